Source: an optimization exercise on an open RTL-to-GDS flow (aim: small area). Production flows keep margins and buffers that such runs may drop.
Only simulation tests tie the RTL to the original design; equivalence was not proved.
Order is by start time. A run may have started before the one above it ended, and the first run may already hold edits.
The series may have gaps, and a smaller design here may also do less where the tests do not look.
In runs 5 to 7 the design's own scripts or RTL, not TritonCTS, make the clock network.
The clock port is modelled as an ideal driver, which makes a skipped or thinned clock tree look cheaper than it is; a real chip needs a root buffer or a tree.

<file path="flow/config.mk">
export PLATFORM = sky130hd
export DESIGN_NAME = main
export DESIGN_NICKNAME = main
export VERILOG_FILES = /design/flow/design.v
export SDC_FILE = /design/flow/constraint.sdc
export NUM_CORES = 4
export LEC_CHECK = 0
export CAP_MARGIN = 20
export CORE_MARGIN = 2
export CORE_UTILIZATION = 40
export SLEW_MARGIN = 20
</file>
<file path="flow/constraint.sdc">
create_clock -name core_clock -period 37.0 [get_ports {clk}]
set_input_delay 7.4000 -clock core_clock [delete_from_list [all_inputs] [get_ports {clk}]]
set_output_delay 7.4000 -clock core_clock [all_outputs]
set_load 0.01 [all_outputs]
</file>
<file path="flow/design.v">
module receiver (
    input  wire       clk,
    input  wire       rst_n,
    input  wire       rx,
    output reg  [7:0] data_out,
    output reg        data_ready
);
    parameter integer CLK_FREQ = 27_000_000;
    parameter integer BAUD_RATE = 115200;
    localparam integer CYC_PER_BIT = CLK_FREQ / BAUD_RATE;
    localparam integer HALF_CYC_PER_BIT = CYC_PER_BIT / 2;
    reg [1:0] rx_sync;
    always @(posedge clk or negedge rst_n) begin
        if (!rst_n) begin
            rx_sync <= 2'b11;
        end else begin
            rx_sync <= {rx_sync[0], rx};
        end
    end
    localparam [1:0] STATE_IDLE = 2'd0;
    localparam [1:0] STATE_START = 2'd1;
    localparam [1:0] STATE_DATA = 2'd2;
    localparam [1:0] STATE_STOP = 2'd3;
    reg [ 1:0] state;
    reg [ 2:0] bit_index;
    reg [15:0] clk_count;
    reg [ 7:0] rx_shift_reg;
    always @(posedge clk or negedge rst_n) begin
        if (!rst_n) begin
            state        <= STATE_IDLE;
            data_out     <= 8'd0;
            data_ready   <= 1'b0;
            bit_index    <= 3'd0;
            clk_count    <= 16'd0;
            rx_shift_reg <= 8'd0;
        end else begin
            data_ready <= 1'b0;
            case (state)
                STATE_IDLE: begin
                    clk_count <= 16'd0;
                    bit_index <= 3'd0;
                    if (rx_sync[1] == 1'b0) begin
                        state <= STATE_START;
                    end
                end
                STATE_START: begin
                    if (clk_count < HALF_CYC_PER_BIT - 1) begin
                        clk_count <= clk_count + 1'b1;
                    end else begin
                        if (rx_sync[1] == 1'b0) begin
                            clk_count <= 16'd0;
                            state     <= STATE_DATA;
                        end else begin
                            state <= STATE_IDLE;
                        end
                    end
                end
                STATE_DATA: begin
                    if (clk_count < CYC_PER_BIT - 1) begin
                        clk_count <= clk_count + 1'b1;
                    end else begin
                        clk_count               <= 16'd0;
                        rx_shift_reg[bit_index] <= rx_sync[1];
                        if (bit_index < 3'd7) begin
                            bit_index <= bit_index + 1'b1;
                        end else begin
                            bit_index <= 3'd0;
                            state     <= STATE_STOP;
                        end
                    end
                end
                STATE_STOP: begin
                    if (clk_count < CYC_PER_BIT - 1) begin
                        clk_count <= clk_count + 1'b1;
                    end else begin
                        clk_count <= 16'd0;
                        if (rx_sync[1] == 1'b1) begin
                            data_out   <= rx_shift_reg;
                            data_ready <= 1'b1;
                        end
                        state <= STATE_IDLE;
                    end
                end
                default: begin
                    state <= STATE_IDLE;
                end
            endcase
        end
    end
endmodule
module transmitter (
    input  wire       clk,
    input  wire       rst_n,
    input  wire [7:0] data_in,
    input  wire       tx_start,
    output reg        tx,
    output reg        busy
);
    parameter integer CLK_FREQ = 27_000_000;
    parameter integer BAUD_RATE = 115200;
    localparam integer CYC_PER_BIT = CLK_FREQ / BAUD_RATE;
    localparam [1:0] STATE_IDLE = 2'd0;
    localparam [1:0] STATE_START = 2'd1;
    localparam [1:0] STATE_DATA = 2'd2;
    localparam [1:0] STATE_STOP = 2'd3;
    reg [ 1:0] state;
    reg [ 2:0] bit_index;
    reg [15:0] clk_count;
    reg [ 7:0] tx_shift_reg;
    always @(posedge clk or negedge rst_n) begin
        if (!rst_n) begin
            state        <= STATE_IDLE;
            tx           <= 1'b1;   
            busy         <= 1'b0;
            bit_index    <= 3'd0;
            clk_count    <= 16'd0;
            tx_shift_reg <= 8'd0;
        end else begin
            case (state)
                STATE_IDLE: begin
                    tx        <= 1'b1;   
                    busy      <= 1'b0;
                    bit_index <= 3'd0;
                    clk_count <= 16'd0;
                    if (tx_start) begin
                        tx_shift_reg <= data_in;
                        state        <= STATE_START;
                        busy         <= 1'b1;
                    end
                end
                STATE_START: begin
                    tx <= 1'b0;   
                    if (clk_count < CYC_PER_BIT - 1) begin
                        clk_count <= clk_count + 1'b1;
                    end else begin
                        clk_count <= 16'd0;
                        state     <= STATE_DATA;
                    end
                end
                STATE_DATA: begin
                    tx <= tx_shift_reg[bit_index];   
                    if (clk_count < CYC_PER_BIT - 1) begin
                        clk_count <= clk_count + 1'b1;
                    end else begin
                        clk_count <= 16'd0;
                        if (bit_index < 3'd7) begin
                            bit_index <= bit_index + 1'b1;
                        end else begin
                            bit_index <= 3'd0;
                            state     <= STATE_STOP;
                        end
                    end
                end
                STATE_STOP: begin
                    tx <= 1'b1;   
                    if (clk_count < CYC_PER_BIT - 1) begin
                        clk_count <= clk_count + 1'b1;
                    end else begin
                        clk_count <= 16'd0;
                        state     <= STATE_IDLE;
                        busy      <= 1'b0;
                    end
                end
                default: state <= STATE_IDLE;
            endcase
        end
    end
endmodule
module fifo (
    input  wire       clk,
    input  wire       rst_n,
    input  wire       write_en,
    input  wire [7:0] write_data,
    output wire       write_full,   
    input  wire       read_en,
    output wire [7:0] read_data,    
    output wire       read_empty,   
    output wire [4:0] count         
);
    parameter integer DEPTH = 16;
    parameter integer ADDR_WIDTH = 4;
    reg [         7:0] fifo_mem  [DEPTH-1:0];
    reg [ADDR_WIDTH:0] write_ptr;
    reg [ADDR_WIDTH:0] read_ptr;
    always @(posedge clk or negedge rst_n) begin
        if (!rst_n) begin
            write_ptr <= 5'd0;
            read_ptr  <= 5'd0;
        end else begin
            if (write_en && !write_full) begin
                fifo_mem[write_ptr[ADDR_WIDTH-1:0]] <= write_data;
                write_ptr                           <= write_ptr + 1'b1;
            end
            if (read_en && !read_empty) begin
                read_ptr <= read_ptr + 1'b1;
            end
        end
    end
    wire [ADDR_WIDTH:0] fill_level = write_ptr - read_ptr;
    assign write_full = fill_level == DEPTH;
    assign read_empty = (write_ptr == read_ptr);
    assign read_data = fifo_mem[read_ptr[ADDR_WIDTH-1:0]];
    assign count = (write_ptr >= read_ptr) ? 
                   (write_ptr[ADDR_WIDTH-1:0] - read_ptr[ADDR_WIDTH-1:0]) :
                   (DEPTH - read_ptr[ADDR_WIDTH-1:0] + write_ptr[ADDR_WIDTH-1:0]);
endmodule
module main (
    input  wire clk,
    input  wire rst_n,
    input  wire rx,
    output wire tx
);
    wire [7:0] rx_data;
    wire       rx_data_ready;
    wire [7:0] fifo_read_data;
    wire       fifo_empty;
    wire       fifo_full;
    wire [4:0] fifo_count;
    reg        fifo_read_en;
    wire       tx_busy;
    reg        tx_start;
    reg  [7:0] tx_data;
    receiver uart_receiver (
        .clk       (clk),
        .rst_n     (rst_n),
        .rx        (rx),
        .data_out  (rx_data),
        .data_ready(rx_data_ready)
    );
    fifo buffer (
        .clk       (clk),
        .rst_n     (rst_n),
        .write_en  (rx_data_ready),
        .write_data(rx_data),
        .write_full(fifo_full),
        .read_en   (fifo_read_en),
        .read_data (fifo_read_data),
        .read_empty(fifo_empty),
        .count     (fifo_count)
    );
    transmitter uart_transmitter (
        .clk     (clk),
        .rst_n   (rst_n),
        .tx_start(tx_start),
        .data_in (tx_data),
        .tx      (tx),
        .busy    (tx_busy)
    );
    always @(posedge clk or negedge rst_n) begin
        if (!rst_n) begin
            fifo_read_en <= 1'b0;
            tx_start     <= 1'b0;
            tx_data      <= 8'd0;
        end else begin
            fifo_read_en <= 1'b0;
            tx_start     <= 1'b0;
            if (!fifo_empty && !tx_busy && !tx_start) begin
                fifo_read_en <= 1'b1;   
                tx_data      <= fifo_read_data;   
                tx_start     <= 1'b1;   
            end
        end
    end
    wire [7:0] tx_captured;
    wire       tx_captured_ready;
    receiver tx_monitor (
        .clk       (clk),
        .rst_n     (rst_n),
        .rx        (tx),
        .data_out  (tx_captured),
        .data_ready(tx_captured_ready)
    );
    reg [7:0] last_tx_captured;
    always @(posedge clk or negedge rst_n) begin
        if (!rst_n) last_tx_captured <= 8'd0;
        else if (tx_captured_ready) last_tx_captured <= tx_captured;
    end
endmodule
</file>
<file path="flow/run.sh">
#!/bin/bash
# synth_recipe.tcl (not shown) runs the flow's synth.tcl, then flattens the netlist and writes it again
# the make line also repeats each setting of config.mk as NAME=value (left out here)
make -C /OpenROAD-flow-scripts/flow DESIGN_CONFIG=/design/flow/config.mk WORK_HOME=/design/flow/orfs CLKGATE_MAP_FILE= SYNTH_SCRIPT=/design/flow/synth_recipe.tcl finish
</file>
==> results of run 1 <==
final timing paths:
path | start | endpoint | slack [ns] | cells past startpoint
worst max-delay path | uart_transmitter.tx | tx | 28.06 | 1
worst min-delay path | uart_receiver.rx_sync[0] | uart_receiver.rx_sync[1] | 0.36 | 0
worst max register to register | buffer.read_ptr[3] | buffer.fifo_mem[3][7] | 33.11 | 8
worst min register to register | uart_receiver.rx_sync[0] | uart_receiver.rx_sync[1] | 0.36 | 0
max in group asynchronous | rst_n | uart_transmitter.clk_count[2] | 29.00 | 2
min in group asynchronous | rst_n | uart_transmitter.busy | 6.87 | 1
stage by stage:
| step | hold slack, ns | instance area, um2 |
|---|---|---|
| floorplan | 0.345 | 9560 |
| global placement | 0.349 | 9890 |
| detailed placement | 0.349 | 9890 |
| CTS | 0.357 | 10700 |
| global route | 0.359 | 10700 |
| finish | 0.355 | 10700 |
metal layers:
layer / up-vias / part of all wire, %
li1: 2760 / -
met1: 2976 / 43
met2: 222 / 47
met3: 46 / 7.0
met4: 0 / 2.5
met5: - / 0
logic make-up after synthesis:
family | count (synthesis) | synth area share (%)
other cells | 1 | 0.0393
flops | 218 | 64.0
fa+ha+maj | 26 | 3.41
compound gates | 155 | 12.2
xor+xnor | 20 | 1.84
simple gates | 212 | 10.9
mux | 43 | 5.11
buf+inv | 60 | 2.52
layout by cell type (no fill, tap or decap), types with 8 or more instances in the layout:
cell type | netlist | layout
edfxtp_1 | 128 | 128
dfrtp_1 | 87 | 87
nor2_1 | 57 | 57
nand2_1 | 57 | 57
nand3_1 | 27 | 27
o21ai_0 | 26 | 26
ha_1 | 26 | 26
clkbuf_16 | 0 | 25
inv_1 | 24 | 24
mux2_2 | 24 | 24
a21oi_1 | 20 | 20
mux2i_1 | 16 | 16
a22oi_1 | 15 | 15
xnor2_1 | 12 | 12
a22o_1 | 10 | 10
o31ai_1 | 10 | 10
and3_1 | 9 | 9
nor2b_1 | 9 | 9
nor3_1 | 10 | 9
o22ai_1 | 9 | 9
xor2_1 | 8 | 8
a31oi_1 | 8 | 8
buf_4 | 0 | 8
conb_1 | 1 | 8
cell type report:
cell class	instances	area, um2	area share (%)
Inverter	24	90.1	0.843
Clock buffer	29	651	6.09
Timing Repair Buffer	10	80.1	0.749
Clock inverter	14	144	1.35
Tap cell	319	399	3.73
Sequential cell	218	6100	57.1
Multi-Input combinational cell	464	3220	30.2
==> out/results.ini, run 1 <==
[global_routing]
antenna_found_initial=0
grt_busiest_layer=met2
grt_overflow_total=0
grt_pass1_wl_mm=33.9
grtUsageMet1_pct=24.5
grt_use_met2_pct=28.1
grt_max_degree=59
grt_pass1_vias=5934
track_usage_pct=17.6
grt_use_met3_pct=3.27

[placement]
post-place-ws_ns=27.74
dp_cells=1035
gp_congestion=0.905
port_buffers=3
hpwl_mm=14.1

[sta]
tightest_slew_ns=1.07
finalHoldViolations=0
final_max_slew_viol_count=0
fin_ws_ns=28.06
setup_violations=0
setup_tns_ns=0
finalCritPeriodShare_pct=24.2
rsz0062_at_grt=no
slew_headroom_pct=28.0
skew_ns=0.0164
post-route-min-period_ns=8.94
fmax_ghz=0.112

[routing]
drt_iter0_drc=671
vias_per_cell=5.57
drc=0
drtAntennaViolNets=0
vias=6004
post_drt_wl_per_cell_um=19.9
routed_wl_mm=21.4
drtPass1Iterations=6

[worst_setup_path]
endpoint_kind=primary output
slowest_stage=clkdlybuf4s50_1
startpoint_type=register
path_cells=clkdlybuf4s50_1
cp.required_ns=29.60
cpLargestDelayFamily=buffers and inverters
crit_arrival_ns=1.54
slowest_delay_ns=0.52
crit_type=reg -> out
cp_max_fo=1
crit_buf_inv=1

[synth]
ys_top_cells_by_area=edfxtp_1 (40%), dfrtp_1 (23%), ha_1 (3.4%)
synthDistinctLibCells=69
synth_seq_cells=218
ys.flop_type=edfxtp_1
synth_edf_count=128
synthesis.area_um2=9530
yosysTopAreaCellShare_pct=40.3
seq_area_frac_synth_pct=64.0
synth_cells=735
yosysWarnings=5
yosysMostFrequentCell=edfxtp_1
syn_area_per_cell_um2=13.0
synth_top_area_cell=edfxtp_1
postSynth.asyncResetShare_pct=41.3
synth_common_cells=edfxtp_1 (128), dfrtp_1 (87), nand2_1 (57), nor2_1 (57), nand3_1 (27)

[floorplanning]
dieHeight_um=158
die-width_um=158
initial_core_util_pct=40.7
die_area_um2=25100
row_count=56
io_pins=4
core_um2=23400

[layout]
final_util_pct=45.7
fillerInstances=2087
largest_reg_flops=128
diodes=0
area_growth_pct=12.1
stdcell_count=1078
final_net_count=772
drive_gt1_share_pct=12.6

[clock_network]
post_cts_buffers=0
clkLatencyLatePin_ns=0.52
cts.reportedPaths.clkPinSlew_ns=0.06
holdBufCountCts=0
numCtsBuffers=25
cts_tree=built
clockBufferDepth=3
cts_max_level=1
cts_root_buf=clkbuf_16
clock_sinks=218
ctsResizeCount=0

[hold_path]
min_path_type=reg -> reg

[flow_run]
maxCapViolCount=0

[outcome]
status=no timing/DRC/antenna violations

Power of run 1 is not shown: the default activity estimate is doubtful for this run.
==> run 2: changes to the inputs <==
==> flow/design.v (replaced) <==
module receiver (
    input  wire       clk,
    input  wire       rst_n,
    input  wire       rx,
    output reg  [2:0] bit_index,
    output reg        sample,
    output reg        data_ready
);
    localparam [1:0] STATE_IDLE = 2'd0;
    localparam [1:0] STATE_START = 2'd1;
    localparam [1:0] STATE_DATA = 2'd2;
    localparam [1:0] STATE_STOP = 2'd3;
    reg [1:0] rx_sync;
    reg [1:0] state;
    reg [7:0] clk_count;
    wire rxs = rx_sync[1];
    always @(posedge clk or negedge rst_n) begin
        if (!rst_n) rx_sync <= 2'b11;
        else rx_sync <= {rx_sync[0], rx};
    end
    always @(posedge clk or negedge rst_n) begin
        if (!rst_n) begin
            state      <= STATE_IDLE;
            data_ready <= 1'b0;
            bit_index  <= 3'd0;
        end else begin
            data_ready <= 1'b0;
            case (state)
                STATE_IDLE: begin
                    if (!rxs) state <= STATE_START;
                end
                STATE_START: begin
                    if (clk_count == 8'd116) state <= rxs ? STATE_IDLE : STATE_DATA;
                end
                STATE_DATA: begin
                    if (clk_count == 8'd233) begin
                        bit_index <= bit_index + 1'b1;
                        if (bit_index == 3'd7) state <= STATE_STOP;
                    end
                end
                default: begin
                    if (clk_count == 8'd233) begin
                        data_ready <= rxs;
                        state      <= STATE_IDLE;
                    end
                end
            endcase
        end
    end
    always @(posedge clk) begin
        if (state == STATE_IDLE || (state == STATE_START && clk_count == 8'd116) || clk_count == 8'd233)
            clk_count <= 8'd0;
        else clk_count <= clk_count + 1'b1;
        if (state == STATE_DATA && clk_count == 8'd233) sample <= rxs;
    end
endmodule
module transmitter (
    input  wire       clk,
    input  wire       rst_n,
    input  wire       start,
    input  wire       fetch_hit,
    input  wire       tap,
    output reg  [2:0] place,
    output wire       idle,
    output wire       taking,
    output reg        tx
);
    localparam [2:0] STATE_IDLE = 3'd0;
    localparam [2:0] STATE_PEND = 3'd1;
    localparam [2:0] STATE_START = 3'd2;
    localparam [2:0] STATE_DATA = 3'd3;
    localparam [2:0] STATE_STOP = 3'd4;
    reg [2:0] state;
    reg [7:0] clk_count;
    reg       next_bit;
    assign idle = state == STATE_IDLE;
    assign taking = state == STATE_PEND;
    wire last = clk_count == 8'd233;
    always @(posedge clk or negedge rst_n) begin
        if (!rst_n) begin
            state <= STATE_IDLE;
            place <= 3'd1;
            tx    <= 1'b1;
        end else begin
            case (state)
                STATE_IDLE: begin
                    tx    <= 1'b1;
                    place <= 3'd1;
                    if (start) state <= STATE_PEND;
                end
                STATE_PEND: begin
                    tx    <= 1'b1;
                    state <= STATE_START;
                end
                STATE_START: begin
                    tx <= 1'b0;
                    if (last) begin
                        state <= STATE_DATA;
                        place <= place + 1'b1;
                    end
                end
                STATE_DATA: begin
                    if (clk_count == 8'd0) tx <= next_bit;
                    if (last) begin
                        place <= place + 1'b1;
                        if (place == 3'd1) state <= STATE_STOP;
                    end
                end
                default: begin
                    tx <= 1'b1;
                    if (last) state <= STATE_IDLE;
                end
            endcase
        end
    end
    always @(posedge clk) begin
        if (state == STATE_IDLE || state == STATE_PEND || last) clk_count <= 8'd0;
        else clk_count <= clk_count + 1'b1;
        if (fetch_hit) next_bit <= tap;
    end
endmodule
module fifo (
    input  wire       clk,
    input  wire       rst_n,
    input  wire       write_en,
    input  wire       write_bit,
    output wire       tap,
    output reg  [4:0] phase_slot,
    output reg  [2:0] phase_bit
);
    reg [143:0] line;
    assign tap = line[143];
    always @(posedge clk) begin
        line <= {line[142:0], write_en ? write_bit : line[143]};
    end
    always @(posedge clk or negedge rst_n) begin
        if (!rst_n) begin
            phase_slot <= 5'd0;
            phase_bit  <= 3'd0;
        end else begin
            phase_bit <= phase_bit + 1'b1;
            if (phase_bit == 3'd7) phase_slot <= (phase_slot == 5'd17) ? 5'd0 : phase_slot + 1'b1;
        end
    end
endmodule
module main (
    input  wire clk,
    input  wire rst_n,
    input  wire rx,
    output wire tx
);
    wire [4:0] phase_slot;
    wire [2:0] phase_bit;
    wire       tap;
    wire [2:0] rx_place;
    wire       rx_bit;
    wire       rx_ready;
    wire [2:0] tx_place;
    wire       tx_idle;
    reg  [4:0] wr_slot;
    reg  [4:0] tx_slot;
    wire       tx_taking;
    wire [4:0] wr_next = (wr_slot == 5'd17) ? 5'd0 : wr_slot + 1'b1;
    wire [4:0] tx_next = (tx_slot == 5'd17) ? 5'd0 : tx_slot + 1'b1;
    wire       empty   = wr_slot == tx_next;
    wire       full    = wr_next == tx_slot;
    fifo line (
        .clk       (clk),
        .rst_n     (rst_n),
        .write_en  ({phase_slot, phase_bit} == {wr_slot, rx_place}),
        .write_bit (rx_bit),
        .tap       (tap),
        .phase_slot(phase_slot),
        .phase_bit (phase_bit)
    );
    receiver uart_receiver (
        .clk       (clk),
        .rst_n     (rst_n),
        .rx        (rx),
        .bit_index (rx_place),
        .sample    (rx_bit),
        .data_ready(rx_ready)
    );
    transmitter uart_transmitter (
        .clk      (clk),
        .rst_n    (rst_n),
        .start    (!empty),
        .fetch_hit({phase_slot, phase_bit} == {tx_slot, tx_place}),
        .tap      (tap),
        .place    (tx_place),
        .idle     (tx_idle),
        .taking   (tx_taking),
        .tx       (tx)
    );
    always @(posedge clk or negedge rst_n) begin
        if (!rst_n) begin
            wr_slot <= 5'd1;
            tx_slot <= 5'd0;
        end else begin
            if (rx_ready && !full) wr_slot <= wr_next;
            if (tx_taking) tx_slot <= tx_next;
        end
    end
endmodule
==> run 2 against run 1 <==
Still clean on timing, DRC and antenna. Core utilization up 1.2 points. Design area down 39%. Hold slack worse by 0.031 ns. Sequential cell count down 23. Register-to-register slack better by 1.5 ns. Clock-buffer cell count down 11. Critical path type unchanged. Critical endpoint unchanged.
==> out/results.ini, run 2 <==
[outcome]
status=no timing/DRC/antenna violations  ; unchanged

[global_routing]
antenna_found_initial=0  ; unchanged
grt_pass1_wl_mm=13.3  ; was 33.9 mm
grt_max_degree=34  ; was 59
grt_overflow_total=0  ; unchanged
track_usage_pct=11.6  ; was 17.6%
grt_pass1_vias=2774  ; was 5934

[sta]
skew_ns=0.0116  ; was 0.0164 ns
finalHoldViolations=0  ; unchanged
final_max_slew_viol_count=0  ; unchanged
fin_ws_ns=28.14  ; was 28.06 ns
fmax_ghz=0.113  ; was 0.112 GHz
setup_violations=0  ; unchanged
slew_headroom_pct=59.1  ; was 28.0%
setup_tns_ns=0  ; unchanged
fin_hold_ws_ns=0.324  ; was 0.355 ns
finalCritPeriodShare_pct=23.9  ; was 24.2%
rsz0062_at_grt=no  ; unchanged
post-route-min-period_ns=8.86  ; was 8.94 ns
tightest_slew_ns=0.609  ; was 1.07 ns

[flow_run]
maxCapViolCount=0  ; unchanged

[placement]
post-place-ws_ns=28.57  ; was 27.74 ns
gp_congestion=0.775  ; was 0.905
port_buffers=3  ; unchanged
hpwl_mm=4.69  ; was 14.1 mm

[worst_setup_path]
cp.required_ns=29.60  ; about the same
cpLargestDelayFamily=flip-flops  ; was buffers and inverters
crit_type=reg -> out  ; unchanged
cp.depth=1  ; unchanged
cp_max_fo=2  ; was 1
slowest_delay_ns=0.53  ; was 0.52 ns
endpoint_kind=primary output  ; unchanged
crit_buf_inv=1  ; unchanged
crit_arrival_ns=1.46  ; was 1.54 ns
r2r_cells=7  ; was 8
slowest_stage=dfstp_2  ; was clkdlybuf4s50_1
startpoint_type=register  ; unchanged
path_cells=clkdlybuf4s50_1  ; unchanged

[synth]
postSynth.asyncResetShare_pct=16.9  ; was 41.3%
yosysTopAreaCellShare_pct=56.1  ; was 40.3%
synth_top_family_by_area=simple AND/OR/NAND/NOR gates  ; was compound AO/OA/AOI/OAI gates
ys.flop_type=dfxtp_1  ; was edfxtp_1
synth_top_area_cell=dfxtp_1  ; was edfxtp_1
yosysWarnings=4  ; was 5
ys_top_cells_by_area=dfxtp_1 (56%), dfrtp_1 (12%), xnor2_1 (4.4%)  ; was edfxtp_1 (40%), dfrtp_1 (23%), ha_1 (3.4%)
synth_seq_cells=195  ; was 218
synth_edf_count=2  ; was 128
synth-simple-area-share_pct=10.1  ; was 10.9%
syn_area_per_cell_um2=13.0  ; about the same
synthDistinctLibCells=47  ; was 69
synth_common_cells=dfxtp_1 (160), nor2_1 (36), xnor2_1 (29)  ; was edfxtp_1 (128), dfrtp_1 (87), nand2_1 (57), nor2_1 (57), nand3_1 (27)
synth_fa_ha_area_share_pct=3.94  ; was 3.41%
yosysMostFrequentCell=dfxtp_1  ; was edfxtp_1
synth_compound_area_share_pct=3.81  ; was 12.2%
seq_area_frac_synth_pct=71.7  ; was 64.0%
synthMuxAreaShare_pct=1.93  ; was 5.11%
synthesis.area_um2=5710  ; was 9530 um2
synthXorXnorAreaFrac_pct=6.59  ; was 1.84%
synth_cells=438  ; was 735

[routing]
vias=2848  ; was 6004
routed_wl_mm=7.61  ; was 21.4 mm
wl_met1_mm=4.14  ; was 9.31 mm
vias_per_cell=4.44  ; was 5.57
wl_met3_um=264  ; was 1.50 mm
drtPass1Iterations=4  ; was 6
drtAntennaViolNets=0  ; unchanged
post_drt_wl_per_cell_um=11.9  ; was 19.9 um
top_layer_used=met4  ; unchanged
drc=0  ; unchanged
drt_iter0_drc=146  ; was 671
route.met2.wl_mm=3.15  ; was 10.1 mm

[clock_network]
cts.reportedPaths.clkPinSlew_ns=0.07  ; was 0.06 ns
ctsResizeCount=0  ; unchanged
clockBufferDepth=2  ; was 3
clkLatencyLatePin_ns=0.42  ; was 0.52 ns
numCtsBuffers=17  ; was 25
post_cts_buffers=0  ; unchanged
cts_root_buf=clkbuf_16  ; unchanged
clock_sinks=195  ; was 218
cts_tree=built  ; unchanged
cts_max_level=4  ; was 1
holdBufCountCts=0  ; unchanged

[layout]
final_common_cell=dfxtp_1  ; was edfxtp_1
area_growth_pct=14.2  ; was 12.1%
drive_gt1_share_pct=9.74  ; was 12.6%
final_net_count=470  ; was 772
diodes=0  ; unchanged
final_cell_mix=dfxtp_1 (160), nor2_1 (36), xnor2_1 (29), dfrtp_1 (28), ha_1 (18)  ; was edfxtp_1 (128), dfrtp_1 (87), nor2_1 (57), nand2_1 (57), nand3_1 (27)
largest_reg_flops=144  ; was 128

[floorplanning]
core_um2=13900  ; was 23400 um2
initial_core_util_pct=41.0  ; was 40.7%
die-width_um=123  ; was 158 um
die_area_um2=15300  ; was 25100 um2
dieHeight_um=123  ; was 158 um
io_pins=4  ; unchanged
row_count=43  ; was 56

[hold_path]
min_path_type=reg -> reg  ; unchanged
min_path_cells=0  ; unchanged

-- run 2: cell count changes in the layout (fill, tap and decap cells not counted), moves of 12 or more --
cell and change:
mux2_2 -20, nor2_1 -21, edfxtp_1 -126, nand3_1 -12, dfxtp_1 +160, nand2_1 -41
o21ai_0 -17, a22oi_1 -14, mux2i_1 -14, inv_1 -12, xnor2_1 +17, dfrtp_1 -59
-- run 2: kinds of logic after synthesis --
kind of cell    count (synthesis)
compound gates                 36
xor+xnor                       43
fa+ha+maj                      18
buf+inv                        24
flops                         195
mux                            10
simple gates                  112
-- run 2: area by class of cell --
type	count	area (um2)
clock buffer	18	439
clock inverter	14	174
fill	1204	7410
inverter	12	45.0
multi-input combinational	219	1510
sequential	195	4100
tap	180	225
timing repair buffer	4	37.5
-- run 2: final timing paths --
kind                                             end  slack (ns)                 from
max                                               tx       28.14  uart_transmitter.tx
min                                   line.line[127]        0.32       line.line[126]
max reg2reg                uart_transmitter.state[0]       34.65           tx_slot[0]
min reg2reg                           line.line[127]        0.32       line.line[126]
max in group asynchronous  uart_transmitter.place[0]       29.27                rst_n
min in group asynchronous                 tx_slot[2]        7.38                rst_n
-- run 2: stage by stage --
| step | cells | util [%] | instance area, um2 |
|---|---|---|---|
| after CTS | 642 | 46.8 | 6520 |
| final | 642 | 46.8 | 6520 |
| after global routing | 642 | 46.8 | 6520 |
| after global placement | 610 | 42.4 | 5910 |
| after floorplan | 438 | - | 5710 |
| after detailed placement | 610 | 42.4 | 5910 |
-- run 2: routing by layer --
metal  GRT usage (%)  up-vias
li1                -     1484
met1            16.7     1330
met2            15.3       28
met3            4.84        6
met4            4.26        0
met5               0        -
Power of run 2 is not shown: the default activity estimate is doubtful for this run.
==> run 3: changes to the inputs <==
==> flow/design.v (replaced) <==
module receiver (
    input  wire       clk,
    input  wire       rst_n,
    input  wire       rx,
    output wire [2:0] place,
    output reg        sample,
    output reg        data_ready
);
    reg [1:0] rx_sync;
    reg       active;
    reg [3:0] step;
    reg [7:0] count;
    wire rxs = rx_sync[1];
    wire at_sample = count[7] & count[6] & count[5] & count[3] & count[0];
    assign place = step[2:0];
    always @(posedge clk or negedge rst_n) begin
        if (!rst_n) rx_sync <= 2'b11;
        else rx_sync <= {rx_sync[0], rx};
    end
    always @(posedge clk or negedge rst_n) begin
        if (!rst_n) begin
            active     <= 1'b0;
            step       <= 4'd0;
            data_ready <= 1'b0;
        end else begin
            data_ready <= 1'b0;
            if (!active) begin
                if (!rxs) begin
                    active <= 1'b1;
                    step   <= 4'd0;
                end
            end else if (at_sample) begin
                if (step == 4'd0) begin
                    if (rxs) active <= 1'b0;
                    else step <= 4'd1;
                end else if (step == 4'd9) begin
                    data_ready <= rxs;
                    active     <= 1'b0;
                end else begin
                    step <= step + 1'b1;
                end
            end
        end
    end
    always @(posedge clk) begin
        if (!active) count <= 8'd117;
        else if (at_sample) count <= 8'd0;
        else count <= count + 1'b1;
        if (active && at_sample && step != 4'd0 && step != 4'd9) sample <= rxs;
    end
endmodule
module transmitter (
    input  wire       clk,
    input  wire       rst_n,
    input  wire       start,
    input  wire       fetch_hit,
    input  wire       tap,
    output wire [2:0] place,
    output wire       taking,
    output reg        tx
);
    reg [3:0] step;
    reg [7:0] count;
    reg       next_bit;
    wire last = count[7] & count[6] & count[5] & count[3] & count[0];
    wire first = count == 8'd0;
    wire idle = step == 4'd0;
    assign taking = step == 4'd1;
    assign place = step[2:0];
    always @(posedge clk or negedge rst_n) begin
        if (!rst_n) begin
            step <= 4'd0;
            tx   <= 1'b1;
        end else begin
            if (idle) begin
                if (start) step <= 4'd1;
            end else if (taking) begin
                step <= 4'd2;
            end else if (last) begin
                step <= (step == 4'd11) ? 4'd0 : step + 1'b1;
            end
            if (step == 4'd2) tx <= 1'b0;
            else if (step >= 4'd3 && step <= 4'd10) begin
                if (first) tx <= next_bit;
            end else tx <= 1'b1;
        end
    end
    always @(posedge clk) begin
        if (idle || taking || last) count <= 8'd0;
        else count <= count + 1'b1;
        if (fetch_hit) next_bit <= tap;
    end
endmodule
module fifo (
    input  wire       clk,
    input  wire       rst_n,
    input  wire       write_en,
    input  wire       write_bit,
    output wire       tap,
    output reg  [4:0] phase_slot,
    output reg  [2:0] phase_place
);
    reg [143:0] line;
    assign tap = line[143];
    always @(posedge clk) begin
        line <= {line[142:0], write_en ? write_bit : line[143]};
    end
    always @(posedge clk or negedge rst_n) begin
        if (!rst_n) begin
            phase_slot  <= 5'd8;
            phase_place <= 3'd0;
        end else begin
            phase_place <= phase_place + 1'b1;
            if (phase_place == 3'd7) phase_slot <= slot_succ(phase_slot);
        end
    end
    function [4:0] slot_succ(input [4:0] s);
        slot_succ = {s[3:0], ~(s[4] ^ (s[0] & ~s[3]))};
    endfunction
endmodule
module main (
    input  wire clk,
    input  wire rst_n,
    input  wire rx,
    output wire tx
);
    wire [4:0] phase_slot;
    wire [2:0] phase_place;
    wire       tap;
    wire [2:0] rx_place;
    wire       rx_bit;
    wire       rx_ready;
    wire [2:0] tx_place;
    wire       tx_taking;
    reg  [4:0] wr_slot;
    reg  [4:0] tx_slot;
    wire [4:0] wr_next = slot_succ(wr_slot);
    wire [4:0] tx_next = slot_succ(tx_slot);
    wire       empty   = wr_slot == tx_next;
    wire       full    = wr_next == tx_slot;
    function [4:0] slot_succ(input [4:0] s);
        slot_succ = {s[3:0], ~(s[4] ^ (s[0] & ~s[3]))};
    endfunction
    fifo line (
        .clk        (clk),
        .rst_n      (rst_n),
        .write_en   ({phase_slot, phase_place} == {wr_slot, rx_place}),
        .write_bit  (rx_bit),
        .tap        (tap),
        .phase_slot (phase_slot),
        .phase_place(phase_place)
    );
    receiver uart_receiver (
        .clk       (clk),
        .rst_n     (rst_n),
        .rx        (rx),
        .place     (rx_place),
        .sample    (rx_bit),
        .data_ready(rx_ready)
    );
    transmitter uart_transmitter (
        .clk      (clk),
        .rst_n    (rst_n),
        .start    (!empty),
        .fetch_hit({phase_slot, phase_place} == {tx_slot, tx_place}),
        .tap      (tap),
        .place    (tx_place),
        .taking   (tx_taking),
        .tx       (tx)
    );
    always @(posedge clk or negedge rst_n) begin
        if (!rst_n) begin
            wr_slot <= 5'd17;
            tx_slot <= 5'd8;
        end else begin
            if (rx_ready && !full) wr_slot <= wr_next;
            if (tx_taking) tx_slot <= tx_next;
        end
    end
endmodule
--- a/flow/config.mk
+++ b/flow/config.mk
@@ -7,5 +7,5 @@
 export LEC_CHECK = 0
 export CAP_MARGIN = 20
 export CORE_MARGIN = 2
-export CORE_UTILIZATION = 40
+export CORE_UTILIZATION = 70
 export SLEW_MARGIN = 20
==> run 3 against run 2 <==
Clock-buffer cell count is 1 lower. Maximum frequency down 1.4%. Register-to-register slack better by 0.33 ns. Clock skew down 0.0020 ns. Synthesized cell count decreased by 7.5%. Design area shrank 3.9%. Non-clock buffer count stayed put. Sequential cell count decreased by 2. Routed wire length rose by 29%. Critical endpoint unchanged. Highest routed layer unchanged.
==> out/results.ini, run 3 <==
[routing]
vias=2916  ; was 2848
drc=0  ; unchanged
wl_met1_mm=4.26  ; was 4.14 mm
routed_wl_mm=9.84  ; was 7.61 mm
post_drt_wl_per_cell_um=18.5  ; was 11.9 um
vias_per_cell=5.47  ; was 4.44
drt_iter0_drc=115  ; was 146
route.met2.wl_mm=5.08  ; was 3.15 mm
drtPass1Iterations=4  ; unchanged
wl_met3_um=267  ; was 264 um
drtAntennaViolNets=0  ; unchanged
top_layer_used=met4  ; unchanged

[synth]
yosysWarnings=4  ; unchanged
ys_top_cells_by_area=dfxtp_1 (58%), dfrtp_1 (11%), xnor2_1 (4.7%)  ; was dfxtp_1 (56%), dfrtp_1 (12%), xnor2_1 (4.4%)
synthesis.area_um2=5550  ; was 5710 um2
postSynth.asyncResetShare_pct=16.1  ; was 16.9%
yosysMostFrequentCell=dfxtp_1  ; unchanged
seq_area_frac_synth_pct=72.9  ; was 71.7%
synth_seq_cells=193  ; was 195
syn_area_per_cell_um2=13.7  ; was 13.0 um2
synth_cells=405  ; was 438
yosysTopAreaCellShare_pct=57.7  ; was 56.1%
synthDistinctLibCells=51  ; was 47
synth_common_cells=dfxtp_1 (160), xnor2_1 (30), dfrtp_1 (24)  ; was dfxtp_1 (160), nor2_1 (36), xnor2_1 (29)
ys.flop_type=dfxtp_1  ; unchanged
synth_edf_count=2  ; unchanged
synth_top_area_cell=dfxtp_1  ; unchanged

[clock_network]
ctsResizeCount=0  ; unchanged
cts_max_level=4  ; unchanged
cts_tree=built  ; unchanged
cts.reportedPaths.clkPinSlew_ns=0.08  ; was 0.07 ns
clkLatencyLatePin_ns=0.54  ; was 0.42 ns
clockBufferDepth=2  ; unchanged
numCtsBuffers=17  ; unchanged
cts_root_buf=clkbuf_8  ; was clkbuf_16
clock_sinks=193  ; was 195
holdBufCountCts=0  ; unchanged
post_cts_buffers=0  ; unchanged

[worst_setup_path]
cp.required_ns=29.60  ; about the same
worstReg2RegStart=uart_transmitter.step[0]  ; was tx_slot[0]
crit_type=reg -> out  ; unchanged
crit_arrival_ns=1.58  ; was 1.46 ns
path_cells=clkdlybuf4s50_1  ; unchanged
rrSetupSlack_ns=34.98  ; was 34.65 ns
cp_max_fo=2  ; unchanged
crit_buf_inv=1  ; unchanged
endpoint_kind=primary output  ; unchanged
slowest_delay_ns=0.53  ; about the same
slowest_stage=dfstp_2  ; unchanged
critPathLaunch=uart_transmitter.tx  ; unchanged
cpLargestDelayFamily=flip-flops  ; unchanged
startpoint_type=register  ; unchanged

[sta]
finalCritPeriodShare_pct=24.3  ; was 23.9%
setup_tns_ns=0  ; unchanged
finalHoldViolations=0  ; unchanged
tightest_slew_ns=0.561  ; was 0.609 ns
setup_violations=0  ; unchanged
post-route-min-period_ns=8.98  ; was 8.86 ns
skew_ns=0.00958  ; was 0.0116 ns
final_max_slew_viol_count=0  ; unchanged
slew_headroom_pct=62.4  ; was 59.1%
fmax_ghz=0.111  ; was 0.113 GHz
rsz0062_at_grt=no  ; unchanged

[placement]
port_buffers=3  ; unchanged
gp_congestion=0.865  ; was 0.775
hpwl_mm=4.67  ; was 4.69 mm

[global_routing]
grt_max_degree=32  ; was 34
grt_pass1_wl_mm=16.4  ; was 13.3 mm
grt_pass1_vias=3074  ; was 2774
track_usage_pct=26.0  ; was 11.6%
grt_overflow_total=0  ; unchanged
antenna_found_initial=0  ; unchanged

[layout]
diodes=0  ; unchanged
drive_gt1_share_pct=14.6  ; was 9.74%
final_cell_mix=dfxtp_1 (160), xnor2_1 (30), dfrtp_1 (24), nor2_1 (22)  ; was dfxtp_1 (160), nor2_1 (36), xnor2_1 (29), dfrtp_1 (28), ha_1 (18)
area_growth_pct=13.0  ; was 14.2%
largest_reg_flops=144  ; unchanged
final_common_cell=dfxtp_1  ; unchanged
final_net_count=433  ; was 470

[floorplanning]
row_count=32  ; was 43
die-width_um=93.0  ; was 123 um
initial_core_util_pct=72.2  ; was 41.0%
io_pins=4  ; unchanged
die_area_um2=8660  ; was 15300 um2
dieHeight_um=93.0  ; was 123 um
core_um2=7690  ; was 13900 um2

[flow_run]
maxCapViolCount=0  ; unchanged

[hold_path]
min_path_type=reg -> reg  ; unchanged
min_from=line.line[126]  ; unchanged

[outcome]
status=no timing/DRC/antenna violations  ; unchanged

[run 3: cell types whose count changed in the layout (fill, tap and decap cells not counted), sizes merged, moves of 4 or more]
cell   before  now
ha         18   12
nor3        6    2
nor2       36   22
mux2        8   13
xor2       14    7
a21oi      12    5
dfrtp      28   24
[run 3: stage by stage]
stage	hold WS, ns	setup WS [ns]	instances	area, um2	utilization (%)
floorplan	0.310	29.07	405	5550	-
global placement	0.312	28.57	501	5650	73.5
detailed placement	0.312	28.57	501	5650	73.5
CTS	0.330	28.00	533	6270	81.6
global route	0.331	27.97	533	6270	81.6
finish	0.326	28.02	533	6270	81.6
[run 3: final timing paths]
path                                             to  cells after the start
setup / recovery                                 tx                      1
hold / removal                       line.line[127]                      0
setup reg to reg           uart_transmitter.step[1]                      6
hold reg to reg                      line.line[127]                      0
max in group asynchronous                wr_slot[4]                      2
min in group asynchronous  uart_transmitter.step[0]                      2
[run 3: cell type report]
type	count	area [um2]
sequential	193	4050
fill	396	1420
multi-input combinational	186	1370
clock buffer	17	414
clock inverter	15	210
tap	102	128
inverter	16	60.1
timing repair buffer	4	37.5
[run 3: cell families (layout without fill, tap and decap cells)]
family | count (synthesis) | after routing | share of synthesized area (%)
fa+ha+maj | 12 | 12 | 2.71
buf+inv | 26 | 52 | 2.30
compound gates | 36 | 36 | 4.69
mux | 17 | 17 | 3.36
flops | 193 | 193 | 72.9
xor+xnor | 38 | 38 | 6.13
simple gates | 83 | 83 | 7.87
[run 3: worst register-to-register path, cell delays in order (launching register included)]
cell and delay [ns]:
dfrtp_1 0.53, inv_1 0.12, ha_1 0.26, nor2_1 0.33, o22ai_4 0.19, o31a_1 0.17, mux2_1 0.32
[run 3: routing by layer]
layer / vias to the layer above / GRT usage [%]
met3: 21 / 6.61
li1: 1371 / -
met4: 0 / 11.9
met1: 1466 / 32.8
met5: - / 0
met2: 58 / 42.6
Power of run 3 is not shown: the default activity estimate is doubtful for this run.
==> run 4: changes to the inputs <==
==> flow/flow/run.sh (new file) <==
#!/bin/bash
# Layout flow: the standard ORFS flow (standard.sh) with
#  - an area-oriented ABC mapping script and no separate adder mapping in
#    synthesis (registers are untouched: they are mapped before ABC runs),
#  - a denser floorplan,
#  - clock tree synthesis without dummy loads, with the buffers below.
# Each step's full output is in orfs/logs; make's own output in make.log.
set -euo pipefail
here=$(pwd)
source flow/params.sh
rm -rf scripts_local
cp -r "$FLOW_HOME/scripts" scripts_local
cp flow/abc.script scripts_local/abc_speed.script
bash standard.sh SCRIPTS_DIR="$here/scripts_local" ADDER_MAP_FILE= \
  CORE_UTILIZATION="$UTIL" PLACE_DENSITY="$DENSITY" CTS_ARGS="$CTS" finish > make.log 2>&1
==> flow/flow/abc.script (new file) <==
strash
dc2
dch -f
amap
==> flow/flow/params.sh (new file) <==
UTIL=70
DENSITY=0.75
CTS="-sink_clustering_enable -repair_clock_nets -dont_use_dummy_load -buf_list sky130_fd_sc_hd__clkbuf_8 -sink_clustering_size 20 -sink_clustering_max_diameter 60"
==> flow/standard.sh (new file) <==
#!/bin/bash
# synth_recipe.tcl (not shown) runs the flow's synth.tcl, then flattens the netlist and writes it again
# the make line also repeats each setting of config.mk as NAME=value (left out here)
make -C /OpenROAD-flow-scripts/flow DESIGN_CONFIG=/design/flow/config.mk WORK_HOME=/design/flow/orfs CLKGATE_MAP_FILE= SYNTH_SCRIPT=/design/flow/synth_recipe.tcl "${@:-finish}"
--- a/flow/config.mk
+++ b/flow/config.mk
@@ -7,5 +7,5 @@
 export LEC_CHECK = 0
 export CAP_MARGIN = 20
 export CORE_MARGIN = 2
-export CORE_UTILIZATION = 70
+export CORE_UTILIZATION = 40
 export SLEW_MARGIN = 20
removed: flow/run.sh
==> run 4 against run 3 <==
Non-clock buffer count unchanged. Core utilization is 3.0 points lower. Register-to-register slack worse by 0.39 ns. Design area fell by 14%. Highest routed layer unchanged. Synthesized area down 9.8%. Largest cell class unchanged. Via count shrank 7.1%. Critical path depth is the same.
==> out/results.ini, run 4 <==
[synth]
yosysMostFrequentCell=dfxtp_1  ; unchanged
synth-simple-area-share_pct=6.77  ; was 7.87%
synth_top_family_by_area=compound AO/OA/AOI/OAI gates  ; was simple AND/OR/NAND/NOR gates
yosysTopAreaCellShare_pct=64.0  ; was 57.7%
synth_edf_count=2  ; unchanged
postSynth.asyncResetShare_pct=16.1  ; unchanged
synth_compound_area_share_pct=9.30  ; was 4.69%
synth_seq_cells=193  ; unchanged
synthDistinctLibCells=28  ; was 51
syn_area_per_cell_um2=13.0  ; was 13.7 um2
synth_common_cells=dfxtp_1 (160), clkinv_1 (41), nor2_1 (37)  ; was dfxtp_1 (160), xnor2_1 (30), dfrtp_1 (24)
synth_cells=386  ; was 405
synthMuxAreaShare_pct=0  ; was 3.36%
synth_top_area_cell=dfxtp_1  ; unchanged
synth_fa_ha_area_share_pct=0  ; was 2.71%
seq_area_frac_synth_pct=80.9  ; was 72.9%
ys.flop_type=dfxtp_1  ; unchanged
yosysWarnings=4  ; unchanged
ys_top_cells_by_area=dfxtp_1 (64%), dfrtp_1 (12%), o22ai_1 (4.5%)  ; was dfxtp_1 (58%), dfrtp_1 (11%), xnor2_1 (4.7%)
synthXorXnorAreaFrac_pct=0  ; was 6.13%
synthesis.area_um2=5010  ; was 5550 um2

[layout]
fillerInstances=398  ; was 396
area_growth_pct=7.82  ; was 13.0%
multi_input_area_um2=805  ; was 1370 um2
final_area_um2=5400  ; was 6270 um2
final_net_count=412  ; was 433
drive_gt1_share_pct=6.14  ; was 14.6%
diodes=0  ; unchanged
final_common_cell=dfxtp_1  ; unchanged
final_cell_mix=dfxtp_1 (160), clkinv_1 (41), nor2_1 (37), o22ai_1 (36), dfrtp_1 (24)  ; was dfxtp_1 (160), xnor2_1 (30), dfrtp_1 (24), nor2_1 (22)
regArea_um2=4050  ; unchanged
largest_reg_flops=144  ; unchanged

[hold_path]
min_path_type=reg -> reg  ; unchanged
holdPathEnd=line.line[92]  ; was line.line[127]
min_path_cells=0  ; unchanged
min_from=line.line[91]  ; was line.line[126]

[worst_setup_path]
crit_buf_inv=1  ; unchanged
cp_max_fo=2  ; unchanged
slowest_delay_ns=0.53  ; about the same
worstReg2RegStart=uart_receiver.count[5]  ; was uart_transmitter.step[0]
slowest_stage=dfstp_2  ; unchanged
cpLargestDelayFamily=flip-flops  ; unchanged
r2r_cells=9  ; was 6
reg2reg_to=uart_receiver.step[3]  ; was uart_transmitter.step[1]
rrSetupSlack_ns=34.59  ; was 34.98 ns
path_cells=clkdlybuf4s50_1  ; unchanged
endpoint_kind=primary output  ; unchanged
crit_arrival_ns=1.46  ; was 1.58 ns
cp.required_ns=29.60  ; about the same
startpoint_type=register  ; unchanged
crit_type=reg -> out  ; unchanged

[clock_network]
clkLatencyLatePin_ns=0.44  ; was 0.54 ns
ctsResizeCount=0  ; unchanged
numCtsBuffers=17  ; unchanged
cts.reportedPaths.clkPinSlew_ns=0.10  ; was 0.08 ns
clock_sinks=193  ; unchanged
cts_max_level=4  ; unchanged
post_cts_buffers=0  ; unchanged
cts_tree=built  ; unchanged
clockBufferDepth=2  ; unchanged
holdBufCountCts=0  ; unchanged
cts_root_buf=clkbuf_8  ; unchanged

[floorplanning]
die-width_um=88.6  ; was 93.0 um
core_um2=6870  ; was 7690 um2
row_count=30  ; was 32
die_area_um2=7840  ; was 8660 um2
dieHeight_um=88.6  ; was 93.0 um
io_pins=4  ; unchanged
initial_core_util_pct=72.9  ; was 72.2%

[placement]
gp_congestion=0.966  ; was 0.865
hpwl_mm=4.29  ; was 4.67 mm
place_area_um2=5160  ; was 5650 um2
port_buffers=3  ; unchanged

[sta]
post-route-min-period_ns=8.86  ; was 8.98 ns
rsz0062_at_grt=no  ; unchanged
setup_tns_ns=0  ; unchanged
setup_violations=0  ; unchanged
slew_headroom_pct=56.1  ; was 62.4%
finalHoldViolations=0  ; unchanged
finalCritPeriodShare_pct=23.9  ; was 24.3%
fmax_ghz=0.113  ; was 0.111 GHz
skew_ns=0.0288  ; was 0.00958 ns
tightest_slew_ns=0.654  ; was 0.561 ns
final_max_slew_viol_count=0  ; unchanged

[global_routing]
grt_overflow_total=0  ; unchanged
grt_pass1_wl_mm=11.4  ; was 16.4 mm
grt_max_degree=32  ; unchanged
track_usage_pct=20.0  ; was 26.0%
antenna_found_initial=0  ; unchanged
grt_pass1_vias=2466  ; was 3074

[routing]
drtAntennaViolNets=0  ; unchanged
vias=2708  ; was 2916
drt_iter0_drc=189  ; was 115
drtPass1Iterations=4  ; unchanged
post_drt_wl_per_cell_um=13.8  ; was 18.5 um
drc=0  ; unchanged
vias_per_cell=5.38  ; was 5.47
routed_wl_mm=6.93  ; was 9.84 mm

[flow_run]
maxCapViolCount=0  ; unchanged

[outcome]
status=no timing/DRC/antenna violations  ; unchanged

==> run 4: cell types whose count changed after synthesis, moves of 7 or more <==
| cell | change |
|---|---|
| clkinv_1 | +41 |
| ha_1 | -12 |
| inv_1 | -16 |
| mux2_2 | -12 |
| nand3_1 | -11 |
| nor2_1 | +15 |
| o22ai_1 | +36 |
| xnor2_1 | -30 |
| xor2_1 | -7 |
==> run 4: final cells by class <==
| class | instances | share of cell area [%] |
|---|---|---|
| inverters | 41 | 2.85 |
| well taps | 96 | 2.23 |
| repair buffers | 4 | 0.695 |
| multi-input cells | 152 | 14.9 |
| clock buffers | 17 | 4.33 |
| flip-flops and latches | 193 | 75.0 |
==> run 4: cell families after synthesis <==
group	count (synthesis)
DFF	193
and+or+nand+nor	79
AOI/OAI and AO/OA	73
buffers and inverters	41
==> run 4: routing by layer <==
layer | vias up | track usage (%) | share of wire [%]
met5 | - | 0 | 0
met2 | 58 | 29.3 | 46
met3 | 22 | 8.02 | 4.5
li1 | 1349 | - | -
met1 | 1279 | 26.9 | 48
met4 | 0 | 8.26 | 2.0
==> run 4: worst max path at each step <==
stage | endpoint | slack, ns | depth (start not counted) | from
global route | tx | 28.09 | 1 | uart_transmitter.tx
detailed placement | tx | 28.57 | 1 | uart_transmitter.tx
global placement | tx | 28.57 | 1 | uart_transmitter.tx
floorplan | tx | 29.07 | 0 | uart_transmitter.tx
finish | tx | 28.14 | 1 | uart_transmitter.tx
CTS | tx | 28.12 | 1 | uart_transmitter.tx
==> run 4: through the flow <==
step / hold slack, ns / utilization, % / setup slack (ns) / std cells
final: 0.296 / 78.6 / 28.14 / 503
after global routing: 0.310 / 78.6 / 28.09 / 503
after CTS: 0.302 / 78.6 / 28.12 / 503
after detailed placement: 0.312 / 75.2 / 28.57 / 486
after global placement: 0.313 / 75.2 / 28.57 / 486
after floorplan: 0.310 / - / 29.07 / 386
Power of run 4 is not shown: the default activity estimate is doubtful for this run.
==> run 5: changes to the inputs <==
==> flow/flow/run.sh (replaced) <==
#!/bin/bash
# Layout flow: the standard ORFS flow (standard.sh) with
#  - an area-oriented ABC mapping script and no separate adder mapping in
#    synthesis (registers are untouched: they are mapped before ABC runs),
#  - a denser floorplan,
#  - a clock tree built by flow/manual_cts.tcl in place of TritonCTS: the
#    clock port drives one root buffer, which drives a few leaf buffers, each
#    feeding the registers of one placement cluster.
# Each step's full output is in orfs/logs; make's own output in make.log.
set -euo pipefail
here=$(pwd)
source flow/params.sh
rm -rf scripts_local
cp -r "$FLOW_HOME/scripts" scripts_local
cp flow/abc.script scripts_local/abc_speed.script
sed -i 's|^log_cmd clock_tree_synthesis .*|source $::env(MANUAL_CTS_TCL)|' scripts_local/cts.tcl
grep -q MANUAL_CTS_TCL scripts_local/cts.tcl
export MANUAL_CTS_TCL="$here/flow/manual_cts.tcl" MCTS_CLOCK_NET=clk MCTS_K MCTS_LEAF MCTS_ROOT
bash standard.sh SCRIPTS_DIR="$here/scripts_local" ADDER_MAP_FILE= \
  CORE_UTILIZATION="$UTIL" PLACE_DENSITY="$DENSITY" finish > make.log 2>&1
==> flow/flow/manual_cts.tcl (new file) <==
# Clock tree built by hand: the clock port drives an optional root buffer,
# which drives MCTS_K leaf buffers; the registers are split among the leaf
# buffers by k-means on their placed positions.
set mcts_k $::env(MCTS_K)
set mcts_leaf $::env(MCTS_LEAF)
set mcts_root [expr {[info exists ::env(MCTS_ROOT)] ? $::env(MCTS_ROOT) : ""}]
set db [ord::get_db]
set block [ord::get_db_block]
set clknet [$block findNet $::env(MCTS_CLOCK_NET)]
set sinks [list]
set xs [list]
set ys [list]
foreach it [$clknet getITerms] {
  set b [[$it getInst] getBBox]
  lappend sinks $it
  lappend xs [expr {([$b xMin] + [$b xMax]) / 2.0}]
  lappend ys [expr {([$b yMin] + [$b yMax]) / 2.0}]
}
set n [llength $sinks]
puts "manual cts: $n sinks, $mcts_k leaf buffers $mcts_leaf, root '$mcts_root'"
# initial centres: sinks spread along a space-filling order (sorted by x)
set order [lsort -real -indices $xs]
set cx [list]
set cy [list]
for {set k 0} {$k < $mcts_k} {incr k} {
  set i [lindex $order [expr {int(($k + 0.5) * $n / $mcts_k)}]]
  lappend cx [lindex $xs $i]
  lappend cy [lindex $ys $i]
}
set cap [expr {int(ceil(double($n) / $mcts_k * 1.15))}]
for {set iter 0} {$iter < 50} {incr iter} {
  # balanced assignment: nearest centre with room, sinks taken in order of distance
  set pairs [list]
  for {set i 0} {$i < $n} {incr i} {
    for {set k 0} {$k < $mcts_k} {incr k} {
      set dx [expr {[lindex $xs $i] - [lindex $cx $k]}]
      set dy [expr {[lindex $ys $i] - [lindex $cy $k]}]
      lappend pairs [list [expr {abs($dx) + abs($dy)}] $i $k]
    }
  }
  set pairs [lsort -real -index 0 $pairs]
  set assign [lrepeat $n -1]
  set count [lrepeat $mcts_k 0]
  foreach p $pairs {
    lassign $p d i k
    if {[lindex $assign $i] >= 0} continue
    if {[lindex $count $k] >= $cap} continue
    lset assign $i $k
    lset count $k [expr {[lindex $count $k] + 1}]
  }
  set sx [lrepeat $mcts_k 0.0]
  set sy [lrepeat $mcts_k 0.0]
  for {set i 0} {$i < $n} {incr i} {
    set k [lindex $assign $i]
    lset sx $k [expr {[lindex $sx $k] + [lindex $xs $i]}]
    lset sy $k [expr {[lindex $sy $k] + [lindex $ys $i]}]
  }
  for {set k 0} {$k < $mcts_k} {incr k} {
    set c [lindex $count $k]
    if {$c > 0} {
      lset cx $k [expr {[lindex $sx $k] / $c}]
      lset cy $k [expr {[lindex $sy $k] / $c}]
    }
  }
}
puts "manual cts: cluster sizes $count"
set leaf_master [$db findMaster $mcts_leaf]
set driver_net $clknet
if {$mcts_root ne ""} {
  set root_master [$db findMaster $mcts_root]
  set root [odb::dbInst_create $block $root_master "clkroot_buf"]
  set rx 0.0
  set ry 0.0
  for {set k 0} {$k < $mcts_k} {incr k} {
    set rx [expr {$rx + [lindex $cx $k]}]
    set ry [expr {$ry + [lindex $cy $k]}]
  }
  $root setLocation [expr {int($rx / $mcts_k)}] [expr {int($ry / $mcts_k)}]
  $root setPlacementStatus PLACED
  set root_net [odb::dbNet_create $block "clknet_root"]
  $root_net setSigType CLOCK
  [$root findITerm A] connect $clknet
  [$root findITerm X] connect $root_net
  set driver_net $root_net
}
for {set k 0} {$k < $mcts_k} {incr k} {
  set buf [odb::dbInst_create $block $leaf_master "clkleaf_buf_$k"]
  $buf setLocation [expr {int([lindex $cx $k])}] [expr {int([lindex $cy $k])}]
  $buf setPlacementStatus PLACED
  set net [odb::dbNet_create $block "clknet_leaf_$k"]
  $net setSigType CLOCK
  [$buf findITerm A] connect $driver_net
  [$buf findITerm X] connect $net
  set leafnet($k) $net
}
for {set i 0} {$i < $n} {incr i} {
  set it [lindex $sinks $i]
  $it disconnect
  $it connect $leafnet([lindex $assign $i])
}
$clknet setSigType CLOCK
set_propagated_clock [all_clocks]
==> flow/flow/params.sh (replaced) <==
UTIL=75
DENSITY=0.80
MCTS_K=10
MCTS_LEAF=sky130_fd_sc_hd__clkbuf_8
MCTS_ROOT=sky130_fd_sc_hd__clkbuf_16
==> run 5 against run 4 <==
Synthesized cell count unchanged. Highest routed layer unchanged. Sequential share of layout area increased by 1.3 points. Sequential cell count unchanged. Critical path type unchanged. Hold slack improved by 0.016 ns. Largest cell class unchanged. Synthesized area unchanged. First-iteration DRC count increased by 15%. Via count increased by 2.3%. Critical path depth unchanged. Maximum frequency increased by 0.45%. Design area decreased by 1.8%. Routed wire length increased by 22%.
==> out/results.ini, run 5 <==
[synth]
synth_common_cells=dfxtp_1 (160), clkinv_1 (41), nor2_1 (37)  ; unchanged
synth_top_area_cell=dfxtp_1  ; unchanged
synthDistinctLibCells=28  ; unchanged
syn_area_per_cell_um2=13.0  ; unchanged
synth_cells=386  ; unchanged
yosysMostFrequentCell=dfxtp_1  ; unchanged
postSynth.asyncResetShare_pct=16.1  ; unchanged
yosysTopAreaCellShare_pct=64.0  ; unchanged
synthesis.area_um2=5010  ; unchanged
synth_seq_cells=193  ; unchanged
ys.flop_type=dfxtp_1  ; unchanged
seq_area_frac_synth_pct=80.9  ; unchanged
yosysWarnings=4  ; unchanged
ys_top_cells_by_area=dfxtp_1 (64%), dfrtp_1 (12%), o22ai_1 (4.5%)  ; unchanged
synth_edf_count=2  ; unchanged

[placement]
dp_cells=467  ; was 486
port_buffers=3  ; unchanged
gp_congestion=0.935  ; was 0.966
hpwl_mm=5.86  ; was 4.29 mm

[sta]
tightest_slew_ns=0.640  ; was 0.654 ns
final_max_slew_viol_count=0  ; unchanged
fmax_ghz=0.113  ; about the same
slew_headroom_pct=57.0  ; was 56.1%
rsz0062_at_grt=no  ; unchanged
post-route-min-period_ns=8.82  ; was 8.86 ns
skew_ns=0.0399  ; was 0.0288 ns
setup_tns_ns=0  ; unchanged
finalCritPeriodShare_pct=23.8  ; was 23.9%
finalHoldViolations=0  ; unchanged
setup_violations=0  ; unchanged

[hold_path]
min_path_type=reg -> reg  ; unchanged
min_from=line.line[87]  ; was line.line[91]
min_path_cells=0  ; unchanged

[worst_setup_path]
critPathLaunch=uart_transmitter.tx  ; unchanged
cp.depth=1  ; unchanged
r2r_cells=9  ; unchanged
crit_buf_inv=1  ; unchanged
slowest_stage=dfstp_2  ; unchanged
path_cells=clkdlybuf4s50_1  ; unchanged
endpoint_kind=primary output  ; unchanged
cp_max_fo=2  ; unchanged
startpoint_type=register  ; unchanged
slowest_delay_ns=0.55  ; was 0.53 ns
cp.required_ns=29.60  ; about the same
crit_type=reg -> out  ; unchanged
worstReg2RegStart=uart_receiver.count[5]  ; unchanged
cpLargestDelayFamily=flip-flops  ; unchanged
crit_arrival_ns=1.42  ; was 1.46 ns

[floorplanning]
row_count=29  ; was 30
initial_core_util_pct=78.4  ; was 72.9%
dieHeight_um=85.7  ; was 88.6 um
die-width_um=85.7  ; was 88.6 um
io_pins=4  ; unchanged
die_area_um2=7340  ; was 7840 um2
core_um2=6390  ; was 6870 um2

[flow_run]
maxCapViolCount=0  ; unchanged

[global_routing]
antenna_found_initial=0  ; unchanged
track_usage_pct=23.5  ; was 20.0%
grt_overflow_total=0  ; unchanged
grt_pass1_wl_mm=13.6  ; was 11.4 mm
grt_pass1_vias=2795  ; was 2466
grt_max_degree=32  ; unchanged

[routing]
drtPass1Iterations=4  ; unchanged
drtAntennaViolNets=0  ; unchanged
vias_per_cell=5.80  ; was 5.38
post_drt_wl_per_cell_um=17.7  ; was 13.8 um
drc=0  ; unchanged
drt_iter0_drc=217  ; was 189
vias=2771  ; was 2708
routed_wl_mm=8.44  ; was 6.93 mm

[layout]
final_cell_mix=dfxtp_1 (160), clkinv_1 (41), nor2_1 (37), o22ai_1 (36), dfrtp_1 (24)  ; unchanged
diodes=0  ; unchanged
stdcell_count=478  ; was 503
final_common_cell=dfxtp_1  ; unchanged
regArea_um2=4050  ; unchanged
drive_gt1_share_pct=4.74  ; was 6.14%
largest_reg_flops=144  ; unchanged
multi_input_area_um2=805  ; unchanged
area_growth_pct=5.92  ; was 7.82%
fillerInstances=328  ; was 398
final_net_count=406  ; was 412

[clock_network]
ctsResizeCount=0  ; unchanged
clkLatencyLatePin_ns=0.36  ; was 0.44 ns
holdBufCountCts=0  ; unchanged
cts.reportedPaths.clkPinSlew_ns=0.12  ; was 0.10 ns
post_cts_buffers=0  ; unchanged

[outcome]
status=no timing/DRC/antenna violations  ; unchanged

[run 5: final cells by class]
class / count / share of cell area (%)
repair buffers: 4 / 0.708
plain buffers: 11 / 3.07
inverters: 41 / 2.90
multi-input cells: 152 / 15.2
well taps: 77 / 1.82
flip-flops and latches: 193 / 76.3
[run 5: stage by stage]
stage | setup slack [ns] | cell area (um2) | hold slack (ns) | utilization [%]
2_1_floorplan | 29.07 | 5010 | 0.310 | -
3_3_place_gp | 28.57 | 5140 | 0.312 | 80.5
3_5_place_dp | 28.56 | 5140 | 0.312 | 80.5
4_1_cts | 28.18 | 5300 | 0.316 | 83.0
5_1_grt | 28.15 | 5300 | 0.316 | 83.0
6_report | 28.18 | 5300 | 0.313 | 83.0
[run 5: worst paths after layout]
kind | endpoint | slack (ns)
max | tx | 28.18
min reg2reg | line.line[88] | 0.31
max in group asynchronous | line.phase_slot[3] | 29.17
min in group asynchronous | line.phase_slot[0] | 7.46
min | line.line[88] | 0.31
max reg2reg | uart_receiver.step[3] | 34.51
[run 5: cells by family after synthesis]
| logic type | Yosys count | share of synthesized area (%) |
|---|---|---|
| buffers and inverters | 41 | 3.07 |
| AOI/OAI and AO/OA | 73 | 9.30 |
| DFF | 193 | 80.9 |
| and+or+nand+nor | 79 | 6.77 |
[run 5: metal layers]
metal | wire length, um | global-route usage, % | up-vias
met5 | 0 | 0 | -
met4 | 385 | 8.66 | 0
met3 | 382 | 3.37 | 37
met2 | 4220 | 41.3 | 87
met1 | 3460 | 30.0 | 1316
li1 | - | - | 1331
Power of run 5 is not shown: the default activity estimate is doubtful for this run.
==> run 6: changes to the inputs <==
--- a/flow/design.v
+++ b/flow/design.v
@@ -97,8 +97,7 @@
     input  wire       write_en,
     input  wire       write_bit,
     output wire       tap,
-    output reg  [4:0] phase_slot,
-    output reg  [2:0] phase_place
+    output reg  [2:0] phase
 );
     reg [143:0] line;
     assign tap = line[143];
@@ -106,17 +105,9 @@
         line <= {line[142:0], write_en ? write_bit : line[143]};
     end
     always @(posedge clk or negedge rst_n) begin
-        if (!rst_n) begin
-            phase_slot  <= 5'd8;
-            phase_place <= 3'd0;
-        end else begin
-            phase_place <= phase_place + 1'b1;
-            if (phase_place == 3'd7) phase_slot <= slot_succ(phase_slot);
-        end
+        if (!rst_n) phase <= 3'd0;
+        else phase <= phase + 1'b1;
     end
-    function [4:0] slot_succ(input [4:0] s);
-        slot_succ = {s[3:0], ~(s[4] ^ (s[0] & ~s[3]))};
-    endfunction
 endmodule
 module main (
     input  wire clk,
@@ -124,31 +115,35 @@
     input  wire rx,
     output wire tx
 );
-    wire [4:0] phase_slot;
-    wire [2:0] phase_place;
+    wire [2:0] phase;
     wire       tap;
     wire [2:0] rx_place;
     wire       rx_bit;
     wire       rx_ready;
     wire [2:0] tx_place;
     wire       tx_taking;
+    localparam [4:0] AT_TAP = 5'd8;
     reg  [4:0] wr_slot;
     reg  [4:0] tx_slot;
-    wire [4:0] wr_next = slot_succ(wr_slot);
-    wire [4:0] tx_next = slot_succ(tx_slot);
-    wire       empty   = wr_slot == tx_next;
-    wire       full    = wr_next == tx_slot;
+    wire       turn    = phase == 3'd7;
+    wire       empty   = wr_slot == slot_succ(tx_slot);
+    wire       full    = slot_succ(wr_slot) == tx_slot;
+    wire       commit  = rx_ready && !full;
+    wire       wr_at_tap = wr_slot[2:0] == AT_TAP[2:0];
+    wire       tx_at_tap = tx_slot[2:0] == AT_TAP[2:0];
     function [4:0] slot_succ(input [4:0] s);
         slot_succ = {s[3:0], ~(s[4] ^ (s[0] & ~s[3]))};
     endfunction
+    function [4:0] slot_pred(input [4:0] s);
+        slot_pred = {~s[0] ^ (s[1] & ~s[4]), s[4:1]};
+    endfunction
     fifo line (
-        .clk        (clk),
-        .rst_n      (rst_n),
-        .write_en   ({phase_slot, phase_place} == {wr_slot, rx_place}),
-        .write_bit  (rx_bit),
-        .tap        (tap),
-        .phase_slot (phase_slot),
-        .phase_place(phase_place)
+        .clk      (clk),
+        .rst_n    (rst_n),
+        .write_en (wr_at_tap && phase == rx_place),
+        .write_bit(rx_bit),
+        .tap      (tap),
+        .phase    (phase)
     );
     receiver uart_receiver (
         .clk       (clk),
@@ -162,7 +157,7 @@
         .clk      (clk),
         .rst_n    (rst_n),
         .start    (!empty),
-        .fetch_hit({phase_slot, phase_place} == {tx_slot, tx_place}),
+        .fetch_hit(tx_at_tap && phase == tx_place),
         .tap      (tap),
         .place    (tx_place),
         .taking   (tx_taking),
@@ -173,8 +168,10 @@
             wr_slot <= 5'd17;
             tx_slot <= 5'd8;
         end else begin
-            if (rx_ready && !full) wr_slot <= wr_next;
-            if (tx_taking) tx_slot <= tx_next;
+            if (commit && !turn) wr_slot <= slot_succ(wr_slot);
+            else if (!commit && turn) wr_slot <= slot_pred(wr_slot);
+            if (tx_taking && !turn) tx_slot <= slot_succ(tx_slot);
+            else if (!tx_taking && turn) tx_slot <= slot_pred(tx_slot);
         end
     end
 endmodule
--- a/flow/flow/manual_cts.tcl
+++ b/flow/flow/manual_cts.tcl
@@ -27,7 +27,7 @@
   lappend cx [lindex $xs $i]
   lappend cy [lindex $ys $i]
 }
-set cap [expr {int(ceil(double($n) / $mcts_k * 1.15))}]
+set cap [expr {int(ceil(double($n) / $mcts_k)) + 1}]
 for {set iter 0} {$iter < 50} {incr iter} {
   # balanced assignment: nearest centre with room, sinks taken in order of distance
   set pairs [list]
==> run 6 against run 5 <==
Still clean on timing, DRC and antenna. Global-route usage is 0.67 points lower. Clock skew is 0.022 ns lower. Design area is 2.4% lower. Core utilization is 1.1 points lower. Critical path depth stayed put. Synthesized cell count is 0.78% lower. Die area is 2.5% lower. Cell count is 0.63% lower. Routed wire length is 7.8% lower. First-iteration DRC count is 23% lower. Worst setup slack better by 0.015 ns. Hold slack better by 0.014 ns. Critical endpoint unchanged.
==> out/results.ini, run 6 <==
[outcome]
status=no timing/DRC/antenna violations  ; unchanged

[sta]
final_max_slew_viol_count=0  ; unchanged
setup_tns_ns=0  ; unchanged
skew_ns=0.0177  ; was 0.0399 ns
finalCritPeriodShare_pct=23.8  ; about the same
fin_hold_ws_ns=0.327  ; was 0.313 ns
fmax_ghz=0.114  ; was 0.113 GHz
tightest_slew_ns=0.632  ; was 0.640 ns
finalHoldViolations=0  ; unchanged
slew_headroom_pct=57.5  ; was 57.0%
fin_ws_ns=28.20  ; was 28.18 ns
setup_violations=0  ; unchanged
post-route-min-period_ns=8.80  ; was 8.82 ns
rsz0062_at_grt=no  ; unchanged

[synth]
synth_seq_cells=188  ; was 193
syn_area_per_cell_um2=12.7  ; was 13.0 um2
synth_common_cells=dfxtp_1 (160), nor2_1 (41), clkinv_1 (38)  ; was dfxtp_1 (160), clkinv_1 (41), nor2_1 (37)
synth_top_area_cell=dfxtp_1  ; unchanged
synth_edf_count=2  ; unchanged
postSynth.asyncResetShare_pct=13.8  ; was 16.1%
synthDistinctLibCells=25  ; was 28
seq_area_frac_synth_pct=80.4  ; was 80.9%
synth_cells=383  ; was 386
ys.flop_type=dfxtp_1  ; unchanged
yosysTopAreaCellShare_pct=65.7  ; was 64.0%
yosysWarnings=4  ; unchanged
synthesis.area_um2=4880  ; was 5010 um2
yosysMostFrequentCell=dfxtp_1  ; unchanged
ys_top_cells_by_area=dfxtp_1 (66%), dfrtp_1 (10%), dfstp_2 (3.2%)  ; was dfxtp_1 (64%), dfrtp_1 (12%), o22ai_1 (4.5%)

[layout]
final_common_cell=dfxtp_1  ; unchanged
drive_gt1_share_pct=4.52  ; was 4.74%
final_cell_mix=dfxtp_1 (160), nor2_1 (41), clkinv_1 (38), nand2_1 (32), dfrtp_1 (20)  ; was dfxtp_1 (160), clkinv_1 (41), nor2_1 (37), o22ai_1 (36), dfrtp_1 (24)
diodes=0  ; unchanged
fillerInstances=336  ; was 328
largest_reg_flops=144  ; unchanged
area_growth_pct=6.08  ; was 5.92%
stdcell_count=475  ; was 478
final_net_count=403  ; was 406

[worst_setup_path]
r2r_cells=9  ; unchanged
crit_buf_inv=1  ; unchanged
cpLargestDelayFamily=flip-flops  ; unchanged
crit_type=reg -> out  ; unchanged
startpoint_type=register  ; unchanged
rrSetupSlack_ns=34.34  ; was 34.51 ns
reg2reg_to=uart_receiver.step[3]  ; unchanged
cp.required_ns=29.60  ; about the same
slowest_delay_ns=0.54  ; was 0.55 ns
slowest_stage=dfstp_2  ; unchanged
crit_arrival_ns=1.40  ; was 1.42 ns
path_cells=clkdlybuf4s50_1  ; unchanged
worstReg2RegStart=uart_receiver.active  ; was uart_receiver.count[5]
cp_max_fo=2  ; unchanged
endpoint_kind=primary output  ; unchanged

[hold_path]
min_from=line.line[87]  ; unchanged
min_path_type=reg -> reg  ; unchanged
min_path_cells=0  ; unchanged
holdPathEnd=line.line[88]  ; unchanged

[routing]
vias_per_cell=5.55  ; was 5.80
vias=2638  ; was 2771
drc=0  ; unchanged
drtAntennaViolNets=0  ; unchanged
drtPass1Iterations=4  ; unchanged
routed_wl_mm=7.78  ; was 8.44 mm
drt_iter0_drc=167  ; was 217
post_drt_wl_per_cell_um=16.4  ; was 17.7 um

[floorplanning]
die-width_um=84.6  ; was 85.7 um
io_pins=4  ; unchanged
initial_core_util_pct=77.2  ; was 78.4%
dieHeight_um=84.6  ; was 85.7 um
core_um2=6310  ; was 6390 um2
die_area_um2=7160  ; was 7340 um2
row_count=29  ; unchanged

[placement]
post-place-ws_ns=28.56  ; about the same
port_buffers=3  ; unchanged
dp_cells=464  ; was 467
gp_congestion=0.875  ; was 0.935
hpwl_mm=5.07  ; was 5.86 mm

[global_routing]
grt_use_met3_pct=2.75  ; was 3.37%
grt_busiest_layer=met2  ; unchanged
grt_max_degree=27  ; was 32
grt_use_met2_pct=38.2  ; was 41.3%
grt_pass1_wl_mm=13.3  ; was 13.6 mm
grt_overflow_total=0  ; unchanged
track_usage_pct=22.9  ; was 23.5%
grtUsageMet1_pct=31.0  ; was 30.0%
antenna_found_initial=0  ; unchanged
grt_pass1_vias=2778  ; was 2795

[clock_network]
holdBufCountCts=0  ; unchanged
post_cts_buffers=0  ; unchanged
cts.reportedPaths.clkPinSlew_ns=0.11  ; was 0.12 ns
ctsResizeCount=0  ; unchanged
clkLatencyLatePin_ns=0.35  ; was 0.36 ns

[flow_run]
maxCapViolCount=0  ; unchanged

## run 6: cell count changes after synthesis, moves of 2 or more
cell,change
nor3_1,+3
nand3_1,+3
o221ai_1,+11
o211ai_1,+2
dfrtp_1,-4
nand2_1,+11
nor2_1,+4
clkinv_1,-3
nor4_1,-2
o22ai_1,-25
## run 6: worst reg2reg max path, delay by kind of cell, from the launching register on
| family | cells | cell delay, ns |
|---|---|---|
| flops | 1 | 0.53 |
| compound gates | 3 | 0.86 |
| buf+inv | 2 | 0.36 |
| simple gates | 4 | 0.80 |
## run 6: layer usage
| layer | up-vias | part of all wire, % |
|---|---|---|
| li1 | 1307 | - |
| met1 | 1231 | 45 |
| met2 | 77 | 48 |
| met3 | 23 | 4.1 |
| met4 | 0 | 3.4 |
| met5 | - | 0 |
## run 6: how the worst max path moves through the flow
stage / startpoint / slack, ns / depth (start not counted) / end
2_1_floorplan: uart_transmitter.tx / 29.07 / 0 / tx
3_3_place_gp: uart_transmitter.tx / 28.58 / 1 / tx
3_5_place_dp: uart_transmitter.tx / 28.56 / 1 / tx
4_1_cts: uart_transmitter.tx / 28.18 / 1 / tx
5_1_grt: uart_transmitter.tx / 28.15 / 1 / tx
6_report: uart_transmitter.tx / 28.20 / 1 / tx
## run 6: layout make-up
class                   count  area, um2  area share [%]
flip-flops and latches    188       3920            75.8
multi-input cells         157        813            15.7
plain buffers              11        163            3.14
inverters                  38        143            2.76
well taps                  77       96.3            1.86
repair buffers              4       37.5           0.726
## run 6: through the flow
| stage | utilization [%] | instance area (um2) |
|---|---|---|
| after detailed placement | 79.4 | 5010 |
| after floorplan | - | 4880 |
| after global routing | 81.9 | 5170 |
| final | 81.9 | 5170 |
| after CTS | 81.9 | 5170 |
| after global placement | 79.4 | 5010 |
## run 6: kinds of logic after synthesis
group,after synthesis,share of synthesized area [%]
and+or+nand+nor,97,8.31
DFF,188,80.4
buffers and inverters,38,2.92
AOI/OAI and AO/OA,60,8.36
Power of run 6 is not shown: the default activity estimate is doubtful for this run.
==> run 7: changes to the inputs <==
--- a/flow/flow/run.sh
+++ b/flow/flow/run.sh
@@ -15,6 +15,7 @@
 cp flow/abc.script scripts_local/abc_speed.script
 sed -i 's|^log_cmd clock_tree_synthesis .*|source $::env(MANUAL_CTS_TCL)|' scripts_local/cts.tcl
 grep -q MANUAL_CTS_TCL scripts_local/cts.tcl
+export BUFFER_PORTS_ARGS="-inputs -outputs -buffer_cell sky130_fd_sc_hd__buf_1"
 export MANUAL_CTS_TCL="$here/flow/manual_cts.tcl" MCTS_CLOCK_NET=clk MCTS_K MCTS_LEAF MCTS_ROOT
 bash standard.sh SCRIPTS_DIR="$here/scripts_local" ADDER_MAP_FILE= \
   CORE_UTILIZATION="$UTIL" PLACE_DENSITY="$DENSITY" finish > make.log 2>&1
==> flow/flow/params.sh (replaced) <==
UTIL=85
DENSITY=0.90
MCTS_K=10
MCTS_LEAF=sky130_fd_sc_hd__clkbuf_8
MCTS_ROOT=sky130_fd_sc_hd__clkbuf_16
==> run 7 against run 6 <==
Largest cell class unchanged. Critical endpoint unchanged. Critical path type unchanged. Synthesized area stayed put. Routed wire length up 67%. Still clean on timing, DRC and antenna. Global-route usage increased by 20 points.
==> out/results.ini, run 7 <==
[outcome]
status=no timing/DRC/antenna violations  ; unchanged

[synth]
synthDistinctLibCells=25  ; unchanged
synthesis.area_um2=4880  ; unchanged
yosysTopAreaCellShare_pct=65.7  ; unchanged
yosysWarnings=4  ; unchanged
synth_edf_count=2  ; unchanged
postSynth.asyncResetShare_pct=13.8  ; unchanged
ys.flop_type=dfxtp_1  ; unchanged
synth_common_cells=dfxtp_1 (160), nor2_1 (41), clkinv_1 (38)  ; unchanged
ys_top_cells_by_area=dfxtp_1 (66%), dfrtp_1 (10%), dfstp_2 (3.2%)  ; unchanged
yosysMostFrequentCell=dfxtp_1  ; unchanged
synth_cells=383  ; unchanged
synth_top_area_cell=dfxtp_1  ; unchanged
seq_area_frac_synth_pct=80.4  ; unchanged
synth_seq_cells=188  ; unchanged
syn_area_per_cell_um2=12.7  ; unchanged

[sta]
post-route-min-period_ns=8.49  ; was 8.80 ns
slew_headroom_pct=40.2  ; was 57.5%
setup_violations=0  ; unchanged
final_max_slew_viol_count=0  ; unchanged
fmax_ghz=0.118  ; was 0.114 GHz
tightest_slew_ns=0.891  ; was 0.632 ns
skew_ns=0.0290  ; was 0.0177 ns
finalHoldViolations=0  ; unchanged
setup_tns_ns=0  ; unchanged
finalCritPeriodShare_pct=23.0  ; was 23.8%
rsz0062_at_grt=no  ; unchanged

[global_routing]
grt_max_degree=27  ; unchanged
track_usage_pct=43.2  ; was 22.9%
grt_overflow_total=0  ; unchanged
grt_pass1_vias=3298  ; was 2778
antenna_found_initial=0  ; unchanged
grt_pass1_wl_mm=19.8  ; was 13.3 mm

[routing]
drc=0  ; unchanged
drtAntennaViolNets=0  ; unchanged
routed_wl_mm=13.0  ; was 7.78 mm
vias=3235  ; was 2638
drtPass1Iterations=6  ; was 4
vias_per_cell=6.88  ; was 5.55
post_drt_wl_per_cell_um=27.6  ; was 16.4 um
drt_iter0_drc=454  ; was 167

[layout]
largest_reg_flops=144  ; unchanged
final_area_um2=5150  ; was 5170 um2
area_growth_pct=5.57  ; was 6.08%
final_cell_mix=dfxtp_1 (160), nor2_1 (41), clkinv_1 (38), nand2_1 (32), dfrtp_1 (20)  ; unchanged
final_net_count=403  ; unchanged
fillerInstances=141  ; was 336
drive_gt1_share_pct=4.52  ; unchanged
final_common_cell=dfxtp_1  ; unchanged
diodes=0  ; unchanged

[floorplanning]
io_pins=4  ; unchanged
initial_core_util_pct=88.0  ; was 77.2%
core_um2=5540  ; was 6310 um2
die_area_um2=6360  ; was 7160 um2
row_count=27  ; was 29
die-width_um=79.8  ; was 84.6 um
dieHeight_um=79.8  ; was 84.6 um

[clock_network]
holdBufCountCts=0  ; unchanged
post_cts_buffers=0  ; unchanged
ctsResizeCount=0  ; unchanged
cts.reportedPaths.clkPinSlew_ns=0.11  ; about the same
clkLatencyLatePin_ns=0.38  ; was 0.35 ns

[placement]
port_buffers=3  ; unchanged
place_area_um2=4990  ; was 5010 um2
gp_congestion=0.913  ; was 0.875
hpwl_mm=7.87  ; was 5.07 mm

[flow_run]
maxCapViolCount=0  ; unchanged

[worst_setup_path]
startpoint_type=register  ; unchanged
cpLargestDelayFamily=flip-flops  ; unchanged
crit_type=reg -> out  ; unchanged
cp_max_fo=2  ; unchanged
crit_arrival_ns=1.09  ; was 1.40 ns
crit_buf_inv=1  ; unchanged
slowest_stage=dfstp_2  ; unchanged
cp.required_ns=29.60  ; about the same
path_cells=buf_1  ; was clkdlybuf4s50_1
endpoint_kind=primary output  ; unchanged
slowest_delay_ns=0.55  ; was 0.54 ns

[hold_path]
min_path_type=reg -> reg  ; unchanged

-- run 7: area by class of cell --
| class | count | area, um2 | share of cell area (%) |
|---|---|---|---|
| Tap cell | 72 | 90.1 | 1.75 |
| Multi-Input combinational cell | 157 | 813 | 15.8 |
| Sequential cell | 188 | 3920 | 76.2 |
| Inverter | 38 | 143 | 2.77 |
| Buffer | 11 | 163 | 3.16 |
| Timing Repair Buffer | 4 | 18.8 | 0.365 |
-- run 7: path summary, 6_finish.rpt --
| kind | startpoint | endpoint | slack [ns] | cells after the start |
|---|---|---|---|---|
| worst min-delay path | line.line[75] | line.line[76] | 0.33 | 0 |
| worst min register to register | line.line[75] | line.line[76] | 0.33 | 0 |
| min in group asynchronous | rst_n | uart_transmitter.step[3] | 7.03 | 2 |
| worst max register to register | wr_slot[0] | wr_slot[2] | 33.58 | 9 |
| max in group asynchronous | rst_n | uart_receiver.rx_sync[0] | 29.62 | 2 |
| worst max-delay path | uart_transmitter.tx | tx | 28.51 | 1 |
-- run 7: kinds of logic after synthesis --
family,Yosys count,share of synthesized area [%]
buf+inv,38,2.92
flops,188,80.4
simple gates,97,8.31
compound gates,60,8.36
-- run 7: routing by layer --
layer / global-route usage (%) / vias up / wire length [um]
li1: - / 1307 / -
met1: 53.5 / 1543 / 4560
met2: 72.4 / 289 / 6220
met3: 8.94 / 96 / 1200
met4: 22.2 / 0 / 990
met5: 0 / - / 0
-- run 7: per-stage QoR --
stage	std cells	hold slack (ns)	setup slack [ns]	util, %
final	470	0.330	28.51	92.9
after global routing	470	0.326	28.47	92.9
after CTS	470	0.329	28.52	92.9
after detailed placement	459	0.312	28.95	90.0
after global placement	459	0.311	28.96	90.0
after floorplan	383	0.310	29.07	-
Power of run 7 is not shown: the default activity estimate is doubtful for this run.

[afterwards: timing with drivers on the ports]
No port has a modelled driver above. Below, the same layouts with a new extraction and two added sets of constraints. Step 1 (the two cells are an assumption about what drives the block):
set clk [get_ports {clk}]
set_driving_cell -lib_cell sky130_fd_sc_hd__clkbuf_16 $clk
set_driving_cell -lib_cell sky130_fd_sc_hd__buf_2 [delete_from_list [all_inputs] $clk]
Step 2 moves the port delays by t, midway between the first and last clock arrival at a register: inputs arrive t later, outputs are due t later. That takes back most of the time a late clock gives input paths. a / b / c = ideal ports / drivers / drivers and shift; a / b = the first two.
run | t, ns | slack for setup (ns) | latest minus earliest clock arrival (ns)
run 1 | 0.559 | 28.060 / 28.011 / 27.738 | 0.017 / 0.016
run 2 | 0.454 | 28.142 / 28.102 / 28.556 | 0.015 / 0.015
run 3 | 0.573 | 28.020 / 27.980 / 28.553 | 0.016 / 0.017
run 4 | 0.447 | 28.145 / 28.116 / 28.563 | 0.038 / 0.038
run 5 | 0.379 | 28.184 / 28.149 / 28.528 | 0.041 / 0.041
run 6 | 0.379 | 28.200 / 28.166 / 28.545 | 0.019 / 0.018
run 7 | 0.398 | 28.508 / 28.475 / 28.874 | 0.029 / 0.029
After both steps setup and hold are still met in every run listed. The setup slack of run 1, which loses most, moves by -0.049 ns with the drivers and by -0.322 ns with both steps.
